This design comes from an exercise in tuning for small area and a short achievable clock period on the open sky130 flow, not from production work.
RTL that was checked went through simulation tests only; none was proved equivalent to the original.
Runs are listed by start time; runs that overlapped did not see each other's results, and the first one shown may already differ from the original design.
The series may have gaps, and a smaller design here may also do less where the tests do not look.
No functional check of the RTL was part of runs 2 and 3.
Power is estimated from default activity; no workload was simulated.

--- flow/config.mk ---
export PLATFORM = sky130hd
export DESIGN_NAME = Processor
export DESIGN_NICKNAME = Processor
export VERILOG_FILES = /design/flow/design.v
export SDC_FILE = /design/flow/constraint.sdc
export NUM_CORES = 8
export LEC_CHECK = 0
export CAP_MARGIN = 20
export CORE_MARGIN = 2
export CORE_UTILIZATION = 40
export SLEW_MARGIN = 20
--- flow/constraint.sdc ---
create_clock -name core_clock -period 27.0 [get_ports {clk}]
set_input_delay 5.4000 -clock core_clock [delete_from_list [all_inputs] [get_ports {clk}]]
set_output_delay 5.4000 -clock core_clock [all_outputs]
set_load 0.01 [all_outputs]
--- flow/design.v ---
`timescale 1ns / 1ps
module Processor #(
    parameter depth = 32,
    parameter width = 32
    )(
    input clk,
    input rst,
    input [31:0] Instruction,    
    input [31:0] DataIn,         
    output [31:0] AddrOut,       
    output [31:0] DataOut,       
    output [31:0] InstrAddr,     
    output MemWrite              
    );
    wire [4:0] waddr;
    wire [4:0] raddr0;
    wire [4:0] raddr1;
    wire MB;
    wire [3:0] FS;
    wire MD;
    wire [2:0] wstrobe;
    wire we;
    wire [4:0] shamnt;    
    wire [31:0] ConsIn;
    wire V;
    wire C;
    wire N;
    wire Z;
    assign MemWrite = (Instruction[6:0] == 7'b0000101);
    CU CU (
        .clk(clk),
        .rst(rst),
        .N(N),
        .Z(Z),
        .instr(Instruction),
        .waddr(waddr),
        .raddr0(raddr0),
        .raddr1(raddr1),
        .MB(MB),
        .FS(FS),
        .MD(MD),
        .wstrobe(wstrobe),
        .we(we),
        .shamnt(shamnt),
        .ConsOut(ConsIn),
        .InstrAddr(InstrAddr)
        );
    Datapath #(
        .depth(depth),
        .width(width)
        ) Datapath (    
        .clk(clk),
        .rst(rst),
        .waddr(waddr),
        .raddr0(raddr0),
        .raddr1(raddr1),
        .MB(MB),
        .FS(FS),
        .MD(MD),
        .wstrobe(wstrobe),
        .we(we),
        .shamnt(shamnt),
        .DataIn(DataIn),
        .ConsIn(ConsIn),
        .DataOut(DataOut),
        .AddrOut(AddrOut),
        .V(V),
        .C(C),
        .N(N),
        .Z(Z)
        );        
endmodule
`timescale 1ns / 1ps
module CU (
    input clk,
    input rst,
    input N,
    input Z,
    input [31:0] instr,
    output [4:0] waddr,
    output [4:0] raddr0,
    output [4:0] raddr1,
    output MB,
    output [3:0] FS,
    output MD,
    output [2:0] wstrobe,
    output we,
    output [4:0] shamnt,
    output [31:0] ConsOut,
    output [31:0] InstrAddr    
    );
    parameter width = 32;
    wire PL;
    wire JB;
    wire BC;
    wire [31:0] Offset;    
    ID ID (
        instr,
        waddr,
        raddr0,
        raddr1,
        MB,
        FS,
        MD,
        wstrobe,
        we,
        shamnt,
        PL,
        JB,
        BC,
        Offset,
        ConsOut
        );
    PC #(
        width
        ) PC (
        clk,
        rst,
        PL,
        JB,
        BC,
        N,
        Z,
        Offset,
        InstrAddr
        );
endmodule
`timescale 1ns / 1ps
module ID(
    input [31:0] instr,
    output [4:0] waddr,
    output [4:0] raddr0,
    output [4:0] raddr1,
    output MB,
    output [3:0] FS,
    output MD,
    output [2:0] wstrobe,
    output we,
    output [4:0] shamnt,
    output PL,
    output JB,
    output BC,
    output reg [31:0] PCOffset,
    output reg [31:0] ConsOut
    );
    wire [6:0] opcode;
    reg [32:0] control;
    assign opcode = instr[6:0];
    assign waddr = control[32:28];
    assign raddr0 = control[27:23];
    assign raddr1 = control[22:18];
    assign MB = control[17];
    assign FS = control[16:13];
    assign MD = control[12];
    assign wstrobe = control[11:9];
    assign we = control[8];
    assign shamnt = control[7:3];
    assign PL = control[2];
    assign JB = control[1];
    assign BC = control[0];   
    always @(*) begin
        case (opcode)
            7'b0: begin      
                case (instr[14:12])
                    3'b000: begin        
                        control <= {instr[11:7], instr[19:15], 5'b0, 1'b1, 4'b0010, 1'b0, 3'b100, 1'b1, 5'b0, 1'b0, 1'b0, 1'b0};
                        ConsOut <= $signed(instr[31:20]);
                        PCOffset <= 32'b0;
                    end
                    3'b001: begin        
                        control <= {instr[11:7], instr[19:15], 5'b0, 1'b1, 4'b1000, 1'b0, 3'b100, 1'b1, 5'b0, 1'b0, 1'b0, 1'b0};
                        ConsOut <= instr[31:20];
                        PCOffset <= 32'b0;
                    end
                    3'b010: begin        
                        control <= {instr[11:7], instr[19:15], 5'b0, 1'b1, 4'b1001, 1'b0, 3'b100, 1'b1, 5'b0, 1'b0, 1'b0, 1'b0};
                        ConsOut <= instr[31:20];
                        PCOffset <= 32'b0;
                    end
                    3'b011: begin        
                        control <= {instr[11:7], instr[19:15], 5'b0, 1'b1, 4'b1010, 1'b0, 3'b100, 1'b1, 5'b0, 1'b0, 1'b0, 1'b0};
                        ConsOut <= instr[31:20];
                        PCOffset <= 32'b0;
                    end
                    3'b100: begin        
                        control <= {instr[11:7], 5'b0, instr[19:15], 1'b0, 4'b1101, 1'b0, 3'b100, 1'b1, instr[24:20], 1'b0, 1'b0, 1'b0};
                        ConsOut <= 32'b0;
                        PCOffset <= 32'b0;
                    end
                    3'b101: begin        
                        control <= {instr[11:7], 5'b0, instr[19:15], 1'b0, instr[30] ? 4'b1110 : 4'b1100, 1'b0, 3'b100, 1'b1, instr[24:20], 1'b0, 1'b0, 1'b0};
                        ConsOut <= 32'b0;
                        PCOffset <= 32'b0;
                    end
                    default: begin
                        control <= 33'b0;
                        ConsOut <= 32'b0;
                        PCOffset <= 32'b0;
                    end
                endcase
            end
            7'b1: begin          
                case (instr[14:12])
                    3'b000: begin        
                        control <= {instr[11:7], instr[19:15], instr[24:20], 1'b0, 4'b0010, 1'b0, 3'b100, 1'b1, 5'b0, 1'b0, 1'b0, 1'b0};
                        ConsOut <= 32'b0;
                        PCOffset <= 32'b0;
                    end
                    3'b001: begin        
                        control <= {instr[11:7], instr[19:15], instr[24:20], 1'b0, 4'b1000, 1'b0, 3'b100, 1'b1, 5'b0, 1'b0, 1'b0, 1'b0};
                        ConsOut <= 32'b0;
                        PCOffset <= 32'b0;
                    end
                    3'b010: begin        
                        control <= {instr[11:7], instr[19:15], instr[24:20], 1'b0, 4'b1001, 1'b0, 3'b100, 1'b1, 5'b0, 1'b0, 1'b0, 1'b0};
                        ConsOut <= 32'b0;
                        PCOffset <= 32'b0;
                    end
                    3'b011: begin       
                        control <= {instr[11:7], instr[19:15], instr[24:20], 1'b0, 4'b1010, 1'b0, 3'b100, 1'b1, 5'b0, 1'b0, 1'b0, 1'b0};
                        ConsOut <= 32'b0;
                        PCOffset <= 32'b0;
                    end
                    3'b110: begin       
                        control <= instr[30] 
                                 ? {instr[11:7], instr[19:15], instr[24:20], 1'b0, 4'b0101, 1'b0, 3'b100, 1'b1, 5'b0, 1'b0, 1'b0, 1'b0}
                                 : {instr[11:7], 5'b0, instr[19:15], 1'b0, 4'b1101, 1'b0, 3'b100, 1'b1, instr[24:20], 1'b0, 1'b0, 1'b0};
                        ConsOut <= 32'b0;
                        PCOffset <= 32'b0;
                    end
                    3'b111: begin        
                        control <= {instr[11:7], 5'b0, instr[19:15], 1'b0, instr[30] ? 4'b1110 : 4'b1100, 1'b0, 3'b100, 1'b1, instr[24:20], 1'b0, 1'b0, 1'b0};
                        ConsOut <= 32'b0;
                        PCOffset <= 32'b0;                                    
                    end
                    default: begin
                        control <= 33'b0;
                        ConsOut <= 32'b0;
                        PCOffset <= 32'b0;
                    end
                endcase                
            end
            7'b10: begin         
                control <= {5'b0, 5'b0, 5'b0, 1'b0, 4'b0000, 1'b0, 3'b100, 1'b0, 5'b0, 1'b1, 1'b1, 1'b0};
                ConsOut <= 32'b0;
                PCOffset <= $signed({instr[31], instr[19:12], instr[20], instr[30:21]});
            end
            7'b11: begin         
                case (instr[14:12])
                    3'b000: begin        
                        control <= {5'b0, instr[19:15], instr[24:20], 1'b0, 4'b0101, 1'b0, 3'b100, 1'b0, 5'b0, 1'b1, 1'b0, 1'b0};
                        ConsOut <= 32'b0;
                        PCOffset <= $signed({instr[31], instr[7], instr[30:25], instr[11:8]});
                    end
                    3'b001: begin        
                        control <= {5'b0, instr[19:15], instr[24:20], 1'b0, 4'b0101, 1'b0, 3'b100, 1'b0, 5'b0, 1'b1, 1'b0, 1'b1};
                        ConsOut <= 32'b0;
                        PCOffset <= $signed({instr[31], instr[7], instr[30:25], instr[11:8]});                  
                    end
                    default: begin
                        control <= 33'b0;
                        ConsOut <= 32'b0;
                        PCOffset <= 32'b0;
                    end
                endcase
            end
            7'b100: begin       
                control <= {instr[11:7], instr[19:15], 5'b0, 1'b0, 4'b0000, 1'b1, instr[14:12], 1'b1, 5'b0, 1'b0, 1'b0, 1'b0};
                ConsOut <= 32'b0;
                PCOffset <= 32'b0;
            end
            7'b101: begin       
                control <= {5'b0, instr[19:15], instr[24:20], 1'b0, 4'b0000, 1'b0, 3'b100, 1'b0, 5'b0, 1'b0, 1'b0, 1'b0};
                ConsOut <= 32'b0;
                PCOffset <= 32'b0;                        
            end
            default: begin
                control <= 33'b0;
                ConsOut <= 32'b0;
                PCOffset <= 32'b0;
            end
        endcase
    end
endmodule
`timescale 1ns / 1ps
module PC #(
    parameter width = 32
    )(
    input clk,
    input rst,
    input PL,
    input JB,
    input BC,
    input N,
    input Z,
    input signed [31:0] Offset,
    output reg [31:0] InstrAddr
    );
    reg [31:0] nextInstr;
    always @(*) begin
        if (!PL)
            nextInstr = InstrAddr + 1;
        else if (JB)
            nextInstr = InstrAddr + Offset;
        else begin
            if (BC)
                nextInstr = InstrAddr + (N ? Offset : 1);
            else
                nextInstr = InstrAddr + (Z ? Offset : 1);
        end
    end
    always @(posedge clk, negedge rst) begin
        if (!rst)
            InstrAddr <= 0;
        else
            InstrAddr <= nextInstr;
    end
endmodule
`timescale 1ns / 1ps
module Datapath #(
    parameter depth = 32,
    parameter width = 32
    )(    
    input clk,
    input rst,
    input [$clog2(depth) - 1: 0] waddr,
    input [$clog2(depth) - 1: 0] raddr0,
    input [$clog2(depth) - 1: 0] raddr1,
    input MB,
    input [3:0] FS,
    input MD,
    input [2:0] wstrobe,
    input we,
    input [4:0] shamnt,
    input [width - 1: 0] DataIn,
    input [width - 1: 0] ConsIn,
    output [width - 1: 0] DataOut,
    output [width - 1: 0] AddrOut,
    output V,
    output C,
    output N,
    output Z
    );
    wire [width - 1: 0] Adata;
    wire [width - 1: 0] Bdata;
    wire [width - 1: 0] B;
    wire [width - 1: 0] Ddata;
    wire [3:0] GSelect;
    wire [1:0] HSelect;
    wire MFSelect;
    wire [width - 1: 0] F;
    assign GSelect = FS;
    assign HSelect = FS[1:0];
    assign MFSelect = FS[3] & FS[2];    
    assign B = MB ? ConsIn : Bdata;
    assign Ddata = MD ? DataIn : F;
    assign AddrOut = Adata;
    assign DataOut = B;
    RF #(
        .width(width),
        .depth(depth)
        ) RF (
        .clk(clk),
        .rst(rst),
        .we(we),
        .waddr(waddr),
        .wdata(Ddata),
        .wstrobe(wstrobe),
        .raddr0(raddr0),
        .rdata0(Adata),
        .raddr1(raddr1),
        .rdata1(Bdata)
        );
    FU #(
        .size(width)
        ) FU (
        .A(Adata),
        .B(B),
        .G_select(GSelect),
        .H_select(HSelect),
        .shamnt(shamnt),
        .MF_select(MFSelect),
        .F(F),
        .V(V),
        .C(C),
        .N(N),
        .Z(Z)
        );
endmodule
`timescale 1ns / 1ps
module RF #(
    parameter depth = 32,
    parameter width = 32
    )(
    input clk,
    input rst,
    input we,
    input [$clog2(depth) - 1: 0] waddr,
    input [width - 1: 0] wdata,
    input [2:0] wstrobe,     
    input [$clog2(depth) - 1: 0] raddr0,
    output [width - 1: 0] rdata0,
    input [$clog2(depth) - 1: 0] raddr1,
    output [width - 1: 0] rdata1
    );
    genvar i, j;
    integer k;
    wire [depth - 1: 0] waddro;
    reg [depth - 1: 0] w_en [0:3];
    wire [width - 1: 0] dout [0: depth - 1];
    wire strobe_byte;
    wire strobe_half;
    wire strobe_word;  
    assign strobe_word = we & (wstrobe == 3'b100);
    assign strobe_half = we & (wstrobe == 3'b010);
    assign strobe_byte = we & (wstrobe == 3'b001);
    Decoder #(
        .depth(depth)
        ) decoder (
        .waddri(waddr),
        .waddro(waddro)
        );
    always @(strobe_word, strobe_half, strobe_byte, waddro) begin
        for (k = 0; k < depth; k = k + 1) begin
            w_en[0][k] = waddro[k] & (strobe_word | strobe_half | strobe_byte) ? 1'b1 : 1'b0;
            w_en[1][k] = waddro[k] & (strobe_word | strobe_half) ? 1'b1 : 1'b0;
            w_en[2][k] = waddro[k] & strobe_word ? 1'b1 : 1'b0;
            w_en[3][k] = waddro[k] & strobe_word ? 1'b1 : 1'b0;
        end
    end    
    generate
        for (i = 0; i < depth; i = i + 1) begin                  
            for (j = 0; j < 4; j = j + 1) begin                
                Register #(
                .width(width / 4)
                ) register (
                .clk(clk),
                .rst(i == 0 ? 1'b0 : rst),
                .en(w_en[j][i]),
                .din(wdata[((j + 1) * (width / 4)) - 1: j * (width / 4)]),
                .dout(dout[i][((j + 1) * (width / 4)) - 1: j * (width / 4)])           
                );
            end                       
        end
    endgenerate
    assign rdata0 = dout[raddr0];
    assign rdata1 = dout[raddr1]; 
endmodule
`timescale 1ns / 1ps
module Register #(
    parameter width = 32
    )(
    input clk,
    input rst,
    input en,
    input [width - 1 : 0] din,
    output reg [width - 1 : 0] dout
    );
    always @(posedge clk, negedge rst) begin
        if (!rst)
            dout <= 0;
        else if (en)
            dout <= din;
    end
endmodule
`timescale 1ns / 1ps
module Decoder #(
    parameter depth = 128
    )(
    input [$clog2(depth) - 1 : 0] waddri,
    output [depth - 1 : 0] waddro
    );
    assign waddro = {{(depth - 1){1'b0}}, {1'b1}} << waddri;
endmodule
`timescale 1ns / 1ps
module FU#(parameter size = 32)(
    input [size-1:0] A,B,
    input [3:0]G_select,  
    input [1:0]H_select,
    input [$clog2(size)-1 : 0] shamnt,
    input MF_select,
    input I_R, I_L,
    output [size-1:0] F,
    output V,C,N,Z
    );
    wire alu_v,alu_c,alu_z,alu_n,sh_v,sh_c,sh_n,sh_z;
    wire [size-1:0] g,h;
    defparam alu.size = size;
    ALU alu(A,B,G_select[3],G_select[2],G_select[1],G_select[0],g,alu_v,alu_c,alu_n,alu_z);
    defparam shifter.size = size;
    Shifter shifter(B,shamnt,H_select,I_R,I_L,h);
    defparam MUX_F.size = size;                
    MUX MUX_F(g,h,MF_select,F);
    assign Z = alu_z;
    assign C = alu_c;
    assign N = alu_n;
    assign V = alu_v;
endmodule
`timescale 1ns / 1ps
module ALU#(parameter size = 32)(
    input [size -1:0] A,B, 
    input S2,S1,S0,  
    input C_in,  
    output [size-1:0]Y,
    output V,C,N,Z  
    );
    wire [size-1:0] au_out, lu_out, alu_out;
    wire v,c,n,au_z,lu_z,alu_z;
    defparam AU.size = size;
    arithmetic_unit AU(A,B,S1,S0,C_in,au_out,v,c,n,au_z);
    defparam LU.size = size;
    logic_unit LU(A,B,S0,C_in,lu_out,lu_z);
    defparam MUX_S.size = size;
    MUX MUX_S(au_out,lu_out,S2,alu_out);
    defparam MUX_Z.size = 1;
    MUX MUX_Z(au_z,lu_z,S2,alu_z);
    assign Y = alu_out;
    assign Z = alu_z;
    assign V = v;
    assign N = n;
    assign C = c;
endmodule
module arithmetic_unit#(parameter size = 32)(
    input [size -1:0] A,B,
    input S1,S0,C_in,
    output [size-1:0] S,
    output V,C,N,Z );
    defparam add_sub.size = size ;
    ADDER add_sub(A,B,S,S1,S0,C_in,V,C,N,Z);
endmodule
module logic_unit#(parameter size = 32)(
    input [size -1:0] A,B,
    input S0,C_in,
    output [size-1:0] S,
    output Z );
    wire [size-1:0] res_and,res_xor,res_or;
    wire [1:0] selector;
    assign selector = {S0,C_in};
    assign res_and = A & B;
    assign res_or = A | B;
    assign res_xor = A ^ B;
    assign S = ( selector == 2'b00 ? res_and : ( selector == 2'b01 ? res_or : ( selector == 2'b10 ? res_xor : 32'h0000))); 
    assign Z = ( S == 32'h0000 ? 1'b1 : 1'b0);
endmodule
module MUX #(parameter size = 32)(
    input [size -1:0] A,B,
    input S2,
    output [size -1:0] S );
    assign S = ( S2 == 1'b1 ? B : ( S2 == 1'b0 ? A : 32'hAAAA));  
endmodule
`timescale 1ns / 1ps
module ADDER#(parameter size = 32)(
    input  [size-1:0] X,Y,
    output [size-1:0] S,
    input S1,S0,
    input C_in,
    output V,C,N,Z);
    wire [size-1:0] res_add,res_sub,neg_y,res_subf;
    wire [1:0]selector;
    wire c_out_add, c_out_sub,c_out_subf,c_in_sub;
    wire less_than,equal_to,greater_than;
    assign neg_y = ~Y;
    assign selector = {S1,S0};
    defparam adder.size = size;
    RCA adder(X,Y,C_in,c_out_add,res_add);
    defparam subtractor.size = size;
    RCA subtractor(X,neg_y,1'b0 ,c_out_sub,res_sub);
    assign c_in_sub = (less_than | equal_to) ? 1'b1 : 1'b0;
    defparam f_subtractor.size = size;
    RCA f_subtractor(X, neg_y, 1'b1, c_out_subf, res_subf);    
    defparam comparator.size = size;
    Comparator comparator(X,Y,less_than,equal_to,greater_than);
    assign S = (selector == 2'b10) ? res_subf :
                (selector == 2'b01) ? res_add : 
                  (selector == 2'b00 )? Y : 
                    (selector == 2'b11) ? Y : 32'h2222; 
    assign V = (S[size-1]^X[size-1]) & ~(X[size-1]^Y[size-1]);
    assign N = ( selector == 2'b10 ? ( less_than == 1'b1 ? 1'b1 : 1'b0) : 1'b0);
    assign Z = ( selector == 2'b00 ? ( Y == 32'h0000 ? 1'b1 : 1'b0) : ( selector == 2'b01 ? ( res_add == 32'h0000 ? 1'b1 : 1'b0) : ( selector == 2'b10 ? ( res_subf == 32'h0000 ? 1'b1 : 1'b0 ) : ( selector == 2'b11 ? ( Y == 32'h0000 ? 1'b1 : 1'b0): 1'b0))));
    assign C = ( selector == 2'b00 ?  1'b0 : ( selector == 2'b01 ? c_out_add : ( selector == 2'b10 ? c_out_subf : ( selector == 2'b11 ? 1'b0 : 1'b0)))); 
endmodule
module Comparator#(parameter size = 32) (
    input [size-1:0] a,
    input [size-1:0] b,
    output reg less_than,
    output reg equal_to,
    output reg greater_than
);
always @(*) begin
    if ($signed(a) < $signed(b)) begin
        less_than = 1'b1;
        equal_to = 1'b0;
        greater_than = 1'b0;
    end else if ($unsigned(a) == $unsigned(b)) begin
        less_than = 1'b0;
        equal_to = 1'b1;
        greater_than = 1'b0;
    end else begin  
        less_than = 1'b0;
        equal_to = 1'b0;
        greater_than = 1'b1;
    end
end
endmodule
module RCA#(parameter size = 32)(
    input [31:0] a,
    input [31:0] b,
    input carry_in,
    output carry_out,
    output [31:0] c
);
    wire [31:0] carry;
    genvar i;
    generate
        for (i=0; i<32; i=i+1) begin : adder_chain
            FA FA_gen (
                .a(a[i]),
                .b(b[i]),
                .carry_in(i==0 ? carry_in : carry[i-1]),
                .sum(c[i]),
                .carry_out(carry[i])
            );
        end
    endgenerate
    assign carry_out = carry[31];
endmodule
module FA (
    input a,
    input b,
    input carry_in,
    output sum,
    output carry_out
);
    assign sum = a ^ b ^ carry_in;
    assign carry_out = (a & b) | (carry_in & (a ^ b));
endmodule
`timescale 1ns / 1ps
module Shifter#(parameter size = 32)(
    input [size-1:0] B,
    input [$clog2(size)-1 : 0] shamnt,
    input [1:0] S,
    input I_R,I_L,
    output [size-1:0] H
    );
    wire [size-1:0] as_out,ls_out;
    defparam ArShift.size = size;
    arithmetic_shifter ArShift(B,S[0],shamnt,as_out);
    defparam LoShift.size = size;
    logical_shifter LoShift(B,S[0],shamnt,ls_out);
    assign H = S[1]==1'b1 ? as_out : (S[1] == 1'b0 ? ls_out : 32'habcd);
endmodule
module logical_shifter#(parameter size = 32)(
    input [size-1:0] B,
    input selection,
    input [$clog2(size)-1 : 0] shift_amount,
    output reg [size-1:0] C
);
    always @* begin
        if (selection == 0) begin
            C = B >> shift_amount;
        end
        else
            C = B << shift_amount;
    end
endmodule
module arithmetic_shifter#(parameter size = 32)(
    input [size-1:0] B,
    input selection,
    input [$clog2(size)-1 : 0] shift_amount,
    output reg [size-1:0] C
);
    always @* begin
        if (selection == 0) 
            C = $signed(B) >>> shift_amount;
        else
            C = $signed(B) <<< shift_amount;
    end
endmodule
--- flow/run.sh ---
#!/bin/bash
# synth_recipe.tcl (not shown) runs the flow's synth.tcl, then flattens the netlist and writes it again
# the make line also repeats each setting of config.mk as NAME=value (left out here)
make -C /OpenROAD-flow-scripts/flow DESIGN_CONFIG=/design/flow/config.mk WORK_HOME=/design/flow/orfs CLKGATE_MAP_FILE= SYNTH_SCRIPT=/design/flow/synth_recipe.tcl finish
==> flow_summary.json, run 1 <==
{
  "skew_ps": 93.9,
  "synth_ff_type": "dfrtp_1",
  "drtIter0Drc": 13200,
  "synth-seq-area-share_pct": 39.4,
  "path_common_cell": "fa_2",
  "rows": 147,
  "register_area_um2": 25600,
  "fin_ws_ps": 658,
  "power_mw": 3.44,
  "syn_avg_cell_area_um2": 9.47,
  "synth.mux.area_fraction_pct": 13.3,
  "synth_top_area_cell": "dfrtp_1",
  "gp_congestion": 1.09,
  "fin_tns_setup_ps": 0,
  "peakVddDrop_v": 0.0000597,
  "antenna_left": 0,
  "final_nets": 7549,
  "dieWidth_um": 407,
  "fin_crit_sh_pct": 97.6,
  "rsz0062_at_grt": "no",
  "die_y_um": 407,
  "dpl.cell_count": 9319,
  "ios": 163,
  "synthTopCellsByCount": "dfrtp_1, nand2_1, mux2_2",
  "drive_gt1_share_pct": 26.1,
  "synthAdderAreaFrac_pct": 4.45,
  "wl_um": 448000,
  "drc": 0,
  "cp.required_ps": 27670,
  "post-route-util_pct": 48.6,
  "cp_max_fo": 7,
  "core_area_um2": 161000,
  "antenna_found_initial": 54,
  "ys_types": 110,
  "synthTopCellsByArea": "dfrtp_1, mux2_2, a22oi_1",
  "groute.usage.overall_pct": 52.2,
  "multiInputGateArea_um2": 37600,
  "synth_xor_area_share_pct": 0.452,
  "yosysMostFrequentCell": "dfrtp_1",
  "p_leak_nw": 34.4,
  "fin_cells": 9575,
  "max_freq_mhz": 38.0,
  "cts_tree": "done",
  "grt_pass1_vias": 66500,
  "synthArstFlopShare_pct": 100,
  "portBuffers": 162,
  "overflow": 0,
  "start_kind": "input pin",
  "synthSimpleGateAreaFrac_pct": 13.9,
  "grt_pass1_wl_um": 597000,
  "worst_ep_arrival_time_ps": 27010,
  "synth_edf_count": 0,
  "holdCritPathClass": "reg -> reg",
  "pre_cts_ws_ps": -1910,
  "routedWlPerCell_um": 46.8,
  "synthCells": 6867,
  "hold_viol_final": 0,
  "synth_top_area_share_pct": 39.4,
  "grt_max_degree": 151,
  "setup_viol": 0,
  "maxCapViolations": 0,
  "cpMaxStageDelayCell": "clkdlybuf4s50_1",
  "fin_crit_ps": 26340,
  "ctsHtreeMaxLevel": 3,
  "path_clk_slew_ps": 60,
  "numCtsBuffers": 112,
  "end_kind": "register",
  "critPathKind": "in -> reg",
  "tightest_slew_ps": 1420,
  "clk_path_buf_depth": 3,
  "hpwl_um": 316000,
  "synth-compound-area-share_pct": 23.4,
  "post_drt_via_cell_ratio": 7.50,
  "clock-sinks": 1024,
  "netlist_area_um2": 65000,
  "cts_root_buffer": "clkbuf_16",
  "hold_ws_ps": 511,
  "critPathBufInv": 7,
  "status": "finished clean",
  "ys_seq_elements": 1024,
  "maxSlewHeadroom_pct": 5.14,
  "fp.dieArea_um2": 166000,
  "n_fill_cell": 15200,
  "stdcell_area_um2": 78200,
  "clk_latency_ps": 830,
  "drtPass1Iterations": 12,
  "synthToLayoutAreaGrowth_pct": 20.3,
  "p_per_area_nw_per_um2": 44.0,
  "synth_top_family_by_area": "compound AO/OA/AOI/OAI gates",
  "ys_warn_count": 9,
  "finalMaxSlewViolations": 0,
  "dpl-instance-area_um2": 73700,
  "critPathTopFamily": "adder cells",
  "slowest_delay_ps": 510,
  "initial_core_util_pct": 40.4,
  "vias": 71900
}
-- kinds of logic after synthesis --
group | Yosys count
compound gates | 2129
simple gates | 1980
flops | 1024
mux | 768
buf+inv | 740
fa+ha+maj | 194
xor+xnor | 32
-- placed cells by master, fill, tap and decap left out, types with 39 or more instances in the layout --
| cell | count |
|---|---|
| nand3_1 | 275 |
| a21oi_1 | 269 |
| clkbuf_16 | 112 |
| mux2i_1 | 128 |
| a22oi_1 | 418 |
| clkdlybuf4s50_1 | 158 |
| and3_1 | 49 |
| buf_4 | 749 |
| o21ai_0 | 309 |
| dfrtp_1 | 1024 |
| nand4_1 | 113 |
| o211ai_1 | 42 |
| a22o_1 | 124 |
| a32oi_1 | 42 |
| mux2_2 | 624 |
| inv_1 | 95 |
| nor3_1 | 104 |
| a222oi_1 | 46 |
| nor2_1 | 488 |
| o22ai_1 | 73 |
| a221o_1 | 39 |
| nand2_1 | 651 |
| a31oi_1 | 96 |
| o21ai_1 | 62 |
| a221oi_1 | 108 |
| ha_1 | 128 |
| fa_2 | 51 |
| o31ai_1 | 57 |
| a211oi_1 | 54 |
-- repair_timing --
action	in CTS	in global routing
setup endpoints to repair	17	21
pin swaps	11	28
hold buffers	0	0
setup buffers	3	10
gates resized for setup	25	72
-- flip-flops by register name, summed over array words and instances, names as in the netlist --
name / count
Datapath.RF.genblk1.genblk1.register.dout: 992
CU.PC.InstrAddr: 32
-- where the power goes --
part | internal (mW) | total [mW] | switching [mW]
clock network | 0.941 | 1.67 | 0.727
logic | 0.0841 | 0.216 | 0.132
registers | 1.55 | 1.56 | 0.0101
total | 2.57 | 3.44 | 0.868
-- tightest hold or removal path: cells and delay by family (launching register included) --
kind | cells | cell delay, ps
flip-flops | 1 | 370
AND/OR/NAND/NOR | 1 | 50
AO/OA/AOI/OAI | 1 | 60
-- layout make-up --
cell class                 count  share of cell area [%]
clock buffer                 151                    4.10
multi-input combinational   5103                    48.1
sequential                  1024                    32.8
clock inverter                51                   0.890
tap                         2160                    3.46
timing repair buffer         949                    10.1
antenna                       38                   0.122
inverter                      99                   0.475
-- per-layer routing --
layer,up-vias,routed length (µm),track usage (%)
li1,27000,-,-
met1,35400,160000,62.9
met2,7002,172000,69.5
met3,2391,71100,27.0
met4,44,44700,39.7
met5,-,700,2.47
-- final timing paths --
kind	slack, ps	cells past startpoint	start	endpoint
setup reg to reg	6670	66	register	CU.PC.InstrAddr[31]
hold / removal	510	2	register	register
min in group asynchronous	4570	1	rst	asynchronous set/reset pin
max in group asynchronous	18990	4	rst	CU.PC.InstrAddr[4]
hold reg to reg	510	2	register	register
setup / recovery	660	77	Instruction[13]	CU.PC.InstrAddr[31]
==> run 2, diff against run 1 <==
==> flow/design.v (replaced) <==
`timescale 1ns / 1ps
module Processor (
    input         clk,
    input         rst,
    input  [31:0] Instruction,
    input  [31:0] DataIn,
    output [31:0] AddrOut,
    output [31:0] DataOut,
    output [31:0] InstrAddr,
    output        MemWrite
    );
    reg  [31:0]      pc;
    reg  [31:1]      valid;
    reg  [32*31-1:0] rfq;       
    wire [31:0] a, b;
    rf_read rda (.rs(Instruction[19:15]), .valid(valid), .d(rfq), .q(a));
    rf_read rdb (.rs(Instruction[24:20]), .valid(valid), .d(rfq), .q(b));
    assign AddrOut   = a;
    assign DataOut   = b;
    assign InstrAddr = pc;
    wire       op0, op0n, sub, s_hi, fill, left, leftn;
    wire [4:0] s, sn;
    wire       s_add, s_g, s_p, s_sr, s_sl;
    wire [2:0] s_ld;
    wire       is_j, is_beq, is_blt;
    ctl c (.instr(Instruction), .a31(a[31]), .memwrite(MemWrite),
           .op0(op0), .op0n(op0n), .sub(sub), .s_hi(s_hi),
           .fill(fill), .left(left), .leftn(leftn), .s(s), .sn(sn),
           .s_add(s_add), .s_g(s_g), .s_p(s_p), .s_sr(s_sr), .s_sl(s_sl),
           .s_ld(s_ld), .is_j(is_j), .is_beq(is_beq), .is_blt(is_blt));
    wire [31:0] bx;
    bsel bs (.b(b), .imm(Instruction[31:20]), .op0(op0), .op0n(op0n),
             .s_hi(s_hi), .sub(sub), .bx(bx));
    wire [31:0] p, g, sum;
    wire        eq;
    genvar i;
    generate
        for (i = 0; i < 32; i = i + 1) begin : pg
            g_ha h (.a(a[i]), .b(bx[i]), .s(p[i]), .c(g[i]));
        end
    endgenerate
    adder32 add (.p(p), .g(g), .cin(sub), .sum(sum), .pall(eq));
    wire lt;
    g_mux2 ltm (.a(a[31]), .b(sum[31]), .s(p[31]), .y(lt));
    wire [31:0] sr;
    shifter sh (.a(a), .fill(fill), .left(left), .leftn(leftn), .s(s), .sn(sn),
                .y(sr));
    wire [31:0] wdata;
    generate
        for (i = 0; i < 32; i = i + 1) begin : wb
            wire t0, t1;
            g_aoi222 u0 (.a0(sum[i]), .a1(s_add), .b0(g[i]), .b1(s_g),
                         .c0(p[i]), .c1(s_p), .y(t0));
            g_aoi222 u1 (.a0(sr[i]), .a1(s_sr), .b0(sr[31 - i]), .b1(s_sl),
                         .c0(DataIn[i]), .c1(s_ld[i < 8 ? 0 : i < 16 ? 1 : 2]),
                         .y(t1));
            g_nand2 u2 (.a(t0), .b(t1), .y(wdata[i]));
        end
    endgenerate
    wire [31:1] en0, en1, en2;
    wen we (.instr(Instruction), .valid(valid), .en0(en0), .en1(en1), .en2(en2));
    wire [31:0] pcn;
    pc_next pn (.pc(pc), .instr(Instruction), .is_j(is_j), .is_beq(is_beq),
                .is_blt(is_blt), .eq(eq), .lt(lt), .pcn(pcn));
    always @(posedge clk, negedge rst) begin
        if (!rst)
            pc <= 32'd0;
        else
            pc <= pcn;
    end
    always @(posedge clk, negedge rst) begin
        if (!rst)
            valid <= 31'd0;
        else
            valid <= valid | en0;
    end
    integer r;
    always @(posedge clk) begin
        for (r = 1; r < 32; r = r + 1) begin
            if (en0[r]) rfq[(r-1)*32 +: 8]       <= wdata[7:0];
            if (en1[r]) rfq[(r-1)*32 + 8 +: 8]   <= wdata[15:8];
            if (en2[r]) rfq[(r-1)*32 + 16 +: 16] <= wdata[31:16];
        end
    end
endmodule
module ctl (
    input  [31:0] instr,
    input         a31,
    output        memwrite,
    output        op0,         
    output        op0n,
    output        sub,         
    output        s_hi,        
    output        fill,        
    output        left,        
    output        leftn,
    output [4:0]  s,           
    output [4:0]  sn,
    output        s_add,       
    output        s_g,
    output        s_p,
    output        s_sr,
    output        s_sl,
    output [2:0]  s_ld,        
    output        is_j,
    output        is_beq,
    output        is_blt
    );
    wire [6:0] op  = instr[6:0];
    wire [2:0] f3  = instr[14:12];
    wire       i30 = instr[30];
    assign memwrite = (op == 7'd5);
    assign op0  = op[0];
    assign op0n = ~op[0];
    assign sub  = (op[1] & op[0]) | ((f3 == 3'd6) & i30);
    assign s_hi = instr[31] & (f3 == 3'd0) & ~op[0];
    assign left  = f3[2] & ~f3[0];
    assign leftn = ~left;
    assign fill  = i30 & f3[0] & a31;
    assign s  = instr[24:20];
    assign sn = ~instr[24:20];
    wire alu = ~op[2];
    assign s_add = alu & ((f3 == 3'd0) | ((f3 == 3'd6) & i30));
    assign s_g   = alu & ((f3 == 3'd1) | (f3 == 3'd2));
    assign s_p   = alu & ((f3 == 3'd2) | (f3 == 3'd3));
    assign s_sr  = alu & ((f3 == 3'd5) | (f3 == 3'd7));
    assign s_sl  = alu & ((f3 == 3'd4) | ((f3 == 3'd6) & ~i30));
    assign s_ld[0] = op[2];
    assign s_ld[1] = op[2] & ((f3 == 3'd4) | (f3 == 3'd2));
    assign s_ld[2] = op[2] & (f3 == 3'd4);
    assign is_j   = (op == 7'd2);
    assign is_beq = (op == 7'd3) & (f3 == 3'd0);
    assign is_blt = (op == 7'd3) & (f3 == 3'd1);
endmodule
module wen (
    input  [31:0] instr,
    input  [31:1] valid,
    output [31:1] en0,
    output [31:1] en1,
    output [31:1] en2
    );
    wire [6:0] op = instr[6:0];
    wire [2:0] f3 = instr[14:12];
    wire [4:0] rd = instr[11:7];
    wire ld_word = (f3 == 3'd4);
    wire ld_half = (f3 == 3'd2);
    wire ld_byte = (f3 == 3'd1);
    wire we = ((op == 7'd0) & (f3 <= 3'd5)) |
              ((op == 7'd1) & (f3 != 3'd4) & (f3 != 3'd5)) |
              ((op == 7'd4) & (ld_word | ld_half | ld_byte));
    wire [31:0] va  = {valid, 1'b0};
    wire        vrd = va[rd];
    wire g0 = we;
    wire g1 = we & (~op[2] | ld_word | ld_half | ~vrd);
    wire g2 = we & (~op[2] | ld_word | ~vrd);
    wire [3:0] p0 = 4'b0001 << rd[1:0];
    wire [7:0] p1 = 8'b00000001 << rd[4:2];
    genvar k;
    generate
        for (k = 1; k < 32; k = k + 1) begin : e
            assign en0[k] = p0[k % 4] & g0 & p1[k / 4];
            assign en1[k] = p0[k % 4] & g1 & p1[k / 4];
            assign en2[k] = p0[k % 4] & g2 & p1[k / 4];
        end
    endgenerate
endmodule
module bsel (
    input  [31:0] b,
    input  [11:0] imm,
    input         op0,
    input         op0n,
    input         s_hi,
    input         sub,
    output [31:0] bx
    );
    genvar i;
    generate
        for (i = 0; i < 32; i = i + 1) begin : bit_
            wire t;
            if (i < 12)
                g_aoi22 m (.a0(b[i]), .a1(op0), .b0(imm[i]), .b1(op0n), .y(t));
            else
                g_aoi21 m (.a0(b[i]), .a1(op0), .b(s_hi), .y(t));
            g_xnor2 x (.a(t), .b(sub), .y(bx[i]));
        end
    endgenerate
endmodule
module adder32 (
    input  [31:0] p,
    input  [31:0] g,
    input         cin,
    output [31:0] sum,
    output        pall
    );
    wire [32:0] c;
    wire [8:0]  cb;
    wire [7:0]  pb;
    assign cb[0] = cin;
    genvar j;
    generate
        for (j = 0; j < 8; j = j + 1) begin : blk
            wire [3:0] pp = p[4*j +: 4];
            wire [3:0] gg = g[4*j +: 4];
            assign c[4*j] = cb[j];
            g_a21o r0 (.a0(pp[0]), .a1(cb[j]),     .b(gg[0]), .y(c[4*j+1]));
            g_a21o r1 (.a0(pp[1]), .a1(c[4*j+1]),  .b(gg[1]), .y(c[4*j+2]));
            g_a21o r2 (.a0(pp[2]), .a1(c[4*j+2]),  .b(gg[2]), .y(c[4*j+3]));
            g_and4 pa (.a(pp[0]), .b(pp[1]), .c(pp[2]), .d(pp[3]), .y(pb[j]));
            if (j < 7) begin : la
                wire g10, g32, p32, gb;
                g_a21o x0 (.a0(pp[1]), .a1(gg[0]), .b(gg[1]), .y(g10));
                g_a21o x1 (.a0(pp[3]), .a1(gg[2]), .b(gg[3]), .y(g32));
                g_and2 x2 (.a(pp[3]), .b(pp[2]), .y(p32));
                g_a21o x3 (.a0(p32), .a1(g10), .b(g32), .y(gb));
                g_a21o x4 (.a0(pb[j]), .a1(cb[j]), .b(gb), .y(cb[j+1]));
            end
        end
        for (j = 0; j < 32; j = j + 1) begin : s_
            g_xor2 x (.a(p[j]), .b(c[j]), .y(sum[j]));
        end
    endgenerate
    wire n0, n1;
    g_nand4 a0 (.a(pb[0]), .b(pb[1]), .c(pb[2]), .d(pb[3]), .y(n0));
    g_nand4 a1 (.a(pb[4]), .b(pb[5]), .c(pb[6]), .d(pb[7]), .y(n1));
    g_nor2  a2 (.a(n0), .b(n1), .y(pall));
endmodule
module shifter (
    input  [31:0] a,
    input         fill,
    input         left,
    input         leftn,
    input  [4:0]  s,
    input  [4:0]  sn,
    output [31:0] y
    );
    wire fill_n = ~fill;
    wire [31:0] x0n, x1, x2n, x3, x4n;
    genvar i;
    generate
        for (i = 0; i < 32; i = i + 1) begin : st
            g_aoi22 r  (.a0(a[31 - i]), .a1(left), .b0(a[i]), .b1(leftn), .y(x0n[i]));
            g_aoi22 s0 (.a0(i + 1  < 32 ? x0n[(i + 1) % 32]  : fill_n), .a1(s[0]),
                        .b0(x0n[i]), .b1(sn[0]), .y(x1[i]));
            g_aoi22 s1 (.a0(i + 2  < 32 ? x1[(i + 2) % 32]   : fill),   .a1(s[1]),
                        .b0(x1[i]),  .b1(sn[1]), .y(x2n[i]));
            g_aoi22 s2 (.a0(i + 4  < 32 ? x2n[(i + 4) % 32]  : fill_n), .a1(s[2]),
                        .b0(x2n[i]), .b1(sn[2]), .y(x3[i]));
            g_aoi22 s3 (.a0(i + 8  < 32 ? x3[(i + 8) % 32]   : fill),   .a1(s[3]),
                        .b0(x3[i]),  .b1(sn[3]), .y(x4n[i]));
            g_aoi22 s4 (.a0(i + 16 < 32 ? x4n[(i + 16) % 32] : fill_n), .a1(s[4]),
                        .b0(x4n[i]), .b1(sn[4]), .y(y[i]));
        end
    endgenerate
endmodule
module pc_next (
    input  [31:0] pc,
    input  [31:0] instr,
    input         is_j,
    input         is_beq,
    input         is_blt,
    input         eq,
    input         lt,
    output [31:0] pcn
    );
    wire [31:0] off;
    assign off[3:0]   = is_j ? instr[24:21] : instr[11:8];
    assign off[9:4]   = instr[30:25];
    assign off[10]    = is_j ? instr[20] : instr[7];
    assign off[18:11] = is_j ? instr[19:12] : {8{instr[31]}};
    assign off[31:19] = {13{instr[31]}};
    wire [31:0] pc1;
    wire [31:1] ci;
    g_inv i0 (.a(pc[0]), .y(pc1[0]));
    assign ci[1] = pc[0];
    genvar i;
    generate
        for (i = 1; i < 32; i = i + 1) begin : inc
            wire co;
            g_ha h (.a(pc[i]), .b(ci[i]), .s(pc1[i]), .c(co));
            if (i < 31) begin : n
                assign ci[i + 1] = co;
            end
        end
    endgenerate
    wire [31:0] pp, gg, pco;
    wire        pall;
    generate
        for (i = 0; i < 32; i = i + 1) begin : pg
            g_ha h (.a(pc[i]), .b(off[i]), .s(pp[i]), .c(gg[i]));
        end
    endgenerate
    adder32 ao (.p(pp), .g(gg), .cin(1'b0), .sum(pco), .pall(pall));
    wire taken = is_j | (is_beq & eq) | (is_blt & lt);
    assign pcn = taken ? pco : pc1;
endmodule
module rf_read (
    input  [4:0]       rs,
    input  [31:1]      valid,
    input  [32*31-1:0] d,
    output [31:0]      q
    );
    wire [31:1] sel;
    rf_sel s (.rs(rs), .valid(valid), .sel(sel));
    genvar j, k;
    generate
        for (j = 0; j < 32; j = j + 1) begin : bt
            wire [30:0] dj;
            for (k = 0; k < 31; k = k + 1) begin : rg
                assign dj[k] = d[k*32 + j];
            end
            rf_bit u (.d(dj), .s(sel), .y(q[j]));
        end
    endgenerate
endmodule
module rf_sel (
    input  [4:0]  rs,
    input  [31:1] valid,
    output [31:1] sel
    );
    wire [3:0] p0 = 4'b0001 << rs[1:0];
    wire [7:0] p1 = 8'b00000001 << rs[4:2];
    genvar k;
    generate
        for (k = 1; k < 32; k = k + 1) begin : s
            assign sel[k] = p0[k % 4] & p1[k / 4] & valid[k];
        end
    endgenerate
endmodule
module rf_bit (
    input  [30:0] d,
    input  [30:0] s,
    output        y
    );
    wire [10:0] t;
    genvar k;
    generate
        for (k = 0; k < 10; k = k + 1) begin : g
            g_aoi222 u (.a0(s[3*k]), .a1(d[3*k]), .b0(s[3*k+1]), .b1(d[3*k+1]),
                        .c0(s[3*k+2]), .c1(d[3*k+2]), .y(t[k]));
        end
    endgenerate
    g_nand2 u10 (.a(s[30]), .b(d[30]), .y(t[10]));
    wire u0, u1, u2;
    g_nand4 n0 (.a(t[0]), .b(t[1]), .c(t[2]),  .d(t[3]), .y(u0));
    g_nand4 n1 (.a(t[4]), .b(t[5]), .c(t[6]),  .d(t[7]), .y(u1));
    g_nand3 n2 (.a(t[8]), .b(t[9]), .c(t[10]), .y(u2));
    g_or3   o  (.a(u0), .b(u1), .c(u2), .y(y));
endmodule
module g_inv (input a, output y);
    assign y = ~a;
endmodule
module g_and2 (input a, b, output y);
    assign y = a & b;
endmodule
module g_and4 (input a, b, c, d, output y);
    assign y = a & b & c & d;
endmodule
module g_nand2 (input a, b, output y);
    assign y = ~(a & b);
endmodule
module g_nand3 (input a, b, c, output y);
    assign y = ~(a & b & c);
endmodule
module g_nand4 (input a, b, c, d, output y);
    assign y = ~(a & b & c & d);
endmodule
module g_nor2 (input a, b, output y);
    assign y = ~(a | b);
endmodule
module g_or3 (input a, b, c, output y);
    assign y = a | b | c;
endmodule
module g_xor2 (input a, b, output y);
    assign y = a ^ b;
endmodule
module g_xnor2 (input a, b, output y);
    assign y = ~(a ^ b);
endmodule
module g_mux2 (input a, b, s, output y);
    assign y = s ? b : a;
endmodule
module g_a21o (input a0, a1, b, output y);
    assign y = (a0 & a1) | b;
endmodule
module g_aoi21 (input a0, a1, b, output y);
    assign y = ~((a0 & a1) | b);
endmodule
module g_aoi22 (input a0, a1, b0, b1, output y);
    assign y = ~((a0 & a1) | (b0 & b1));
endmodule
module g_aoi222 (input a0, a1, b0, b1, c0, c1, output y);
    assign y = ~((a0 & a1) | (b0 & b1) | (c0 & c1));
endmodule
module g_ha (input a, b, output s, c);
    assign s = a ^ b;
    assign c = a & b;
endmodule
--- a/flow/config.mk
+++ b/flow/config.mk
@@ -7,5 +7,7 @@
 export LEC_CHECK = 0
 export CAP_MARGIN = 20
 export CORE_MARGIN = 2
-export CORE_UTILIZATION = 40
+export CORE_UTILIZATION = 60
+export PLACE_DENSITY = 0.7
 export SLEW_MARGIN = 20
+export SYNTH_HIERARCHICAL = 1
==> flow_summary.json, run 2 <==
{
  "status": "finished clean",
  "peakVddDrop_v": 0.0000815,
  "max_freq_mhz": 68.6,
  "ys_warn_count": 7,
  "skew_ps": 54.8,
  "ios": 163,
  "grt_pass1_vias": 36900,
  "cts_hold_buffers": 0,
  "synthToLayoutAreaGrowth_pct": 15.6,
  "maxSlewHeadroom_pct": 18.0,
  "fin_cells": 4601,
  "numCtsBuffers": 105,
  "maxCapViolations": 0,
  "start_kind": "input pin",
  "fin_tns_setup_ps": 0,
  "syn_avg_cell_area_um2": 15.9,
  "gp_congestion": 1.05,
  "worst_ep_arrival_time_ps": 9180,
  "p_per_area_nw_per_um2": 65.7,
  "largest-register": "rfq",
  "use_met2_pct": 61.9,
  "clk_latency_ps": 700,
  "dpl.cell_count": 4397,
  "groute.usage.overall_pct": 42.8,
  "fin_crit_ps": 14580,
  "drive_gt1_share_pct": 18.9,
  "rows": 104,
  "dieWidth_um": 289,
  "cp_max_fo": 32,
  "final_common_cell": "edfxtp_1",
  "grt_util_met3_pct": 12.3,
  "synthCells": 3073,
  "tightest_slew_ps": 1230,
  "overflow": 0,
  "routedWlPerCell_um": 39.9,
  "core_area_um2": 80500,
  "drtIter0Drc": 11700,
  "hpwl_um": 119000,
  "grt_max_degree": 64,
  "dpl-instance-area_um2": 52900,
  "cts_tree": "done",
  "initial_core_util_pct": 60.6,
  "stdcell_area_um2": 56500,
  "wl_um": 184000,
  "post_drt_via_cell_ratio": 8.49,
  "hold_viol_final": 0,
  "largest_registers": "rfq: 992 flops, pc: 32 flops, valid: 31 flops",
  "portBuffers": 162,
  "critPathKind": "in -> out",
  "antenna_found_initial": 3,
  "vias": 39100,
  "setup_viol": 0,
  "clk_path_buf_depth": 3,
  "path_clk_slew_ps": 70,
  "drtPass1Iterations": 17,
  "drc": 0,
  "cts_setup_buffers": 0,
  "fp.dieArea_um2": 83700,
  "end_kind": "primary output",
  "die_y_um": 289,
  "grt_pass1_wl_um": 256000,
  "antenna_left": 0,
  "netlist_area_um2": 48800,
  "grt-busiest-layer": "met2",
  "fin_crit_sh_pct": 54.0,
  "cts_root_buffer": "clkbuf_16",
  "cts_resized": 0,
  "largest_reg_flops": 992,
  "rsz0062_at_grt": "no",
  "holdCritPathClass": "reg -> reg",
  "p_leak_nw": 18.9,
  "final_cell_mix": "edfxtp_1, a222oi_1, a22oi_2",
  "hold_ws_ps": 519,
  "ctsHtreeMaxLevel": 3,
  "grtUsageMet1_pct": 56.5,
  "clock-sinks": 1055,
  "cp.required_ps": 21600,
  "finalMaxSlewViolations": 0,
  "final_nets": 3607
}
==> run 2: cell count changes in the layout (fill, tap and decap cells not counted), sizes merged, moves of 129 or more <==
cell	before	now
a22oi	422	204
o21ai	385	5
nor2	556	41
mux2	624	44
nand2	665	123
a21oi	279	20
nand3	279	68
a222oi	46	704
buf	788	153
mux2i	130	1
dfrtp	1024	63
edfxtp	0	992
==> run 2: final timing paths <==
check | startpoint | end | slack, ps | cells after the start
worst min register to register | valid[27] | valid[27] | 520 | 1
min in group asynchronous | rst | pc[19] | 4930 | 2
worst max-delay path | Instruction[18] | AddrOut[31] | 12420 | 8
max in group asynchronous | rst | valid[22] | 21390 | 2
worst min-delay path | valid[27] | valid[27] | 520 | 1
worst max register to register | valid[12] | rfq[153] | 19630 | 14
==> run 2: worst max-delay path: stages <==
cell and delay [ps]:
clkdlybuf4s50_1 810, nor3b_2 480, and3_1 320, buf_4 490, a222oi_1 150, nand4_1 260, or3_1 570, clkdlybuf4s50_1 660
==> run 2: per-stage QoR <==
step,setup WS [ps],power [mW],utilization [%]
CTS,12680,3.70,70.0
global route,12500,3.80,70.1
detailed placement,12690,2.24,65.6
floorplan,12680,2.09,-
global placement,12710,2.23,65.6
finish,12420,3.71,70.1
==> run 2: report_power, final <==
group	switching, mW	internal [mW]	leakage, nW	total [mW]
logic	0.229	0.144	8.66	0.373
clock network	0.638	0.850	1.68	1.49
registers	0.0171	1.83	8.52	1.85
==> run 2: layout make-up <==
class	instances	area, µm²
Sequential cell	1055	31400
Clock inverter	71	786
Inverter	11	41.3
Fill cell	5277	24100
Tap cell	1060	1330
Antenna cell	5	12.5
Clock buffer	126	2730
Timing Repair Buffer	308	2730
Multi-Input combinational cell	1965	17500
==> run 2: per-layer routing <==
layer | share of wire, % | wire (µm) | up-vias
li1 | - | - | 15200
met1 | 33 | 60000 | 18900
met2 | 42 | 77700 | 4175
met3 | 16 | 29900 | 789
met4 | 8.6 | 15800 | 4
met5 | 0.011 | 20 | -
==> run 3, diff against run 2 <==
--- a/flow/design.v
+++ b/flow/design.v
@@ -40,8 +40,9 @@
         end
     endgenerate
     adder32 add (.p(p), .g(g), .cin(sub), .sum(sum), .pall(eq));
-    wire lt;
-    g_mux2 ltm (.a(a[31]), .b(sum[31]), .s(p[31]), .y(lt));
+    wire lt_n, p31n;
+    g_inv p31i (.a(p[31]), .y(p31n));
+    g_muxi ltm (.a(a[31]), .b(sum[31]), .s(p[31]), .sn(p31n), .y(lt_n));
     wire [31:0] sr;
     shifter sh (.a(a), .fill(fill), .left(left), .leftn(leftn), .s(s), .sn(sn),
                 .y(sr));
@@ -61,7 +62,7 @@
     wen we (.instr(Instruction), .valid(valid), .en0(en0), .en1(en1), .en2(en2));
     wire [31:0] pcn;
     pc_next pn (.pc(pc), .instr(Instruction), .is_j(is_j), .is_beq(is_beq),
-                .is_blt(is_blt), .eq(eq), .lt(lt), .pcn(pcn));
+                .is_blt(is_blt), .eq(eq), .lt_n(lt_n), .pcn(pcn));
     always @(posedge clk, negedge rst) begin
         if (!rst)
             pc <= 32'd0;
@@ -139,6 +140,26 @@
     output [31:1] en1,
     output [31:1] en2
     );
+    wire [3:0] h0, h1, h2;      
+    wire [7:0] p1n;             
+    wen_dec d (.instr(instr), .valid(valid), .h0(h0), .h1(h1), .h2(h2), .p1n(p1n));
+    genvar k;
+    generate
+        for (k = 1; k < 32; k = k + 1) begin : e
+            g_nor2 n0 (.a(h0[k % 4]), .b(p1n[k / 4]), .y(en0[k]));
+            g_nor2 n1 (.a(h1[k % 4]), .b(p1n[k / 4]), .y(en1[k]));
+            g_nor2 n2 (.a(h2[k % 4]), .b(p1n[k / 4]), .y(en2[k]));
+        end
+    endgenerate
+endmodule
+module wen_dec (
+    input  [31:0] instr,
+    input  [31:1] valid,
+    output [3:0]  h0,
+    output [3:0]  h1,
+    output [3:0]  h2,
+    output [7:0]  p1n
+    );
     wire [6:0] op = instr[6:0];
     wire [2:0] f3 = instr[14:12];
     wire [4:0] rd = instr[11:7];
@@ -154,15 +175,10 @@
     wire g1 = we & (~op[2] | ld_word | ld_half | ~vrd);
     wire g2 = we & (~op[2] | ld_word | ~vrd);
     wire [3:0] p0 = 4'b0001 << rd[1:0];
-    wire [7:0] p1 = 8'b00000001 << rd[4:2];
-    genvar k;
-    generate
-        for (k = 1; k < 32; k = k + 1) begin : e
-            assign en0[k] = p0[k % 4] & g0 & p1[k / 4];
-            assign en1[k] = p0[k % 4] & g1 & p1[k / 4];
-            assign en2[k] = p0[k % 4] & g2 & p1[k / 4];
-        end
-    endgenerate
+    assign h0 = ~(p0 & {4{g0}});
+    assign h1 = ~(p0 & {4{g1}});
+    assign h2 = ~(p0 & {4{g2}});
+    assign p1n = ~(8'b00000001 << rd[4:2]);
 endmodule
 module bsel (
     input  [31:0] b,
@@ -177,15 +193,14 @@
     generate
         for (i = 0; i < 32; i = i + 1) begin : bit_
             wire t;
-            if (i < 12)
-                g_aoi22 m (.a0(b[i]), .a1(op0), .b0(imm[i]), .b1(op0n), .y(t));
-            else
-                g_aoi21 m (.a0(b[i]), .a1(op0), .b(s_hi), .y(t));
+            g_muxi m (.a(i < 12 ? imm[i % 12] : s_hi), .b(b[i]), .s(op0), .sn(op0n), .y(t));
             g_xnor2 x (.a(t), .b(sub), .y(bx[i]));
         end
     endgenerate
 endmodule
-module adder32 (
+module adder32 #(
+    parameter INV = 0            
+    )(
     input  [31:0] p,
     input  [31:0] g,
     input         cin,
@@ -216,7 +231,10 @@
             end
         end
         for (j = 0; j < 32; j = j + 1) begin : s_
-            g_xor2 x (.a(p[j]), .b(c[j]), .y(sum[j]));
+            if (INV)
+                g_xnor2 x (.a(p[j]), .b(c[j]), .y(sum[j]));
+            else
+                g_xor2 x (.a(p[j]), .b(c[j]), .y(sum[j]));
         end
     endgenerate
     wire n0, n1;
@@ -238,17 +256,17 @@
     genvar i;
     generate
         for (i = 0; i < 32; i = i + 1) begin : st
-            g_aoi22 r  (.a0(a[31 - i]), .a1(left), .b0(a[i]), .b1(leftn), .y(x0n[i]));
-            g_aoi22 s0 (.a0(i + 1  < 32 ? x0n[(i + 1) % 32]  : fill_n), .a1(s[0]),
-                        .b0(x0n[i]), .b1(sn[0]), .y(x1[i]));
-            g_aoi22 s1 (.a0(i + 2  < 32 ? x1[(i + 2) % 32]   : fill),   .a1(s[1]),
-                        .b0(x1[i]),  .b1(sn[1]), .y(x2n[i]));
-            g_aoi22 s2 (.a0(i + 4  < 32 ? x2n[(i + 4) % 32]  : fill_n), .a1(s[2]),
-                        .b0(x2n[i]), .b1(sn[2]), .y(x3[i]));
-            g_aoi22 s3 (.a0(i + 8  < 32 ? x3[(i + 8) % 32]   : fill),   .a1(s[3]),
-                        .b0(x3[i]),  .b1(sn[3]), .y(x4n[i]));
-            g_aoi22 s4 (.a0(i + 16 < 32 ? x4n[(i + 16) % 32] : fill_n), .a1(s[4]),
-                        .b0(x4n[i]), .b1(sn[4]), .y(y[i]));
+            g_muxi r  (.a(a[i]), .b(a[31 - i]), .s(left), .sn(leftn), .y(x0n[i]));
+            g_muxi s0 (.a(x0n[i]), .b(i + 1  < 32 ? x0n[(i + 1) % 32]  : fill_n),
+                       .s(s[0]), .sn(sn[0]), .y(x1[i]));
+            g_muxi s1 (.a(x1[i]),  .b(i + 2  < 32 ? x1[(i + 2) % 32]   : fill),
+                       .s(s[1]), .sn(sn[1]), .y(x2n[i]));
+            g_muxi s2 (.a(x2n[i]), .b(i + 4  < 32 ? x2n[(i + 4) % 32]  : fill_n),
+                       .s(s[2]), .sn(sn[2]), .y(x3[i]));
+            g_muxi s3 (.a(x3[i]),  .b(i + 8  < 32 ? x3[(i + 8) % 32]   : fill),
+                       .s(s[3]), .sn(sn[3]), .y(x4n[i]));
+            g_muxi s4 (.a(x4n[i]), .b(i + 16 < 32 ? x4n[(i + 16) % 32] : fill_n),
+                       .s(s[4]), .sn(sn[4]), .y(y[i]));
         end
     endgenerate
 endmodule
@@ -259,39 +277,51 @@
     input         is_beq,
     input         is_blt,
     input         eq,
-    input         lt,
+    input         lt_n,
     output [31:0] pcn
     );
+    wire is_jn = ~is_j;
     wire [31:0] off;
-    assign off[3:0]   = is_j ? instr[24:21] : instr[11:8];
+    genvar i;
+    generate
+        for (i = 0; i < 4; i = i + 1) begin : o0
+            g_a22o m (.a0(instr[21 + i]), .a1(is_j), .b0(instr[8 + i]), .b1(is_jn), .y(off[i]));
+        end
+        for (i = 0; i < 8; i = i + 1) begin : o1
+            g_a22o m (.a0(instr[12 + i]), .a1(is_j), .b0(instr[31]), .b1(is_jn), .y(off[11 + i]));
+        end
+    endgenerate
     assign off[9:4]   = instr[30:25];
-    assign off[10]    = is_j ? instr[20] : instr[7];
-    assign off[18:11] = is_j ? instr[19:12] : {8{instr[31]}};
+    g_a22o o10 (.a0(instr[20]), .a1(is_j), .b0(instr[7]), .b1(is_jn), .y(off[10]));
     assign off[31:19] = {13{instr[31]}};
-    wire [31:0] pc1;
-    wire [31:1] ci;
-    g_inv i0 (.a(pc[0]), .y(pc1[0]));
+    wire [31:0] pc1n;
+    wire [31:0] ci;
+    assign ci[0] = 1'b1;
     assign ci[1] = pc[0];
-    genvar i;
+    assign pc1n[0] = pc[0];
     generate
         for (i = 1; i < 32; i = i + 1) begin : inc
-            wire co;
-            g_ha h (.a(pc[i]), .b(ci[i]), .s(pc1[i]), .c(co));
+            g_xnor2 x (.a(pc[i]), .b(ci[i]), .y(pc1n[i]));
             if (i < 31) begin : n
-                assign ci[i + 1] = co;
+                g_and2 c (.a(pc[i]), .b(ci[i]), .y(ci[i + 1]));
             end
         end
     endgenerate
-    wire [31:0] pp, gg, pco;
+    wire [31:0] pp, gg, pcon;
     wire        pall;
     generate
         for (i = 0; i < 32; i = i + 1) begin : pg
             g_ha h (.a(pc[i]), .b(off[i]), .s(pp[i]), .c(gg[i]));
         end
     endgenerate
-    adder32 ao (.p(pp), .g(gg), .cin(1'b0), .sum(pco), .pall(pall));
-    wire taken = is_j | (is_beq & eq) | (is_blt & lt);
-    assign pcn = taken ? pco : pc1;
+    adder32 #(.INV(1)) ao (.p(pp), .g(gg), .cin(1'b0), .sum(pcon), .pall(pall));
+    wire taken  = is_j | (is_beq & eq) | (is_blt & ~lt_n);
+    wire takenn = ~taken;
+    generate
+        for (i = 0; i < 32; i = i + 1) begin : m
+            g_muxi m (.a(pc1n[i]), .b(pcon[i]), .s(taken), .sn(takenn), .y(pcn[i]));
+        end
+    endgenerate
 endmodule
 module rf_read (
     input  [4:0]       rs,
@@ -376,21 +406,18 @@
 module g_xnor2 (input a, b, output y);
     assign y = ~(a ^ b);
 endmodule
-module g_mux2 (input a, b, s, output y);
-    assign y = s ? b : a;
-endmodule
 module g_a21o (input a0, a1, b, output y);
     assign y = (a0 & a1) | b;
 endmodule
-module g_aoi21 (input a0, a1, b, output y);
-    assign y = ~((a0 & a1) | b);
-endmodule
-module g_aoi22 (input a0, a1, b0, b1, output y);
-    assign y = ~((a0 & a1) | (b0 & b1));
-endmodule
 module g_aoi222 (input a0, a1, b0, b1, c0, c1, output y);
     assign y = ~((a0 & a1) | (b0 & b1) | (c0 & c1));
 endmodule
+module g_muxi (input a, b, s, sn, output y);
+    assign y = ~((b | sn) & (a | s));
+endmodule
+module g_a22o (input a0, a1, b0, b1, output y);
+    assign y = (a0 & a1) | (b0 & b1);
+endmodule
 module g_ha (input a, b, output s, c);
     assign s = a ^ b;
     assign c = a & b;
==> flow/flow/run.sh (new file) <==
#!/bin/bash
set -euo pipefail
here=$(cd "$(dirname "$0")" && pwd)
work=$(dirname "$here")
cd "$work"
source "$here/params.sh"
bash standard.sh synth > flow_synth.log 2>&1
bash standard.sh "BUFFER_PORTS_ARGS=-buffer_cell $PORT_BUF" \
    "SETUP_SLACK_MARGIN=$REPAIR_MARGIN" $EXTRA finish > flow_layout.log 2>&1
==> flow/flow/params.sh (new file) <==
PORT_BUF=sky130_fd_sc_hd__buf_2
REPAIR_MARGIN=14
EXTRA="CTS_BUF_LIST=sky130_fd_sc_hd__clkbuf_8"
==> flow/standard.sh (new file) <==
#!/bin/bash
# synth_recipe.tcl (not shown) runs the flow's synth.tcl, then flattens the netlist and writes it again
# the make line also repeats each setting of config.mk as NAME=value (left out here)
make -C /OpenROAD-flow-scripts/flow DESIGN_CONFIG=/design/flow/config.mk WORK_HOME=/design/flow/orfs CLKGATE_MAP_FILE= SYNTH_SCRIPT=/design/flow/synth_recipe.tcl "${@:-finish}"
removed: flow/run.sh
==> flow_summary.json, run 3 <==
{
  "status": "finished clean",
  "ctsHtreeMaxLevel": 4,
  "drtIter0Drc": 13300,
  "grt-busiest-layer": "met2",
  "end_kind": "primary output",
  "maxCapViolations": 0,
  "final_common_cell": "edfxtp_1",
  "core_area_um2": 77600,
  "maxSlewHeadroom_pct": 9.33,
  "initial_core_util_pct": 60.8,
  "p_leak_nw": 19.0,
  "grt_max_degree": 44,
  "syn_avg_cell_area_um2": 15.3,
  "cp_max_fo": 32,
  "fp.dieArea_um2": 80900,
  "final_nets": 3709,
  "numCtsBuffers": 166,
  "fin_crit_sh_pct": 48.9,
  "skew_ps": 70.2,
  "netlist_area_um2": 47200,
  "grtUsageMet1_pct": 59.9,
  "synthToLayoutAreaGrowth_pct": 18.3,
  "grt_pass1_wl_um": 276000,
  "rows": 102,
  "fin_crit_ps": 13200,
  "max_freq_mhz": 75.8,
  "cp.required_ps": 21600,
  "fin_tns_setup_ps": 0,
  "drtPass1Iterations": 22,
  "drc": 0,
  "stdcell_area_um2": 55800,
  "power.share.clock_pct": 37.2,
  "post_drt_via_cell_ratio": 8.79,
  "dieWidth_um": 284,
  "gp_congestion": 1.09,
  "power.internal_mw": 2.65,
  "holdCritPathClass": "reg -> reg",
  "hold_viol_final": 0,
  "dpl.cell_count": 4378,
  "antenna_found_initial": 13,
  "drive_gt1_share_pct": 19.0,
  "cts_tree": "done",
  "antenna_left": 0,
  "largest_reg_flops": 992,
  "combPwrFrac_pct": 11.2,
  "largest-register": "rfq",
  "groute.usage.overall_pct": 48.4,
  "critPathKind": "in -> out",
  "dpl-instance-area_um2": 50200,
  "fin_cells": 4777,
  "vias": 42000,
  "clk_path_buf_depth": 3,
  "grt_pass1_vias": 38700,
  "power_frac_seq_pct": 51.6,
  "start_kind": "input pin",
  "wl_um": 209000,
  "grt_util_met3_pct": 22.9,
  "swShare_pct": 26.7,
  "overflow": 0,
  "switching_power_mw": 0.966,
  "setup_viol": 0,
  "cts_root_buffer": "clkbuf_8",
  "worst_ep_arrival_time_ps": 7800,
  "ys_warn_count": 7,
  "peakVddDrop_v": 0.000108,
  "clk_latency_ps": 880,
  "finalMaxSlewViolations": 0,
  "use_met2_pct": 66.2,
  "hpwl_um": 122000,
  "r2r_slack_ps": 19670,
  "largest_registers": "rfq: 992 flops, pc: 32 flops, valid: 31 flops",
  "ios": 163,
  "synthCells": 3080,
  "cts_hold_buffers": 0,
  "tightest_slew_ps": 1360,
  "path_clk_slew_ps": 70,
  "routedWlPerCell_um": 43.8,
  "portBuffers": 162,
  "clock-sinks": 1055,
  "rsz0062_at_grt": "yes",
  "final_cell_mix": "edfxtp_1, a222oi_1, o22ai_1",
  "p_per_area_nw_per_um2": 64.7,
  "die_y_um": 284
}
==> run 3: per-layer routing <==
metal  wire [µm]  vias to the layer above  share of wire [%]
li1            -                    15600                  -
met1       63900                    19900                 31
met2       82200                     5261                 39
met3       41700                     1220                 20
met4       21300                       14                 10
met5         223                        -               0.11
==> run 3: layout make-up <==
type | count | area (µm²)
Sequential cell | 1055 | 31400
Fill cell | 5128 | 21800
Multi-Input combinational cell | 1995 | 16300
Timing Repair Buffer | 345 | 3490
Clock buffer | 169 | 2330
Tap cell | 1040 | 1300
Clock inverter | 139 | 932
Inverter | 16 | 60.1
Antenna cell | 18 | 45.0
==> run 3: timing repair <==
action	in CTS	in global routing
setup buffers	15	28
cloned	8	16
setup endpoints to repair	64	61
pin swaps	106	103
resized for setup	187	116
==> run 3: final timing paths <==
check | depth (start not counted) | endpoint | startpoint
max in group asynchronous | 2 | valid[26] | rst
setup / recovery | 9 | DataOut[5] | Instruction[24]
hold reg to reg | 1 | valid[12] | valid[12]
setup reg to reg | 25 | pc[16] | valid[19]
hold / removal | 1 | valid[12] | valid[12]
min in group asynchronous | 1 | pc[28] | rst
==> run 3: power by group through the flow <==
stage / Combinational, mW / Sequential (mW) / Clock (mW)
6_report: 0.406 / 1.86 / 1.34
5_1_grt: 0.422 / 1.87 / 1.41
4_1_cts: 0.377 / 1.86 / 1.34
3_5_place_dp: 0.370 / 1.90 / 0
3_3_place_gp: 0.357 / 1.90 / 0
2_1_floorplan: 0.234 / 1.90 / 0
==> run 3: through the flow <==
step	setup WS [ps]	util [%]	power, mW	hold slack [ps]
2_1_floorplan	14040	-	2.13	451
3_3_place_gp	13170	64.7	2.25	507
3_5_place_dp	13130	64.7	2.27	507
4_1_cts	13960	70.3	3.58	521
5_1_grt	13880	71.9	3.70	553
6_report	13800	72.0	3.61	536
==> run 3: worst max-delay path, cell delays in order <==
cell      delay [ps]
buf_12           110
buf_12           140
nor3b_2          190
and3_4           200
buf_12           160
a222oi_1         430
nand4_1          360
or3_4            550
buf_6            140
==> run 4, diff against run 3 <==
--- a/flow/design.v
+++ b/flow/design.v
@@ -58,8 +58,9 @@
             g_nand2 u2 (.a(t0), .b(t1), .y(wdata[i]));
         end
     endgenerate
-    wire [31:1] en0, en1, en2;
-    wen we (.instr(Instruction), .valid(valid), .en0(en0), .en1(en1), .en2(en2));
+    wire [31:1] en0, en1, en2, en0n, en1n, en2n;
+    wen we (.instr(Instruction), .valid(valid), .en0(en0), .en1(en1), .en2(en2),
+            .en0n(en0n), .en1n(en1n), .en2n(en2n));
     wire [31:0] pcn;
     pc_next pn (.pc(pc), .instr(Instruction), .is_j(is_j), .is_beq(is_beq),
                 .is_blt(is_blt), .eq(eq), .lt_n(lt_n), .pcn(pcn));
@@ -75,14 +76,20 @@
         else
             valid <= valid | en0;
     end
-    integer r;
-    always @(posedge clk) begin
-        for (r = 1; r < 32; r = r + 1) begin
-            if (en0[r]) rfq[(r-1)*32 +: 8]       <= wdata[7:0];
-            if (en1[r]) rfq[(r-1)*32 + 8 +: 8]   <= wdata[15:8];
-            if (en2[r]) rfq[(r-1)*32 + 16 +: 16] <= wdata[31:16];
+    wire [32*31-1:0] rfd;
+    genvar r, j;
+    generate
+        for (r = 1; r < 32; r = r + 1) begin : rr
+            for (j = 0; j < 32; j = j + 1) begin : rb
+                wire e  = j < 8 ? en0[r]  : j < 16 ? en1[r]  : en2[r];
+                wire en = j < 8 ? en0n[r] : j < 16 ? en1n[r] : en2n[r];
+                g_a22o m (.a0(wdata[j]), .a1(e), .b0(rfq[(r-1)*32 + j]), .b1(en),
+                          .y(rfd[(r-1)*32 + j]));
+            end
         end
-    end
+    endgenerate
+    always @(posedge clk)
+        rfq <= rfd;
 endmodule
 module ctl (
     input  [31:0] instr,
@@ -138,7 +145,10 @@
     input  [31:1] valid,
     output [31:1] en0,
     output [31:1] en1,
-    output [31:1] en2
+    output [31:1] en2,
+    output [31:1] en0n,
+    output [31:1] en1n,
+    output [31:1] en2n
     );
     wire [3:0] h0, h1, h2;      
     wire [7:0] p1n;             
@@ -149,6 +159,9 @@
             g_nor2 n0 (.a(h0[k % 4]), .b(p1n[k / 4]), .y(en0[k]));
             g_nor2 n1 (.a(h1[k % 4]), .b(p1n[k / 4]), .y(en1[k]));
             g_nor2 n2 (.a(h2[k % 4]), .b(p1n[k / 4]), .y(en2[k]));
+            g_inv  i0 (.a(en0[k]), .y(en0n[k]));
+            g_inv  i1 (.a(en1[k]), .y(en1n[k]));
+            g_inv  i2 (.a(en2[k]), .y(en2n[k]));
         end
     endgenerate
 endmodule
==> flow/flow/params.sh (replaced) <==
PORT_BUF=sky130_fd_sc_hd__buf_2
REPAIR_MARGIN=13.5
EXTRA=""
--- a/flow/config.mk
+++ b/flow/config.mk
@@ -7,7 +7,10 @@
 export LEC_CHECK = 0
 export CAP_MARGIN = 20
 export CORE_MARGIN = 2
-export CORE_UTILIZATION = 60
-export PLACE_DENSITY = 0.7
+export CORE_UTILIZATION = 50
+export CTS_BUF_LIST = sky130_fd_sc_hd__clkbuf_8
+export CTS_CLUSTER_DIAMETER = 60
+export CTS_CLUSTER_SIZE = 14
+export PLACE_DENSITY = 0.65
 export SLEW_MARGIN = 20
 export SYNTH_HIERARCHICAL = 1
==> flow_summary.json, run 4 <==
{
  "clk_path_buf_depth": 3,
  "fin_crit_sh_pct": 50.3,
  "core_area_um2": 91700,
  "cp_max_fo": 24,
  "hold_ws_ps": 506,
  "drc": 0,
  "ys_warn_count": 7,
  "cts_tree": "done",
  "maxCapViolations": 0,
  "numCtsBuffers": 96,
  "rsz0062_at_grt": "yes",
  "grt_pass1_vias": 43200,
  "rows": 111,
  "setup_viol": 0,
  "post_drt_via_cell_ratio": 8.21,
  "ctsHtreeMaxLevel": 3,
  "hold_path_end": "rfq[146]",
  "worst_ep_arrival_time_ps": 8190,
  "fin_cells": 5796,
  "holdCritStartpoint": "rfq[146]",
  "tightest_slew_ps": 1260,
  "power_mw": 3.03,
  "cts_hold_buffers": 0,
  "r2r_start": "valid[19]",
  "end_kind": "primary output",
  "routedWlPerCell_um": 37.6,
  "fin_tns_setup_ps": 0,
  "grtUsageMet1_pct": 57.1,
  "cp.required_ps": 21600,
  "largest_registers": "rfq: 992 flops, pc: 32 flops, valid: 31 flops",
  "dpl-instance-area_um2": 49600,
  "p_per_area_nw_per_um2": 58.5,
  "grt_pass1_wl_um": 305000,
  "p_leak_nw": 20.3,
  "clock-sinks": 1055,
  "path_clk_slew_ps": 80,
  "min_path_cells": 1,
  "n_fill_cell": 8009,
  "antenna_left": 0,
  "start_kind": "input pin",
  "hold_viol_final": 0,
  "grt_util_met3_pct": 13.6,
  "skew_ps": 50.6,
  "ios": 163,
  "dieWidth_um": 308,
  "holdCritPathClass": "reg -> reg",
  "drtPass1Iterations": 15,
  "final_nets": 4679,
  "grt_max_degree": 64,
  "critPathKind": "in -> out",
  "final_cell_mix": "a22o_1, dfxtp_1, a222oi_1",
  "die_y_um": 308,
  "use_met2_pct": 60.9,
  "post-route-util_pct": 56.5,
  "largest_reg_flops": 992,
  "initial_core_util_pct": 50.5,
  "r2r_cells": 26,
  "dpl.cell_count": 5636,
  "status": "finished clean",
  "fin_ws_ps": 13410,
  "portBuffers": 162,
  "netlist_area_um2": 46300,
  "final_common_cell": "a22o_1",
  "grt-busiest-layer": "met2",
  "vias": 47600,
  "syn_avg_cell_area_um2": 11.1,
  "max_freq_mhz": 73.6,
  "r2r_slack_ps": 19610,
  "stdcell_area_um2": 51800,
  "r2r_end": "pc[18]",
  "drive_gt1_share_pct": 11.6,
  "fp.dieArea_um2": 95000,
  "largest-register": "rfq",
  "antenna_found_initial": 15,
  "synthToLayoutAreaGrowth_pct": 11.9,
  "maxSlewHeadroom_pct": 15.8,
  "wl_um": 218000,
  "hpwl_um": 140000,
  "overflow": 0,
  "peakVddDrop_v": 0.0000424,
  "synthCells": 4165,
  "pre_cts_ws_ps": 12980,
  "finalMaxSlewViolations": 0,
  "gp_congestion": 0.991,
  "drtIter0Drc": 13100,
  "groute.usage.overall_pct": 43.4,
  "fin_crit_ps": 13590,
  "clk_latency_ps": 810,
  "cts_root_buffer": "clkbuf_8"
}
-- run 4: layout make-up --
class / count / area [µm²] / area share (%)
clock buffers: 103 / 1420 / 2.74
multi-input cells: 2987 / 24600 / 47.5
repair buffers: 300 / 1910 / 3.68
inverters: 109 / 409 / 0.790
diodes: 8 / 20.0 / 0.0386
clock inverters: 48 / 520 / 1.00
flip-flops and latches: 1055 / 21400 / 41.4
well taps: 1186 / 1480 / 2.86
-- run 4: how the worst max path moves through the flow --
stage / slack, ps / start / to / depth (start not counted)
after global placement: 13020 / Instruction[24] / DataOut[26] / 8
after global routing: 13410 / Instruction[16] / AddrOut[29] / 8
after CTS: 13440 / Instruction[23] / DataOut[26] / 9
after detailed placement: 12980 / Instruction[24] / DataOut[26] / 8
after floorplan: 14040 / Instruction[12] / pc[0] / 22
final: 13410 / Instruction[19] / AddrOut[27] / 8
-- run 4: power breakdown --
part,internal [mW],switching [mW],leakage [nW],total (mW)
sequential,1.59,0.0350,8.83,1.62
clock,0.444,0.584,1.03,1.03
combinational,0.144,0.239,10.5,0.383
total,2.18,0.858,20.3,3.03
-- run 4: routing by layer --
metal / share of wire, % / vias to the layer above
met1: 37 / 22800
met3: 15 / 904
met2: 40 / 4485
met5: 0.025 / -
li1: - / 19400
met4: 7.7 / 10
-- run 4: what timing repair did --
action                     CTS  global route
resized for setup           26            21
buffers inserted             0             1
setup endpoints to repair   45            42
pin swaps                    2            10
-- run 4: critical path, cell delays in order --
cell and delay [ps]:
buf_2 170, nor3b_2 190, and3_1 370, buf_4 350
a222oi_1 490, nand4_1 390, or3_4 590, buf_2 180
==> run 5, diff against run 4 <==
==> flow/flow/run.sh (replaced) <==
#!/bin/bash
set -euo pipefail
here=$(cd "$(dirname "$0")" && pwd)
work=$(dirname "$here")
cd "$work"
source "$here/params.sh"
bash standard.sh synth > flow_synth.log 2>&1
bash standard.sh "BUFFER_PORTS_ARGS=-buffer_cell $PORT_BUF" \
    "SETUP_SLACK_MARGIN=$REPAIR_MARGIN" "CTS_ARGS=$CTS" finish > flow_layout.log 2>&1
==> flow/flow/params.sh (replaced) <==
PORT_BUF=sky130_fd_sc_hd__buf_2
REPAIR_MARGIN=13.5
CTS="-sink_clustering_enable -repair_clock_nets -buf_list sky130_fd_sc_hd__clkbuf_8 -sink_clustering_size 14 -sink_clustering_max_diameter 60 -dont_use_dummy_load"
==> flow_summary.json, run 5 <==
{
  "tightest_slew_ps": 1270,
  "die_y_um": 308,
  "holdCritPathClass": "reg -> reg",
  "path_clk_slew_ps": 100,
  "r2r_start": "valid[19]",
  "final_cell_mix": "a22o_1, dfxtp_1, a222oi_1",
  "peakVddDrop_v": 0.0000424,
  "worst_ep_arrival_time_ps": 8210,
  "grt_max_degree": 64,
  "p_leak_nw": 20.0,
  "rsz0062_at_grt": "yes",
  "start_kind": "input pin",
  "drc": 0,
  "maxCapViolations": 0,
  "fp.dieArea_um2": 95000,
  "post-route-util_pct": 55.9,
  "groute.usage.overall_pct": 43.4,
  "cp_max_fo": 43,
  "status": "finished clean",
  "hold_viol_final": 0,
  "cts_hold_buffers": 0,
  "drtIter0Drc": 13000,
  "cts_tree": "done",
  "cp.required_ps": 21600,
  "clock-sinks": 1055,
  "path_cells": "buf_6 -> and3b_2 -> and3_2 -> a222oi_1 -> nand3_1 -> or3_1 -> buf_2",
  "routedWlPerCell_um": 37.9,
  "fin_crit_sh_pct": 50.4,
  "critPathTopFamily": "simple AND/OR/NAND/NOR gates",
  "dpl-instance-area_um2": 49600,
  "antenna_found_initial": 19,
  "numCtsBuffers": 96,
  "netlist_area_um2": 46300,
  "core_area_um2": 91700,
  "drtPass1Iterations": 17,
  "clk_path_buf_depth": 3,
  "largest_reg_flops": 992,
  "post_drt_via_cell_ratio": 8.29,
  "maxSlewHeadroom_pct": 15.0,
  "drive_gt1_share_pct": 10.9,
  "vias": 47600,
  "rows": 111,
  "largest-register": "rfq",
  "hpwl_um": 140000,
  "hold_ws_ps": 506,
  "end_kind": "primary output",
  "ios": 163,
  "grt_pass1_vias": 43000,
  "setup_viol": 0,
  "synthToLayoutAreaGrowth_pct": 10.6,
  "cpMaxStageDelayCell": "a222oi_1",
  "grt_pass1_wl_um": 304000,
  "clk_latency_ps": 800,
  "slowest_delay_ps": 680,
  "syn_avg_cell_area_um2": 11.1,
  "skew_ps": 98.9,
  "cp-startpoint": "Instruction[20]",
  "ys_warn_count": 7,
  "stdcell_area_um2": 51200,
  "dieWidth_um": 308,
  "ctsHtreeMaxLevel": 3,
  "wl_um": 218000,
  "finalMaxSlewViolations": 0,
  "holdCritStartpoint": "rfq[625]",
  "critPathBufInv": 2,
  "overflow": 0,
  "portBuffers": 162,
  "fin_tns_setup_ps": 0,
  "final_common_cell": "a22o_1",
  "initial_core_util_pct": 50.5,
  "final_nets": 4679,
  "antenna_left": 0,
  "largest_registers": "rfq: 992 flops, pc: 32 flops, valid: 31 flops",
  "cts_root_buffer": "clkbuf_8",
  "gp_congestion": 0.991,
  "synthCells": 4165,
  "fin_crit_ps": 13610,
  "p_per_area_nw_per_um2": 55.7,
  "max_freq_mhz": 73.5,
  "critPathKind": "in -> out"
}
[run 5: path summary, 6_finish.rpt]
kind / cells past startpoint / endpoint / slack, ps
worst max-delay path: 7 / DataOut[9] / 13390
worst min-delay path: 1 / rfq[625] / 510
worst max register to register: 26 / pc[18] / 19600
worst min register to register: 1 / rfq[625] / 510
max in group asynchronous: 2 / valid[21] / 21600
min in group asynchronous: 2 / valid[7] / 4830
[run 5: worst register-to-register path: cells and delay by family, from the launching register on]
| family | cells | cell delay (ps) |
|---|---|---|
| and+or+nand+nor | 5 | 1300 |
| DFF | 1 | 470 |
| adders and majority gates | 1 | 380 |
| xor gates and xnor gates | 2 | 280 |
| buffers and inverters | 2 | 710 |
| AOI/OAI and AO/OA | 16 | 4120 |
[run 5: layout make-up]
cell class,count,area (µm²)
fillers,8092,40500
repair buffers,300,1910
diodes,9,22.5
inverters,109,409
multi-input cells,2987,24600
well taps,1186,1480
flip-flops and latches,1055,21400
clock buffers,96,1320
[run 5: per-stage QoR]
step,setup WS (ps),std cells,power (mW)
detailed placement,12980,5636,2.03
CTS,13440,5732,2.84
global placement,13020,5636,2.02
global route,13410,5738,2.93
floorplan,14040,4167,1.89
finish,13390,5742,2.85
[run 5: routing by layer]
layer	global-route usage (%)	share of wire, %	vias to the layer above
met2	60.8	40	4468
met3	13.5	15	966
li1	-	-	19400
met1	57.4	38	22800
met5	0.310	0.057	-
met4	28.1	7.7	18
[run 5: repair_timing]
| action | 4_1_cts | 5_1_grt |
|---|---|---|
| endpoints found under the setup margin | 45 | 44 |
| buffers inserted | 0 | 1 |
| gates resized for setup | 26 | 24 |
| pin swaps | 2 | 12 |
[run 5: power by group]
group	switching, mW	internal, mW
clock	0.532	0.316
sequential	0.0353	1.59
combinational	0.239	0.144
==> run 6, diff against run 5 <==
==> flow/flow/params.sh (replaced) <==
PORT_BUF=sky130_fd_sc_hd__buf_2
REPAIR_MARGIN=13.75
CTS="-sink_clustering_enable -repair_clock_nets -buf_list sky130_fd_sc_hd__clkbuf_8 -sink_clustering_size 14 -sink_clustering_max_diameter 60 -dont_use_dummy_load"
==> flow_summary.json, run 6 <==
{
  "status": "finished clean",
  "p_per_area_nw_per_um2": 55.3,
  "synthToLayoutAreaGrowth_pct": 11.6,
  "die_y_um": 308,
  "grtUsageMet1_pct": 57.4,
  "path_common_cell": "buf_6",
  "combPwrFrac_pct": 13.5,
  "initial_core_util_pct": 50.5,
  "fin_tns_setup_ps": 0,
  "antenna_left": 0,
  "path_clk_slew_ps": 70,
  "stdcell_area_um2": 51700,
  "maxCapViolations": 0,
  "dieWidth_um": 308,
  "groute.usage.overall_pct": 43.4,
  "rows": 111,
  "max_freq_mhz": 74.8,
  "hold_viol_final": 0,
  "n_fill_cell": 8040,
  "slowest_delay_ps": 590,
  "largest_registers": "rfq: 992 flops, pc: 32 flops, valid: 31 flops",
  "clock-sinks": 1055,
  "setup_viol": 0,
  "numCtsBuffers": 96,
  "grt_max_degree": 64,
  "power.internal_mw": 2.05,
  "cp.required_ps": 21600,
  "cpMaxStageDelayCell": "or3_4",
  "wl_um": 218000,
  "final_nets": 4685,
  "routedWlPerCell_um": 37.9,
  "antenna_found_initial": 14,
  "holdCritPathClass": "reg -> reg",
  "dpl-instance-area_um2": 49600,
  "hpwl_um": 140000,
  "peakVddDrop_v": 0.0000420,
  "final_cell_mix": "a22o_1, dfxtp_1, a222oi_1",
  "core_area_um2": 91700,
  "drtPass1Iterations": 14,
  "grt_util_met3_pct": 13.4,
  "worst_ep_arrival_time_ps": 7970,
  "gp_congestion": 0.991,
  "grt_pass1_wl_um": 305000,
  "vias": 47500,
  "clk_latency_ps": 800,
  "ys_warn_count": 7,
  "fin_crit_ps": 13370,
  "power_frac_seq_pct": 56.8,
  "grt_pass1_vias": 43100,
  "start_kind": "input pin",
  "grt-busiest-layer": "met2",
  "use_met2_pct": 60.6,
  "finalMaxSlewViolations": 0,
  "swShare_pct": 28.3,
  "drtIter0Drc": 13100,
  "clk_path_buf_depth": 3,
  "critPathKind": "in -> out",
  "overflow": 0,
  "path_cells": "buf_6 -> buf_12 -> nor3b_2 -> and3_2 -> buf_6 -> a222oi_1 -> nand4_1 -> or3_4 -> buf_2",
  "rsz0062_at_grt": "yes",
  "end_kind": "primary output",
  "cp_max_fo": 24,
  "fp.dieArea_um2": 95000,
  "register_area_um2": 21400,
  "critPathBufInv": 4,
  "switching_power_mw": 0.807,
  "fin_crit_sh_pct": 49.5,
  "syn_avg_cell_area_um2": 11.1,
  "ios": 163,
  "portBuffers": 162,
  "cts_root_buffer": "clkbuf_8",
  "post_drt_via_cell_ratio": 8.27,
  "r2r_slack_ps": 19730,
  "maxSlewHeadroom_pct": 17.1,
  "drc": 0,
  "synthCells": 4165,
  "final_common_cell": "a22o_1",
  "drive_gt1_share_pct": 11.6,
  "largest_reg_flops": 992,
  "ctsHtreeMaxLevel": 3,
  "p_leak_nw": 20.0,
  "netlist_area_um2": 46300,
  "multiInputGateArea_um2": 24800,
  "critPathTopFamily": "simple AND/OR/NAND/NOR gates",
  "tightest_slew_ps": 1240,
  "power.share.clock_pct": 29.7,
  "cts_tree": "done",
  "largest-register": "rfq",
  "skew_ps": 94.0
}
## run 6: cell count changes in the layout (fill, tap and decap cells not counted), moves of 2 or more
cell       change
buf_12         +8
or3_1         -17
buf_4         -22
and3_2        -12
buf_6         +19
or3_4         +17
diode_2        +2
and3_4        +22
and3_1        -10
clkbuf_16      +2
## run 6: power by group through the flow
| stage | sequential, mW | combinational [mW] | clock [mW] |
|---|---|---|---|
| after CTS | 1.62 | 0.372 | 0.849 |
| after global routing | 1.63 | 0.407 | 0.904 |
| after detailed placement | 1.66 | 0.370 | 0 |
| after global placement | 1.66 | 0.366 | 0 |
| after floorplan | 1.66 | 0.237 | 0 |
| final | 1.62 | 0.386 | 0.848 |
## run 6: per-layer routing
layer,routed length (µm),share of wire (%),vias to the layer above
li1,-,-,19400
met1,82800,38,22800
met2,87100,40,4443
met3,31300,14,896
met4,17000,7.8,8
met5,47,0.022,-
## run 6: worst register-to-register path: stages, from the launching register on
cell and delay, ps:
dfrtp_1 480, and3_1 200, buf_6 260, a222oi_1 480, nand4_1 260, or3_1 520, o22ai_1 310, xnor2_1 120
ha_1 380, and2_1 200, a21o_1 210, a21o_1 210, a21o_1 240, a21o_1 250, a21o_1 220, a21o_1 210
a21o_1 210, a21o_1 200, a21o_1 190, a21o_1 190, a21o_1 170, xor2_1 160, o22ai_1 590, nor2b_4 100
a211oi_4 220, buf_4 390, o22ai_1 180
## run 6: final timing paths
check,startpoint,to,cells after the start
max,Instruction[23],DataOut[29],9
min,rfq[792],rfq[792],1
max reg2reg,valid[19],pc[18],26
min reg2reg,rfq[792],rfq[792],1
max in group asynchronous,rst,valid[21],2
min in group asynchronous,rst,valid[7],2
## run 6: what timing repair did
item,in CTS,in global routing
hold buffers,0,0
gates resized for setup,90,60
pin swaps,36,45
setup endpoints to repair,62,61
cloned,0,2
setup buffers,1,4
## run 6: area by class of cell
type,instances,share of cell area [%]
multi-input combinational,2987,48.0
sequential,1055,41.5
timing repair buffer,306,4.18
tap,1186,2.87
clock buffer,96,2.56
inverter,109,0.792
antenna,11,0.0533
## run 6: stage by stage
step	instances	setup slack (ps)	hold WS [ps]	power, mW	utilization [%]
2_1_floorplan	4167	14040	451	1.89	-
3_3_place_gp	5636	13020	476	2.02	54.2
3_5_place_dp	5636	12980	477	2.03	54.2
4_1_cts	5733	13730	498	2.84	56.0
5_1_grt	5743	13680	512	2.94	56.3
6_report	5750	13630	504	2.86	56.4
==> run 7, diff against run 6 <==
--- a/flow/design.v
+++ b/flow/design.v
@@ -10,20 +10,19 @@
     output        MemWrite
     );
     reg  [31:0]      pc;
-    reg  [31:1]      valid;
     reg  [32*31-1:0] rfq;       
     wire [31:0] a, b;
-    rf_read rda (.rs(Instruction[19:15]), .valid(valid), .d(rfq), .q(a));
-    rf_read rdb (.rs(Instruction[24:20]), .valid(valid), .d(rfq), .q(b));
+    rf_read rda (.rs(Instruction[19:15]), .d(rfq), .q(a));
+    rf_read rdb (.rs(Instruction[24:20]), .d(rfq), .q(b));
     assign AddrOut   = a;
     assign DataOut   = b;
     assign InstrAddr = pc;
     wire       op0, op0n, sub, s_hi, fill, left, leftn;
     wire [4:0] s, sn;
     wire       s_add, s_g, s_p, s_sr, s_sl;
-    wire [2:0] s_ld;
+    wire       s_ld;
     wire       is_j, is_beq, is_blt;
-    ctl c (.instr(Instruction), .a31(a[31]), .memwrite(MemWrite),
+    ctl c (.instr(Instruction), .rst(rst), .a31(a[31]), .memwrite(MemWrite),
            .op0(op0), .op0n(op0n), .sub(sub), .s_hi(s_hi),
            .fill(fill), .left(left), .leftn(leftn), .s(s), .sn(sn),
            .s_add(s_add), .s_g(s_g), .s_p(s_p), .s_sr(s_sr), .s_sl(s_sl),
@@ -53,13 +52,13 @@
             g_aoi222 u0 (.a0(sum[i]), .a1(s_add), .b0(g[i]), .b1(s_g),
                          .c0(p[i]), .c1(s_p), .y(t0));
             g_aoi222 u1 (.a0(sr[i]), .a1(s_sr), .b0(sr[31 - i]), .b1(s_sl),
-                         .c0(DataIn[i]), .c1(s_ld[i < 8 ? 0 : i < 16 ? 1 : 2]),
+                         .c0(DataIn[i]), .c1(s_ld),
                          .y(t1));
             g_nand2 u2 (.a(t0), .b(t1), .y(wdata[i]));
         end
     endgenerate
     wire [31:1] en0, en1, en2, en0n, en1n, en2n;
-    wen we (.instr(Instruction), .valid(valid), .en0(en0), .en1(en1), .en2(en2),
+    wen we (.instr(Instruction), .rst(rst), .en0(en0), .en1(en1), .en2(en2),
             .en0n(en0n), .en1n(en1n), .en2n(en2n));
     wire [31:0] pcn;
     pc_next pn (.pc(pc), .instr(Instruction), .is_j(is_j), .is_beq(is_beq),
@@ -70,12 +69,6 @@
         else
             pc <= pcn;
     end
-    always @(posedge clk, negedge rst) begin
-        if (!rst)
-            valid <= 31'd0;
-        else
-            valid <= valid | en0;
-    end
     wire [32*31-1:0] rfd;
     genvar r, j;
     generate
@@ -93,6 +86,7 @@
 endmodule
 module ctl (
     input  [31:0] instr,
+    input         rst,         
     input         a31,
     output        memwrite,
     output        op0,         
@@ -109,7 +103,7 @@
     output        s_p,
     output        s_sr,
     output        s_sl,
-    output [2:0]  s_ld,        
+    output        s_ld,        
     output        is_j,
     output        is_beq,
     output        is_blt
@@ -127,22 +121,20 @@
     assign fill  = i30 & f3[0] & a31;
     assign s  = instr[24:20];
     assign sn = ~instr[24:20];
-    wire alu = ~op[2];
+    wire alu = ~op[2] & rst;
     assign s_add = alu & ((f3 == 3'd0) | ((f3 == 3'd6) & i30));
     assign s_g   = alu & ((f3 == 3'd1) | (f3 == 3'd2));
     assign s_p   = alu & ((f3 == 3'd2) | (f3 == 3'd3));
     assign s_sr  = alu & ((f3 == 3'd5) | (f3 == 3'd7));
     assign s_sl  = alu & ((f3 == 3'd4) | ((f3 == 3'd6) & ~i30));
-    assign s_ld[0] = op[2];
-    assign s_ld[1] = op[2] & ((f3 == 3'd4) | (f3 == 3'd2));
-    assign s_ld[2] = op[2] & (f3 == 3'd4);
+    assign s_ld  = op[2] & rst;
     assign is_j   = (op == 7'd2);
     assign is_beq = (op == 7'd3) & (f3 == 3'd0);
     assign is_blt = (op == 7'd3) & (f3 == 3'd1);
 endmodule
 module wen (
     input  [31:0] instr,
-    input  [31:1] valid,
+    input         rst,
     output [31:1] en0,
     output [31:1] en1,
     output [31:1] en2,
@@ -152,13 +144,13 @@
     );
     wire [3:0] h0, h1, h2;      
     wire [7:0] p1n;             
-    wen_dec d (.instr(instr), .valid(valid), .h0(h0), .h1(h1), .h2(h2), .p1n(p1n));
+    wen_dec d (.instr(instr), .h0(h0), .h1(h1), .h2(h2), .p1n(p1n));
     genvar k;
     generate
         for (k = 1; k < 32; k = k + 1) begin : e
-            g_nor2 n0 (.a(h0[k % 4]), .b(p1n[k / 4]), .y(en0[k]));
-            g_nor2 n1 (.a(h1[k % 4]), .b(p1n[k / 4]), .y(en1[k]));
-            g_nor2 n2 (.a(h2[k % 4]), .b(p1n[k / 4]), .y(en2[k]));
+            g_oai21 n0 (.a0(h0[k % 4]), .a1(p1n[k / 4]), .b(rst), .y(en0[k]));
+            g_oai21 n1 (.a0(h1[k % 4]), .a1(p1n[k / 4]), .b(rst), .y(en1[k]));
+            g_oai21 n2 (.a0(h2[k % 4]), .a1(p1n[k / 4]), .b(rst), .y(en2[k]));
             g_inv  i0 (.a(en0[k]), .y(en0n[k]));
             g_inv  i1 (.a(en1[k]), .y(en1n[k]));
             g_inv  i2 (.a(en2[k]), .y(en2n[k]));
@@ -167,7 +159,6 @@
 endmodule
 module wen_dec (
     input  [31:0] instr,
-    input  [31:1] valid,
     output [3:0]  h0,
     output [3:0]  h1,
     output [3:0]  h2,
@@ -182,11 +173,9 @@
     wire we = ((op == 7'd0) & (f3 <= 3'd5)) |
               ((op == 7'd1) & (f3 != 3'd4) & (f3 != 3'd5)) |
               ((op == 7'd4) & (ld_word | ld_half | ld_byte));
-    wire [31:0] va  = {valid, 1'b0};
-    wire        vrd = va[rd];
     wire g0 = we;
-    wire g1 = we & (~op[2] | ld_word | ld_half | ~vrd);
-    wire g2 = we & (~op[2] | ld_word | ~vrd);
+    wire g1 = we & (~op[2] | ld_word | ld_half);
+    wire g2 = we & (~op[2] | ld_word);
     wire [3:0] p0 = 4'b0001 << rd[1:0];
     assign h0 = ~(p0 & {4{g0}});
     assign h1 = ~(p0 & {4{g1}});
@@ -338,12 +327,11 @@
 endmodule
 module rf_read (
     input  [4:0]       rs,
-    input  [31:1]      valid,
     input  [32*31-1:0] d,
     output [31:0]      q
     );
     wire [31:1] sel;
-    rf_sel s (.rs(rs), .valid(valid), .sel(sel));
+    rf_sel s (.rs(rs), .sel(sel));
     genvar j, k;
     generate
         for (j = 0; j < 32; j = j + 1) begin : bt
@@ -357,18 +345,26 @@
 endmodule
 module rf_sel (
     input  [4:0]  rs,
-    input  [31:1] valid,
     output [31:1] sel
     );
-    wire [3:0] p0 = 4'b0001 << rs[1:0];
-    wire [7:0] p1 = 8'b00000001 << rs[4:2];
+    wire [3:0] p0;
+    wire [7:0] p1;
+    rf_dec d (.rs(rs), .p0(p0), .p1(p1));
     genvar k;
     generate
         for (k = 1; k < 32; k = k + 1) begin : s
-            assign sel[k] = p0[k % 4] & p1[k / 4] & valid[k];
+            g_and2 a (.a(p0[k % 4]), .b(p1[k / 4]), .y(sel[k]));
         end
     endgenerate
 endmodule
+module rf_dec (
+    input  [4:0] rs,
+    output [3:0] p0,
+    output [7:0] p1
+    );
+    assign p0 = 4'b0001 << rs[1:0];
+    assign p1 = 8'b00000001 << rs[4:2];
+endmodule
 module rf_bit (
     input  [30:0] d,
     input  [30:0] s,
@@ -422,6 +418,9 @@
 module g_a21o (input a0, a1, b, output y);
     assign y = (a0 & a1) | b;
 endmodule
+module g_oai21 (input a0, a1, b, output y);
+    assign y = ~((a0 | a1) & b);
+endmodule
 module g_aoi222 (input a0, a1, b0, b1, c0, c1, output y);
     assign y = ~((a0 & a1) | (b0 & b1) | (c0 & c1));
 endmodule
==> flow_summary.json, run 7 <==
{
  "cts_hold_buffers": 0,
  "grt_max_degree": 75,
  "rows": 110,
  "r2r_start": "rfq[194]",
  "fin_tns_setup_ps": 0,
  "critPathKind": "in -> out",
  "vias": 46000,
  "status": "finished clean",
  "skew_ps": 113,
  "max_freq_mhz": 74.8,
  "antenna_found_initial": 8,
  "hold_viol_final": 0,
  "core_area_um2": 89600,
  "post_drt_via_cell_ratio": 8.11,
  "final_cell_mix": "a22o_1, dfxtp_1, a222oi_1",
  "wl_um": 198000,
  "clk_latency_ps": 830,
  "end_kind": "primary output",
  "holdCritStartpoint": "rfq[735]",
  "maxCapViolations": 0,
  "fp.dieArea_um2": 92500,
  "rsz0062_at_grt": "yes",
  "largest-register": "rfq",
  "final_common_cell": "a22o_1",
  "drc": 0,
  "final_nets": 4614,
  "fin_crit_ps": 13370,
  "dieWidth_um": 304,
  "path_clk_slew_ps": 60,
  "start_kind": "input pin",
  "cp_max_fo": 32,
  "maxSlewHeadroom_pct": 27.1,
  "ctsHtreeMaxLevel": 3,
  "initial_core_util_pct": 50.3,
  "r2r_end": "pc[13]",
  "worst_ep_arrival_time_ps": 7970,
  "fin_cells": 5665,
  "clk_path_buf_depth": 3,
  "syn_avg_cell_area_um2": 11.1,
  "clock-sinks": 1024,
  "setup_viol": 0,
  "drive_gt1_share_pct": 11.9,
  "grt_pass1_vias": 40900,
  "p_per_area_nw_per_um2": 72.3,
  "numCtsBuffers": 92,
  "largest_registers": "rfq: 992 flops, pc: 32 flops",
  "dpl.cell_count": 5537,
  "p_leak_nw": 20.5,
  "antenna_left": 0,
  "drtPass1Iterations": 15,
  "tightest_slew_ps": 1090,
  "holdCritPathClass": "reg -> reg",
  "fin_crit_sh_pct": 49.5,
  "drtIter0Drc": 11300,
  "grt_pass1_wl_um": 282000,
  "groute.usage.overall_pct": 39.7,
  "min_path_cells": 1,
  "cts_root_buffer": "clkbuf_8",
  "overflow": 0,
  "ys_warn_count": 7,
  "synthCells": 4055,
  "gp_congestion": 1.01,
  "synthToLayoutAreaGrowth_pct": 12.9,
  "peakVddDrop_v": 0.0000402,
  "r2r_slack_ps": 20560,
  "portBuffers": 162,
  "netlist_area_um2": 45000,
  "hpwl_um": 128000,
  "routedWlPerCell_um": 35.0,
  "hold_path_end": "rfq[735]",
  "finalMaxSlewViolations": 0,
  "die_y_um": 304,
  "r2r_cells": 23,
  "cp.required_ps": 21600,
  "largest_reg_flops": 992,
  "ios": 163,
  "cts_tree": "done"
}
==> run 7: timing repair <==
action / in CTS / in global routing
buffers inserted: 4 / 10
endpoints found under the setup margin: 61 / 63
gates cloned: 1 / 14
pin swaps: 43 / 59
resized for setup: 65 / 104
==> run 7: how the worst max path moves through the flow <==
stage | start | cells past startpoint | slack (ps) | end
floorplan | Instruction[12] | 22 | 14060 | pc[0]
global placement | Instruction[20] | 7 | 13220 | DataOut[1]
detailed placement | Instruction[20] | 8 | 13190 | DataOut[30]
CTS | Instruction[24] | 9 | 13710 | DataOut[30]
global route | Instruction[23] | 9 | 13690 | DataOut[24]
finish | Instruction[23] | 9 | 13630 | DataOut[17]
==> run 7: metal layers <==
| layer | up-vias | GRT usage, % | share of wire, % |
|---|---|---|---|
| met3 | 541 | 13.4 | 16 |
| met1 | 22400 | 56.0 | 40 |
| met4 | 6 | 14.3 | 4.1 |
| li1 | 19200 | - | - |
| met2 | 3891 | 56.0 | 41 |
| met5 | - | 0 | 0.022 |
==> run 7: where the power goes <==
| part | internal, mW | switching [mW] | total, mW | leakage, nW |
|---|---|---|---|---|
| Clock | 0.303 | 0.524 | 0.828 | 0.662 |
| Sequential | 1.74 | 0.196 | 1.93 | 8.61 |
| Combinational | 0.400 | 0.520 | 0.921 | 11.2 |
| Total | 2.44 | 1.24 | 3.68 | 20.5 |
==> run 7: layout make-up <==
class,instances,area (µm²)
Fill cell,7858,38700
Multi-Input combinational cell,2919,24300
Sequential cell,1024,20700
Timing Repair Buffer,341,2740
Tap cell,1176,1470
Clock buffer,92,1270
Inverter,106,398
Antenna cell,7,17.5
==> run 7: critical path: stages <==
cell and delay, ps:
buf_2 160, buf_12 180, nor3b_2 190, and2_1 160
buf_12 190, a222oi_1 480, nand4_1 470, or3_4 560
buf_2 160
==> run 7: per-stage QoR <==
step	worst slack [ps]	util, %	power [mW]	area, µm²	hold slack [ps]
global placement	13220	54.1	2.80	48500	476
CTS	13710	55.9	3.62	50100	502
floorplan	14060	-	2.49	45100	462
global route	13690	56.8	3.81	50800	511
detailed placement	13190	54.1	2.81	48500	477
finish	13630	56.8	3.68	50900	503
==> run 8, diff against run 7 <==
--- a/flow/design.v
+++ b/flow/design.v
@@ -330,8 +330,8 @@
     input  [32*31-1:0] d,
     output [31:0]      q
     );
-    wire [31:1] sel;
-    rf_sel s (.rs(rs), .sel(sel));
+    wire [31:1] sel, selh;
+    rf_sel s (.rs(rs), .sel(sel), .selh(selh));
     genvar j, k;
     generate
         for (j = 0; j < 32; j = j + 1) begin : bt
@@ -339,13 +339,14 @@
             for (k = 0; k < 31; k = k + 1) begin : rg
                 assign dj[k] = d[k*32 + j];
             end
-            rf_bit u (.d(dj), .s(sel), .y(q[j]));
+            rf_bit u (.d(dj), .s(j < 16 ? sel : selh), .y(q[j]));
         end
     endgenerate
 endmodule
 module rf_sel (
     input  [4:0]  rs,
-    output [31:1] sel
+    output [31:1] sel,         
+    output [31:1] selh         
     );
     wire [3:0] p0;
     wire [7:0] p1;
@@ -354,6 +355,7 @@
     generate
         for (k = 1; k < 32; k = k + 1) begin : s
             g_and2 a (.a(p0[k % 4]), .b(p1[k / 4]), .y(sel[k]));
+            g_and2 h (.a(p0[k % 4]), .b(p1[k / 4]), .y(selh[k]));
         end
     endgenerate
 endmodule
==> flow_summary.json, run 8 <==
{
  "min_path_cells": 1,
  "fin_cells": 5686,
  "post-route-util_pct": 56.6,
  "numCtsBuffers": 91,
  "synthToLayoutAreaGrowth_pct": 12.1,
  "antenna_found_initial": 17,
  "cpMaxStageDelayCell": "nand4_1",
  "holdCritStartpoint": "rfq[684]",
  "fin_ws_ps": 13600,
  "final_nets": 4632,
  "status": "finished clean",
  "fin_tns_setup_ps": 0,
  "rows": 110,
  "dieWidth_um": 305,
  "clk_latency_ps": 810,
  "peakVddDrop_v": 0.0000474,
  "drtPass1Iterations": 22,
  "ctsHtreeMaxLevel": 3,
  "dpl.cell_count": 5539,
  "drc": 0,
  "rsz0062_at_grt": "yes",
  "dpl-instance-area_um2": 48400,
  "core_area_um2": 90000,
  "pre_cts_ws_ps": 12880,
  "hold_path_end": "rfq[684]",
  "final_cell_mix": "a22o_1, dfxtp_1, a222oi_1",
  "die_y_um": 305,
  "vias": 46700,
  "gp_congestion": 1.05,
  "initial_core_util_pct": 50.5,
  "fin_crit_sh_pct": 49.6,
  "path_clk_slew_ps": 70,
  "wl_um": 211000,
  "routedWlPerCell_um": 37.1,
  "end_kind": "primary output",
  "syn_avg_cell_area_um2": 11.0,
  "fin_crit_ps": 13400,
  "ios": 163,
  "stdcell_area_um2": 50900,
  "setup_viol": 0,
  "groute.usage.overall_pct": 42.3,
  "ys_warn_count": 7,
  "largest-register": "rfq",
  "clk_path_buf_depth": 3,
  "cts_root_buffer": "clkbuf_8",
  "tightest_slew_ps": 1270,
  "cts_tree": "done",
  "hold_ws_ps": 506,
  "grt_pass1_wl_um": 294000,
  "p_leak_nw": 20.5,
  "r2r_start": "rfq[192]",
  "overflow": 0,
  "power_mw": 3.72,
  "grt_max_degree": 73,
  "holdCritPathClass": "reg -> reg",
  "portBuffers": 162,
  "cp.required_ps": 21600,
  "netlist_area_um2": 45400,
  "start_kind": "input pin",
  "post_drt_via_cell_ratio": 8.21,
  "cts_hold_buffers": 0,
  "final_common_cell": "a22o_1",
  "cp-startpoint": "Instruction[19]",
  "clock-sinks": 1024,
  "r2r_cells": 23,
  "path_cells": "buf_4 -> and3b_2 -> and2_4 -> a222oi_1 -> nand4_1 -> or3_4 -> buf_6",
  "antenna_left": 0,
  "slowest_delay_ps": 620,
  "p_per_area_nw_per_um2": 73.0,
  "worst_ep_arrival_time_ps": 8000,
  "max_freq_mhz": 74.6,
  "r2r_end": "pc[29]",
  "hold_viol_final": 0,
  "critPathKind": "in -> out",
  "drive_gt1_share_pct": 13.1,
  "drtIter0Drc": 12500,
  "maxCapViolations": 0,
  "largest_registers": "rfq: 992 flops, pc: 32 flops",
  "skew_ps": 82.7,
  "synthCells": 4117,
  "grt_pass1_vias": 41200,
  "fp.dieArea_um2": 93300,
  "largest_reg_flops": 992,
  "cp_max_fo": 9,
  "hpwl_um": 140000,
  "r2r_slack_ps": 20420,
  "maxSlewHeadroom_pct": 15.0,
  "n_fill_cell": 7961,
  "finalMaxSlewViolations": 0
}
## run 8: layout make-up
type / count / area, µm² / area share, %
clock buffer: 91 / 1250 / 2.46
tap: 1176 / 1470 / 2.89
sequential: 1024 / 20700 / 40.6
inverter: 106 / 398 / 0.781
antenna: 10 / 25.0 / 0.0491
timing repair buffer: 294 / 2180 / 4.27
multi-input combinational: 2985 / 24900 / 49.0
## run 8: worst max path at each step
stage | endpoint | slack, ps | cells after the start
after global placement | DataOut[16] | 12850 | 7
after detailed placement | DataOut[25] | 12880 | 7
after global routing | AddrOut[14] | 13710 | 8
final | AddrOut[14] | 13600 | 7
after CTS | AddrOut[18] | 13660 | 8
after floorplan | pc[0] | 14060 | 22
## run 8: critical path, delay by kind of cell
| family | cells | cell delay, ps |
|---|---|---|
| and+or+nand+nor | 4 | 1680 |
| buffers and inverters | 2 | 310 |
| AOI/OAI and AO/OA | 1 | 590 |
## run 8: power breakdown
group / switching (mW) / total (mW) / internal [mW]
combinational: 0.549 / 0.954 / 0.406
clock: 0.515 / 0.815 / 0.300
sequential: 0.211 / 1.95 / 1.74
total: 1.28 / 3.72 / 2.44
## run 8: routing by layer
| layer | wire, µm | part of all wire (%) | global-route usage (%) | up-vias |
|---|---|---|---|---|
| met3 | 32300 | 15 | 14.1 | 724 |
| met4 | 14600 | 6.9 | 23.3 | 4 |
| met2 | 83800 | 40 | 59.1 | 4335 |
| met5 | 26 | 0.012 | 0.155 | - |
| met1 | 80000 | 38 | 57.1 | 22400 |
| li1 | - | - | - | 19200 |
## run 8: timing repair
action / in CTS / in global routing
resized for setup: 166 / 93
cloned: 5 / 7
pin swaps: 96 / 77
buffers inserted: 11 / 22
endpoints found under the setup margin: 64 / 62
==> run 9, diff against run 8 <==
--- a/flow/design.v
+++ b/flow/design.v
@@ -330,8 +330,8 @@
     input  [32*31-1:0] d,
     output [31:0]      q
     );
-    wire [31:1] sel, selh;
-    rf_sel s (.rs(rs), .sel(sel), .selh(selh));
+    wire [31:1] sel;
+    rf_sel s (.rs(rs), .sel(sel));
     genvar j, k;
     generate
         for (j = 0; j < 32; j = j + 1) begin : bt
@@ -339,14 +339,13 @@
             for (k = 0; k < 31; k = k + 1) begin : rg
                 assign dj[k] = d[k*32 + j];
             end
-            rf_bit u (.d(dj), .s(j < 16 ? sel : selh), .y(q[j]));
+            rf_bit u (.d(dj), .s(sel), .y(q[j]));
         end
     endgenerate
 endmodule
 module rf_sel (
     input  [4:0]  rs,
-    output [31:1] sel,         
-    output [31:1] selh         
+    output [31:1] sel
     );
     wire [3:0] p0;
     wire [7:0] p1;
@@ -355,7 +354,6 @@
     generate
         for (k = 1; k < 32; k = k + 1) begin : s
             g_and2 a (.a(p0[k % 4]), .b(p1[k / 4]), .y(sel[k]));
-            g_and2 h (.a(p0[k % 4]), .b(p1[k / 4]), .y(selh[k]));
         end
     endgenerate
 endmodule
--- a/flow/config.mk
+++ b/flow/config.mk
@@ -11,6 +11,7 @@
 export CTS_BUF_LIST = sky130_fd_sc_hd__clkbuf_8
 export CTS_CLUSTER_DIAMETER = 60
 export CTS_CLUSTER_SIZE = 14
+export GPL_ROUTABILITY_DRIVEN = 0
 export PLACE_DENSITY = 0.65
 export SLEW_MARGIN = 20
 export SYNTH_HIERARCHICAL = 1
==> flow_summary.json, run 9 <==
{
  "final_common_cell": "a22o_1",
  "path_cells": "buf_2 -> nor2b_2 -> and2_1 -> buf_8 -> a222oi_1 -> nand4_1 -> or3_4 -> buf_2",
  "largest-register": "rfq",
  "setup_viol": 0,
  "power.internal_mw": 2.43,
  "netlist_area_um2": 45000,
  "drtIter0Drc": 11600,
  "cp.required_ps": 21600,
  "vias": 45600,
  "skew_ps": 138,
  "finalMaxSlewViolations": 0,
  "grt_pass1_wl_um": 272000,
  "antenna_left": 0,
  "groute.usage.overall_pct": 37.9,
  "largest_registers": "rfq: 992 flops, pc: 32 flops",
  "critPathKind": "in -> out",
  "rsz0062_at_grt": "yes",
  "ys_warn_count": 7,
  "hpwl_um": 125000,
  "power_frac_seq_pct": 53.0,
  "path_common_cell": "buf_2",
  "fin_tns_setup_ps": 0,
  "grt_max_degree": 89,
  "cts_tree": "done",
  "initial_core_util_pct": 50.3,
  "start_kind": "input pin",
  "fin_crit_sh_pct": 49.4,
  "p_leak_nw": 20.4,
  "clock-sinks": 1024,
  "hold_ws_ps": 505,
  "ctsHtreeMaxLevel": 3,
  "status": "finished clean",
  "cp_max_fo": 32,
  "combPwrFrac_pct": 24.8,
  "grt_pass1_vias": 40800,
  "numCtsBuffers": 90,
  "routedWlPerCell_um": 33.3,
  "dieWidth_um": 304,
  "rows": 110,
  "ios": 163,
  "largest_reg_flops": 992,
  "drtPass1Iterations": 23,
  "cts_hold_buffers": 0,
  "power.share.clock_pct": 22.2,
  "die_y_um": 304,
  "synthToLayoutAreaGrowth_pct": 12.3,
  "worst_ep_arrival_time_ps": 7940,
  "antenna_found_initial": 5,
  "wl_um": 188000,
  "final_nets": 4610,
  "switching_power_mw": 1.23,
  "maxCapViolations": 0,
  "cts_root_buffer": "clkbuf_8",
  "p_per_area_nw_per_um2": 72.3,
  "holdCritPathClass": "reg -> reg",
  "portBuffers": 162,
  "hold_viol_final": 0,
  "fin_crit_ps": 13340,
  "end_kind": "primary output",
  "max_freq_mhz": 74.9,
  "drc": 0,
  "slowest_delay_ps": 580,
  "path_clk_slew_ps": 50,
  "drive_gt1_share_pct": 11.6,
  "post_drt_via_cell_ratio": 8.06,
  "maxSlewHeadroom_pct": 31.5,
  "tightest_slew_ps": 1030,
  "core_area_um2": 89600,
  "syn_avg_cell_area_um2": 11.1,
  "clk_latency_ps": 800,
  "swShare_pct": 33.5,
  "synthCells": 4055,
  "clk_path_buf_depth": 3,
  "overflow": 0,
  "peakVddDrop_v": 0.0000365,
  "cpMaxStageDelayCell": "or3_4",
  "fp.dieArea_um2": 92500,
  "n_fill_cell": 7962,
  "final_cell_mix": "a22o_1, dfxtp_1, a222oi_1"
}
## run 9: layout make-up
type | instances | area (µm²) | area share (%)
multi-input cells | 2919 | 24300 | 48.0
clock buffers | 90 | 1240 | 2.45
diodes | 8 | 20.0 | 0.0396
inverters | 106 | 398 | 0.786
well taps | 1176 | 1470 | 2.91
flip-flops and latches | 1024 | 20700 | 40.8
repair buffers | 339 | 2530 | 5.01
## run 9: stage by stage
stage	power, mW	std cells	utilization (%)	instance area [µm²]	setup slack (ps)
after floorplan	2.49	4057	-	45100	14060
after global placement	2.79	5542	54.1	48500	13280
after detailed placement	2.80	5544	54.2	48500	13260
after CTS	3.60	5638	55.8	50000	13700
after global routing	3.79	5656	56.5	50600	13730
final	3.66	5662	56.5	50600	13660
## run 9: worst paths after layout
check / from / end / slack, ps / cells past startpoint
max in group asynchronous: rst / pc[9] / 20920 / 2
setup reg to reg: rfq[675] / pc[10] / 20470 / 24
hold reg to reg: rfq[353] / rfq[353] / 510 / 1
hold / removal: rfq[353] / rfq[353] / 510 / 1
min in group asynchronous: rst / pc[25] / 4600 / 1
setup / recovery: Instruction[16] / AddrOut[18] / 13660 / 8
## run 9: power groups by stage
stage	combinational (mW)	sequential, mW	clock (mW)
floorplan	0.581	1.91	0
global placement	0.836	1.95	0
detailed placement	0.851	1.95	0
CTS	0.866	1.92	0.814
global route	0.959	1.96	0.869
finish	0.909	1.94	0.812
## run 9: what timing repair did
action / CTS / global route
cloned: 0 / 8
setup buffers: 4 / 8
resized for setup: 50 / 94
endpoints found under the setup margin: 60 / 63
pin swaps: 35 / 77
## run 9: critical path: cells and delay by family
kind,cells,cell delay [ps]
AO/OA/AOI/OAI,1,470
AND/OR/NAND/NOR,4,1530
buffers and inverters,3,520
## run 9: metal layers
metal	GRT usage (%)	up-vias	share of wire, %
li1	-	19100	-
met1	52.8	22100	40
met2	54.0	3814	41
met3	12.3	552	15
met4	14.5	0	4.3
met5	0.155	-	0

==> port drivers added, routing unchanged <==
How much do the figures lean on ideal ports? The routed layouts below were timed once more, with nothing changed but the port constraints. Step 1: set_driving_cell puts a clkbuf_16 on clk and a buf_2 on each other input, an assumption about the parent block. Step 2 adds t to the input delays and takes it off the output delays; t is the mean of the earliest and latest rising clock arrival at the registers after step 1. Input paths then give back, and output paths get back, about the clock's delay inside the block. a / b / c = ideal ports / drivers / drivers and shift; a / b = the first two.
| run | t, ns | setup slack, ns | worst slew at a driven data input, ns |
|---|---|---|---|
| run 1 | 0.866 | 0.658 / 0.706 / -0.160 | 0.12 |
| run 2 | 0.749 | 12.421 / 12.380 / 12.380 | 0.05 |
| run 3 | 0.916 | 13.803 / 13.673 / 13.673 | 0.23 |
| run 4 | 0.855 | 13.408 / 13.365 / 13.365 | 0.11 |
| run 5 | 0.827 | 13.389 / 13.347 / 13.347 | 0.11 |
| run 6 | 0.826 | 13.627 / 13.587 / 13.587 | 0.12 |
| run 7 | 0.842 | 13.629 / 13.597 / 13.597 | 0.09 |
| run 8 | 0.838 | 13.596 / 13.480 / 13.480 | 0.13 |
| run 9 | 0.797 | 13.656 / 13.628 / 13.628 | 0.07 |
Met with ideal ports but missed after step 2: setup timing in run 1. The setup slack of run 1, which loses most, moves by +0.048 ns with the drivers and by -0.818 ns with both steps.
